Context: an optimization exercise on an open-source flow, tuned for small area. The choices shown serve that exercise and are no tape-out recipe. In this exercise RTL edits were held to simulation tests only and were not proved equivalent to the original. Order is by start time. A run may have started before the one above it ended, and the first run may already hold edits. The series may have gaps, and a smaller design here may also do less where the tests do not look. No activity file was given, so power comes from the tool's default toggle rates.

==> design/flow/config.mk <==
export PLATFORM = sky130hd
export DESIGN_NAME = eriscv
export DESIGN_NICKNAME = eriscv
export VERILOG_FILES = /design/flow/design.v
export SDC_FILE = /design/flow/constraint.sdc
export NUM_CORES = 4
export LEC_CHECK = 0
export CAP_MARGIN = 20
export CORE_MARGIN = 2
export CORE_UTILIZATION = 40
export SLEW_MARGIN = 20
==> design/flow/constraint.sdc <==
create_clock -name core_clock -period 10.0 [get_ports {clk}]
set_input_delay 2.0000 -clock core_clock [delete_from_list [all_inputs] [get_ports {clk}]]
set_output_delay 2.0000 -clock core_clock [all_outputs]
set_load 0.01 [all_outputs]
==> design/flow/design.v <==
module pc_reg(
    input wire                  clk,
    input wire                  rst,
	input wire                  branch_flag_i,
	input wire[31:0]         branch_addr_i,
    output reg[31:0]    pc,   
	output reg                  ce
    );
	always @ (posedge clk) begin
		if (rst == 1'b1) begin
			ce <= 1'b0;    
		end else begin
			ce <= 1'b1;     
		end
	end
    always @ (posedge clk) begin
		if (ce == 1'b0) begin
			pc <= 32'h00000000;    
		end else begin
			if(branch_flag_i == 1'b1) begin
				pc <= branch_addr_i;
			end else begin 
				pc <= pc + 4'h4;       
			end
		end
	end
endmodule
module if_id(
	input wire clk,
	input wire rst,
	input wire[31:0]  if_pc,
	input wire[31:0]      if_inst,
	output reg[31:0]  id_pc,
	output reg[31:0]      id_inst  
);
	always @ (posedge clk) begin
		if (rst == 1'b1) begin
			id_pc <= 32'h00000000;
			id_inst <= 32'h00000000;
	  end else begin
			id_pc <= if_pc;
			id_inst <= if_inst;
		end
	end
endmodule
module id(
	input wire                  rst,
	input wire[31:0]	pc_i,    
	input wire[31:0]        inst_i,  
	input wire[31:0]         reg1_rdata_i,  
	input wire[31:0]         reg2_rdata_i,  
	input wire                  ex_reg_we_i,      
	input wire[31:0]         ex_reg_wdata_i,   
	input wire[4:0]     ex_reg_waddr_i,   
	input wire                  mem_reg_we_i,     
	input wire [31:0]        mem_reg_wdata_i,  
	input wire [4:0]    mem_reg_waddr_i,  
	output reg                  reg1_re_o,     
	output reg                  reg2_re_o,     
	output reg[4:0]     reg1_raddr_o,  
	output reg[4:0]     reg2_raddr_o,  
	output reg[7:0]       aluop_o,       
	output reg[2:0]      alusel_o,      
	output reg[31:0]         s_op1_o,       
	output reg[31:0]         s_op2_o,       
	output reg[4:0]     reg_waddr_o,   
	output reg                  reg_we_o,      
	output reg                  branch_flag_o,   
	output reg[31:0]         branch_addr_o,   
	output reg[31:0]         link_addr_o,     
	output reg[31:0]         mem_offset
);
	wire[6:0] opcode = inst_i[6:0];
	wire[2:0] funct3 = inst_i[14:12];
	wire[6:0] funct7 = inst_i[31:25];
	wire[4:0] rd     = inst_i[11:7];
	wire[4:0] rs1    = inst_i[19:15];
	wire[4:0] rs2    = inst_i[24:20];
	wire[4:0] shamt  = inst_i[24:20];
	wire[31:0] I_imm = {{21{inst_i[31]}},inst_i[31:20]};
	wire[31:0] U_imm = {inst_i[31],inst_i[30:12],12'b0};
	wire[31:0] S_imm = {{21{inst_i[31]}},inst_i[30:25], inst_i[11:7]};
	wire[31:0] B_imm = {{22{inst_i[31]}}, inst_i[7], inst_i[30:25], inst_i[11:8],1'b0};
	wire[31:0] J_imm = {{12{inst_i[31]}}, inst_i[19:12], inst_i[20], inst_i[30:21],1'b0};
	reg[31:0] imm;   
	reg inst_valid;      
	wire[31:0] pc_plus_4;
	wire[31:0] reg1_plus_I_imm;
    wire[31:0] pc_plus_J_imm;
    wire[31:0] pc_plus_B_imm;
	assign pc_plus_4 = pc_i + 4;
    assign reg1_plus_I_imm = s_op1_o + I_imm;
    assign pc_plus_J_imm = pc_i + J_imm;
   	assign pc_plus_B_imm = pc_i + B_imm;
	wire reg1_reg2_eq;
    wire reg1_reg2_ne;
    wire reg1_reg2_lt;
    wire reg1_reg2_ltu;
    wire reg1_reg2_ge;
    wire reg1_reg2_geu;
    assign reg1_reg2_eq  = (s_op1_o == s_op2_o);
    assign reg1_reg2_ne  = (s_op1_o != s_op2_o);
	assign reg1_reg2_lt  = ($signed(s_op1_o) < $signed(s_op2_o));
	assign reg1_reg2_ltu = (s_op1_o < s_op2_o);
	assign reg1_reg2_ge  = ($signed(s_op1_o) >= $signed(s_op2_o));
	assign reg1_reg2_geu = (s_op1_o >= s_op2_o);
	always @ (*) begin	
		if (rst == 1'b1) begin
			alusel_o <= 3'b000; 
			aluop_o <= 0; 
			inst_valid <= 1'b0; 
			reg1_re_o <= 0; 
			reg1_raddr_o <= 5'b00000; 
			reg2_re_o <= 0; 
			reg2_raddr_o <= 5'b00000; 
			reg_we_o <= 0; 
			reg_waddr_o <= 5'b00000; 
			imm <= 0; 
			mem_offset <= 0;
			branch_flag_o <= 0; 
			branch_addr_o <= 0; 
			link_addr_o <= 0;
		end 
		else begin
			alusel_o <= 3'b000; 
			aluop_o <= 0; 
			inst_valid <= 1'b0; 
			reg1_re_o <= 0; 
			reg1_raddr_o <= rs1; 
			reg2_re_o <= 0; 
			reg2_raddr_o <= rs2; 
			reg_we_o <= 0; 
			reg_waddr_o <= rd; 
			imm <= 0; 
			mem_offset <= 0;
			branch_flag_o <= 0; 
			branch_addr_o <= 0; 
			link_addr_o <= 0;
			case (opcode)
				7'b0110111 : begin
			alusel_o <= 3'b100; 
			aluop_o <= 7; 
			inst_valid <= 1'b0; 
			reg1_re_o <= 0; 
			reg1_raddr_o <= 5'b00000; 
			reg2_re_o <= 0; 
			reg2_raddr_o <= 5'b00000; 
			reg_we_o <= 1; 
			reg_waddr_o <= rd; 
			imm <= U_imm; 
			mem_offset <= 0;
				end
				7'b0010111 : begin
			alusel_o <= 3'b100; 
			aluop_o <= 7; 
			inst_valid <= 1'b0; 
			reg1_re_o <= 0; 
			reg1_raddr_o <= 5'b00000; 
			reg2_re_o <= 0; 
			reg2_raddr_o <= 5'b00000; 
			reg_we_o <= 1; 
			reg_waddr_o <= rd; 
			imm <= U_imm; 
			mem_offset <= 0;
				end
				7'b1101111 : begin
			alusel_o <= 3'b110; 
			aluop_o <= 11; 
			inst_valid <= 1'b0; 
			reg1_re_o <= 0; 
			reg1_raddr_o <= 5'b00000; 
			reg2_re_o <= 0; 
			reg2_raddr_o <= 5'b00000; 
			reg_we_o <= 1; 
			reg_waddr_o <= rd; 
			imm <= 0; 
			mem_offset <= 0;
			branch_flag_o <= 1; 
			branch_addr_o <= pc_plus_J_imm; 
			link_addr_o <= pc_plus_4;
				end
				7'b1100111 : begin
			alusel_o <= 3'b110; 
			aluop_o <= 12; 
			inst_valid <= 1'b0; 
			reg1_re_o <= 1; 
			reg1_raddr_o <= rs1; 
			reg2_re_o <= 0; 
			reg2_raddr_o <= 5'b00000; 
			reg_we_o <= 1; 
			reg_waddr_o <= rd; 
			imm <= 0; 
			mem_offset <= 0;
			branch_flag_o <= 1; 
			branch_addr_o <= (reg1_plus_I_imm & (~1)); 
			link_addr_o <= pc_plus_4;
				end
				7'b1100011 : begin
					case (funct3)
						3'b000 : begin
			alusel_o <= 3'b110; 
			aluop_o <= 13; 
			inst_valid <= 1'b0; 
			reg1_re_o <= 1; 
			reg1_raddr_o <= rs1; 
			reg2_re_o <= 1; 
			reg2_raddr_o <= rs2; 
			reg_we_o <= 0; 
			reg_waddr_o <= 5'b00000; 
			imm <= 0; 
			mem_offset <= 0;
							if (reg1_reg2_eq) 
			branch_flag_o <= 1; 
			branch_addr_o <= pc_plus_B_imm; 
			link_addr_o <= 0;
						end
						3'b001 : begin
			alusel_o <= 3'b110; 
			aluop_o <= 14; 
			inst_valid <= 1'b0; 
			reg1_re_o <= 1; 
			reg1_raddr_o <= rs1; 
			reg2_re_o <= 1; 
			reg2_raddr_o <= rs2; 
			reg_we_o <= 0; 
			reg_waddr_o <= 5'b00000; 
			imm <= 0; 
			mem_offset <= 0;
							if (reg1_reg2_ne) 
			branch_flag_o <= 1; 
			branch_addr_o <= pc_plus_B_imm; 
			link_addr_o <= 0;
						end
						3'b100 : begin
			alusel_o <= 3'b110; 
			aluop_o <= 15; 
			inst_valid <= 1'b0; 
			reg1_re_o <= 1; 
			reg1_raddr_o <= rs1; 
			reg2_re_o <= 1; 
			reg2_raddr_o <= rs2; 
			reg_we_o <= 0; 
			reg_waddr_o <= 5'b00000; 
			imm <= 0; 
			mem_offset <= 0;
							if (reg1_reg2_lt) 
			branch_flag_o <= 1; 
			branch_addr_o <= pc_plus_B_imm; 
			link_addr_o <= 0;
						end
						3'b101 : begin
			alusel_o <= 3'b110; 
			aluop_o <= 16; 
			inst_valid <= 1'b0; 
			reg1_re_o <= 1; 
			reg1_raddr_o <= rs1; 
			reg2_re_o <= 1; 
			reg2_raddr_o <= rs2; 
			reg_we_o <= 0; 
			reg_waddr_o <= 5'b00000; 
			imm <= 0; 
			mem_offset <= 0;
							if (reg1_reg2_ge) 
			branch_flag_o <= 1; 
			branch_addr_o <= pc_plus_B_imm; 
			link_addr_o <= 0;
						end
						3'b110 : begin
			alusel_o <= 3'b110; 
			aluop_o <= 17; 
			inst_valid <= 1'b0; 
			reg1_re_o <= 1; 
			reg1_raddr_o <= rs1; 
			reg2_re_o <= 1; 
			reg2_raddr_o <= rs2; 
			reg_we_o <= 0; 
			reg_waddr_o <= 5'b00000; 
			imm <= 0; 
			mem_offset <= 0;
							if (reg1_reg2_ltu) 
			branch_flag_o <= 1; 
			branch_addr_o <= pc_plus_B_imm; 
			link_addr_o <= 0;
						end
						3'b111 : begin
			alusel_o <= 3'b110; 
			aluop_o <= 18; 
			inst_valid <= 1'b0; 
			reg1_re_o <= 1; 
			reg1_raddr_o <= rs1; 
			reg2_re_o <= 1; 
			reg2_raddr_o <= rs2; 
			reg_we_o <= 0; 
			reg_waddr_o <= 5'b00000; 
			imm <= 0; 
			mem_offset <= 0;
							if (reg1_reg2_geu) 
			branch_flag_o <= 1; 
			branch_addr_o <= pc_plus_B_imm; 
			link_addr_o <= 0;
						end
						default : begin
						end
					endcase  
				end
				7'b0010011: begin                        
					case (funct3)
						3'b000 : begin
			alusel_o <= 3'b100; 
			aluop_o <= 7; 
			inst_valid <= 1'b0; 
			reg1_re_o <= 1; 
			reg1_raddr_o <= rs1; 
			reg2_re_o <= 0; 
			reg2_raddr_o <= 5'b00000; 
			reg_we_o <= 1; 
			reg_waddr_o <= rd; 
			imm <= I_imm; 
			mem_offset <= 0;
						end
						3'b010 : begin
			alusel_o <= 3'b100; 
			aluop_o <= 9; 
			inst_valid <= 1'b0; 
			reg1_re_o <= 1; 
			reg1_raddr_o <= rs1; 
			reg2_re_o <= 0; 
			reg2_raddr_o <= 5'b00000; 
			reg_we_o <= 1; 
			reg_waddr_o <= rd; 
			imm <= I_imm; 
			mem_offset <= 0;
						end
						3'b011 : begin
			alusel_o <= 3'b100; 
			aluop_o <= 10; 
			inst_valid <= 1'b0; 
			reg1_re_o <= 1; 
			reg1_raddr_o <= rs1; 
			reg2_re_o <= 0; 
			reg2_raddr_o <= 5'b00000; 
			reg_we_o <= 1; 
			reg_waddr_o <= rd; 
			imm <= I_imm; 
			mem_offset <= 0;
						end
						3'b100 : begin
			alusel_o <= 3'b001; 
			aluop_o <= 3; 
			inst_valid <= 1'b0; 
			reg1_re_o <= 1; 
			reg1_raddr_o <= rs1; 
			reg2_re_o <= 0; 
			reg2_raddr_o <= 5'b00000; 
			reg_we_o <= 1; 
			reg_waddr_o <= rd; 
			imm <= I_imm; 
			mem_offset <= 0;
						end
						3'b110: begin    
			alusel_o <= 3'b001; 
			aluop_o <= 2; 
			inst_valid <= 1'b0; 
			reg1_re_o <= 1; 
			reg1_raddr_o <= rs1; 
			reg2_re_o <= 0; 
			reg2_raddr_o <= 5'b00000; 
			reg_we_o <= 1; 
			reg_waddr_o <= rd; 
			imm <= I_imm; 
			mem_offset <= 0;
						end
						3'b111 : begin
			alusel_o <= 3'b001; 
			aluop_o <= 1; 
			inst_valid <= 1'b0; 
			reg1_re_o <= 1; 
			reg1_raddr_o <= rs1; 
			reg2_re_o <= 0; 
			reg2_raddr_o <= 5'b00000; 
			reg_we_o <= 1; 
			reg_waddr_o <= rd; 
			imm <= I_imm; 
			mem_offset <= 0;
						end
						3'b001 : begin
			alusel_o <= 3'b010; 
			aluop_o <= 4; 
			inst_valid <= 1'b0; 
			reg1_re_o <= 1; 
			reg1_raddr_o <= rs1; 
			reg2_re_o <= 0; 
			reg2_raddr_o <= 5'b00000; 
			reg_we_o <= 1; 
			reg_waddr_o <= rd; 
			imm <= shamt; 
			mem_offset <= 0;
						end
						3'b101 : begin
							case (funct7)
								7'b0000000 : begin
			alusel_o <= 3'b010; 
			aluop_o <= 5; 
			inst_valid <= 1'b0; 
			reg1_re_o <= 1; 
			reg1_raddr_o <= rs1; 
			reg2_re_o <= 0; 
			reg2_raddr_o <= 5'b00000; 
			reg_we_o <= 1; 
			reg_waddr_o <= rd; 
			imm <= shamt; 
			mem_offset <= 0;
								end
								7'b0100000 : begin
			alusel_o <= 3'b010; 
			aluop_o <= 6; 
			inst_valid <= 1'b0; 
			reg1_re_o <= 1; 
			reg1_raddr_o <= rs1; 
			reg2_re_o <= 0; 
			reg2_raddr_o <= 5'b00000; 
			reg_we_o <= 1; 
			reg_waddr_o <= rd; 
			imm <= shamt; 
			mem_offset <= 0;
								end
								default : begin
								end
							endcase   
						end
						default : begin
						end
					endcase  
				end
				7'b0110011: begin
					case (funct3)
						3'b000 : begin
							case (funct7)
								7'b0000000 : begin
			alusel_o <= 3'b100; 
			aluop_o <= 7; 
			inst_valid <= 1'b0; 
			reg1_re_o <= 1; 
			reg1_raddr_o <= rs1; 
			reg2_re_o <= 1; 
			reg2_raddr_o <= rs2; 
			reg_we_o <= 1; 
			reg_waddr_o <= rd; 
			imm <= 0; 
			mem_offset <= 0;
								end
								7'b0100000 : begin
			alusel_o <= 3'b100; 
			aluop_o <= 8; 
			inst_valid <= 1'b0; 
			reg1_re_o <= 1; 
			reg1_raddr_o <= rs1; 
			reg2_re_o <= 1; 
			reg2_raddr_o <= rs2; 
			reg_we_o <= 1; 
			reg_waddr_o <= rd; 
			imm <= 0; 
			mem_offset <= 0;
								end
								default : begin
								end
							endcase  
						end
						3'b001 : begin
			alusel_o <= 3'b010; 
			aluop_o <= 4; 
			inst_valid <= 1'b0; 
			reg1_re_o <= 1; 
			reg1_raddr_o <= rs1; 
			reg2_re_o <= 1; 
			reg2_raddr_o <= rs2; 
			reg_we_o <= 1; 
			reg_waddr_o <= rd; 
			imm <= 0; 
			mem_offset <= 0;
						end
						3'b010 : begin
			alusel_o <= 3'b100; 
			aluop_o <= 9; 
			inst_valid <= 1'b0; 
			reg1_re_o <= 1; 
			reg1_raddr_o <= rs1; 
			reg2_re_o <= 1; 
			reg2_raddr_o <= rs2; 
			reg_we_o <= 1; 
			reg_waddr_o <= rd; 
			imm <= 0; 
			mem_offset <= 0;
						end
						3'b011 : begin
			alusel_o <= 3'b100; 
			aluop_o <= 10; 
			inst_valid <= 1'b0; 
			reg1_re_o <= 1; 
			reg1_raddr_o <= rs1; 
			reg2_re_o <= 1; 
			reg2_raddr_o <= rs2; 
			reg_we_o <= 1; 
			reg_waddr_o <= rd; 
			imm <= 0; 
			mem_offset <= 0;
						end
						3'b100 : begin
			alusel_o <= 3'b001; 
			aluop_o <= 3; 
			inst_valid <= 1'b0; 
			reg1_re_o <= 1; 
			reg1_raddr_o <= rs1; 
			reg2_re_o <= 1; 
			reg2_raddr_o <= rs2; 
			reg_we_o <= 1; 
			reg_waddr_o <= rd; 
			imm <= 0; 
			mem_offset <= 0;
						end
						3'b101 : begin
							case (funct7)
								7'b0000000 : begin
			alusel_o <= 3'b010; 
			aluop_o <= 5; 
			inst_valid <= 1'b0; 
			reg1_re_o <= 1; 
			reg1_raddr_o <= rs1; 
			reg2_re_o <= 1; 
			reg2_raddr_o <= rs2; 
			reg_we_o <= 1; 
			reg_waddr_o <= rd; 
			imm <= 0; 
			mem_offset <= 0;
								end
								7'b0100000 : begin
			alusel_o <= 3'b010; 
			aluop_o <= 6; 
			inst_valid <= 1'b0; 
			reg1_re_o <= 1; 
			reg1_raddr_o <= rs1; 
			reg2_re_o <= 1; 
			reg2_raddr_o <= rs2; 
			reg_we_o <= 1; 
			reg_waddr_o <= rd; 
			imm <= 0; 
			mem_offset <= 0;
								end
								default : begin
								end
							endcase  
						end
						3'b110 : begin
			alusel_o <= 3'b001; 
			aluop_o <= 2; 
			inst_valid <= 1'b0; 
			reg1_re_o <= 1; 
			reg1_raddr_o <= rs1; 
			reg2_re_o <= 1; 
			reg2_raddr_o <= rs2; 
			reg_we_o <= 1; 
			reg_waddr_o <= rd; 
			imm <= 0; 
			mem_offset <= 0;
						end
						3'b111 : begin
			alusel_o <= 3'b001; 
			aluop_o <= 1; 
			inst_valid <= 1'b0; 
			reg1_re_o <= 1; 
			reg1_raddr_o <= rs1; 
			reg2_re_o <= 1; 
			reg2_raddr_o <= rs2; 
			reg_we_o <= 1; 
			reg_waddr_o <= rd; 
			imm <= 0; 
			mem_offset <= 0;
						end
						default : begin
						end
					endcase  
				end
				7'b0000011 : begin
					case (funct3)
						3'b000 : begin
			alusel_o <= 3'b111; 
			aluop_o <= 19; 
			inst_valid <= 1'b0; 
			reg1_re_o <= 1; 
			reg1_raddr_o <= rs1; 
			reg2_re_o <= 0; 
			reg2_raddr_o <= 0; 
			reg_we_o <= 1; 
			reg_waddr_o <= rd; 
			imm <= 0; 
			mem_offset <= I_imm;
						end
						3'b001 : begin
			alusel_o <= 3'b111; 
			aluop_o <= 20; 
			inst_valid <= 1'b0; 
			reg1_re_o <= 1; 
			reg1_raddr_o <= rs1; 
			reg2_re_o <= 0; 
			reg2_raddr_o <= 0; 
			reg_we_o <= 1; 
			reg_waddr_o <= rd; 
			imm <= 0; 
			mem_offset <= I_imm;
						end
						3'b010 : begin
			alusel_o <= 3'b111; 
			aluop_o <= 21; 
			inst_valid <= 1'b0; 
			reg1_re_o <= 1; 
			reg1_raddr_o <= rs1; 
			reg2_re_o <= 0; 
			reg2_raddr_o <= 0; 
			reg_we_o <= 1; 
			reg_waddr_o <= rd; 
			imm <= 0; 
			mem_offset <= I_imm;
						end
						3'b100 : begin
			alusel_o <= 3'b111; 
			aluop_o <= 22; 
			inst_valid <= 1'b0; 
			reg1_re_o <= 1; 
			reg1_raddr_o <= rs1; 
			reg2_re_o <= 0; 
			reg2_raddr_o <= 0; 
			reg_we_o <= 1; 
			reg_waddr_o <= rd; 
			imm <= 0; 
			mem_offset <= I_imm;
						end
						3'b101 : begin
			alusel_o <= 3'b111; 
			aluop_o <= 23; 
			inst_valid <= 1'b0; 
			reg1_re_o <= 1; 
			reg1_raddr_o <= rs1; 
			reg2_re_o <= 0; 
			reg2_raddr_o <= 0; 
			reg_we_o <= 1; 
			reg_waddr_o <= rd; 
			imm <= 0; 
			mem_offset <= I_imm;
						end
						default : begin
						end
					endcase  
				end
				7'b0100011 : begin
					case (funct3)
						3'b000 : begin
			alusel_o <= 3'b111; 
			aluop_o <= 24; 
			inst_valid <= 1'b0; 
			reg1_re_o <= 1; 
			reg1_raddr_o <= rs1; 
			reg2_re_o <= 1; 
			reg2_raddr_o <= rs2; 
			reg_we_o <= 0; 
			reg_waddr_o <= 0; 
			imm <= 0; 
			mem_offset <= S_imm;
						end
						3'b001 : begin
			alusel_o <= 3'b111; 
			aluop_o <= 25; 
			inst_valid <= 1'b0; 
			reg1_re_o <= 1; 
			reg1_raddr_o <= rs1; 
			reg2_re_o <= 1; 
			reg2_raddr_o <= rs2; 
			reg_we_o <= 0; 
			reg_waddr_o <= 0; 
			imm <= 0; 
			mem_offset <= S_imm;
						end
						3'b010 : begin
			alusel_o <= 3'b111; 
			aluop_o <= 26; 
			inst_valid <= 1'b0; 
			reg1_re_o <= 1; 
			reg1_raddr_o <= rs1; 
			reg2_re_o <= 1; 
			reg2_raddr_o <= rs2; 
			reg_we_o <= 0; 
			reg_waddr_o <= 0; 
			imm <= 0; 
			mem_offset <= S_imm;
						end
						default : begin
						end
					endcase  
				end
				default : begin
				end
			endcase   
		end   
	end   
	always @ (*) begin
		if(rst == 1'b1) begin 
			s_op1_o <= 32'h00000000; 
		end 
		else if((reg1_re_o == 1'b1) && (ex_reg_we_i == 1'b1) && (ex_reg_waddr_i == reg1_raddr_o) && (reg1_raddr_o != 5'b00000)) begin 
			s_op1_o <= ex_reg_wdata_i; 
		end 
		else if((reg1_re_o == 1'b1) && (mem_reg_we_i == 1'b1) && (mem_reg_waddr_i == reg1_raddr_o) && (reg1_raddr_o != 5'b00000)) begin 
			s_op1_o <= mem_reg_wdata_i; 
		end 
		else if(reg1_re_o == 1'b1) begin 
			s_op1_o <= reg1_rdata_i; 
		end 
		else if((reg1_re_o == 1'b0) && (opcode == 7'b0010111)) begin 
			s_op1_o <= pc_i; 
		end 
		else begin 
			s_op1_o <= 32'h00000000; 
		end
	end
	always @ (*) begin
		if(rst == 1'b1) begin 
			s_op2_o <= 32'h00000000; 
		end 
		else if((reg2_re_o == 1'b1) && (ex_reg_we_i == 1'b1) && (ex_reg_waddr_i == reg2_raddr_o) && (reg2_raddr_o != 5'b00000)) begin 
			s_op2_o <= ex_reg_wdata_i; 
		end 
		else if((reg2_re_o == 1'b1) && (mem_reg_we_i == 1'b1) && (mem_reg_waddr_i == reg2_raddr_o) && (reg2_raddr_o != 5'b00000)) begin 
			s_op2_o <= mem_reg_wdata_i; 
		end 
		else if(reg2_re_o == 1'b1) begin 
			s_op2_o <= reg2_rdata_i; 
		end 
		else if(reg2_re_o == 1'b0) begin 
			s_op2_o <= imm; 
		end 
		else begin 
			s_op2_o <= 32'h00000000; 
		end
	end
endmodule
module regs(
	input wire clk,
	input wire rst,
	input wire               we,      
	input wire[4:0]  waddr,   
	input wire[31:0]      wdata,   
	input wire               re1,     
	input wire[4:0]  raddr1,  
	output reg[31:0]      rdata1,  
	input wire               re2,     
	input wire[4:0]	 raddr2,  
	output reg[31:0]      rdata2   
);
reg[31:0]  regs[0:32-1];
always @ (posedge clk) begin
	if (rst == 1'b0) begin
		if((we == 1'b1) && (waddr != 5'h0)) begin
			regs[waddr] <= wdata;
		end
	end
end
always @ (*) begin
	if(rst == 1'b1) begin
		rdata1 <= 32'h00000000;
	end else if(raddr1 == 5'h0) begin  
	  	rdata1 <= 32'h00000000;    
	end else if((raddr1 == waddr) && (we == 1'b1) && (re1 == 1'b1)) begin
		rdata1 <= wdata;    
	end else if(re1 == 1'b1) begin
	    rdata1 <= regs[raddr1];
	end else begin
	    rdata1 <= 32'h00000000;
	end
end
always @ (*) begin
	if(rst == 1'b1) begin
		rdata2 <= 32'h00000000;
	end else if(raddr2 == 5'h0) begin
	  	rdata2 <= 32'h00000000;
	end else if((raddr2 == waddr) && (we == 1'b1) && (re2 == 1'b1)) begin
	  	rdata2 <= wdata;
	end else if(re2 == 1'b1) begin
	    rdata2 <= regs[raddr2];
	end else begin
	    rdata2 <= 32'h00000000;
	end
end
endmodule
module id_ex(
	input wire clk,
	input wire rst,
	input wire[7:0]         id_aluop,
	input wire[2:0]        id_alusel,
	input wire[31:0]           id_s_op1,
	input wire[31:0]           id_s_op2,
	input wire[4:0]       id_reg_waddr,
	input wire                    id_reg_we,	
	input wire[31:0]           id_link_addr,
	input wire[31:0]           id_mem_offset,
	output reg[7:0]         ex_aluop,
	output reg[2:0]        ex_alusel,
	output reg[31:0]           ex_s_op1,
	output reg[31:0]           ex_s_op2,
	output reg[4:0]       ex_reg_waddr,
	output reg                    ex_reg_we,
	output reg[31:0]           ex_link_addr,
	output reg[31:0]           ex_mem_offset
);
	always @ (posedge clk) begin
		if (rst == 1'b1) begin
			ex_aluop <= 0;
			ex_alusel <= 3'b000;
			ex_s_op1 <= 32'h00000000;
			ex_s_op2 <= 32'h00000000;
			ex_reg_waddr <= 5'b00000;
			ex_reg_we <= 1'b0;
			ex_link_addr <= 32'h00000000;
			ex_mem_offset <= 32'h00000000;
		end 
		else begin	
			ex_aluop <= id_aluop;
			ex_alusel <= id_alusel;
			ex_s_op1 <= id_s_op1;
			ex_s_op2 <= id_s_op2;
			ex_reg_waddr <= id_reg_waddr;
			ex_reg_we <= id_reg_we;	
			ex_link_addr <= id_link_addr;
			ex_mem_offset <= id_mem_offset;
		end
	end
endmodule
module ex(
	input wire rst,
	input wire[7:0]       aluop_i,
	input wire[2:0]      alusel_i,
	input wire[31:0]         s_op1_i,
	input wire[31:0]         s_op2_i,
	input wire[4:0]     reg_waddr_i,
	input wire                  reg_we_i,
	input wire[31:0]         link_addr_i,  
	input wire[31:0]         mem_offset,
	output reg[4:0]     reg_waddr_o,
	output reg                  reg_we_o,
	output reg[31:0]         reg_wdata_o,
	output wire[7:0]      aluop_o,
	output reg[31:0]         mem_addr_o,
	output wire[31:0]        rt_data_o
);
	reg[31:0] logic_out;
	reg[31:0] shift_out;
	reg[31:0] arith_out;
	reg[31:0] mem_out;
	assign aluop_o = aluop_i;
	assign rt_data_o = s_op2_i;
	always @ (*) begin
		if((rst == 1'b1) || (alusel_i != 3'b001)) begin
			logic_out <= 32'h00000000;
		end 
		else begin
			case (aluop_i)
				3: begin
					logic_out <= s_op1_i ^ s_op2_i;
				end
				2 : begin
					logic_out <= s_op1_i | s_op2_i;
				end
				1 : begin
					logic_out <= s_op1_i & s_op2_i;
				end
				default: begin
					logic_out <= 32'h00000000;
				end
			endcase 
		end     
	end  
	always @ (*) begin
		if((rst == 1'b1) || (alusel_i != 3'b010)) begin
			shift_out = 32'h00000000;
		end else begin
			case (aluop_i)
				4 : begin
					shift_out <= s_op1_i << s_op2_i[4:0];
				end
				5 : begin
					shift_out <= s_op1_i >> s_op2_i[4:0];
				end
				6 : begin   
					shift_out <= ({32{s_op1_i[31]}} << (6'd32 - {1'b0, s_op2_i[4:0]})) | (s_op1_i >> s_op2_i[4:0]);
					end
				default : begin
					shift_out <= 32'h00000000;
				end
			endcase  
		end  
	end  
	always @ (*) begin
		if((rst == 1'b1) || (alusel_i != 3'b100)) begin
			arith_out <= 32'h00000000;
		end else begin
			case (aluop_i)
				7 : begin
					arith_out <= s_op1_i + s_op2_i;
				end
				8 : begin
					arith_out <= s_op1_i - s_op2_i;
				end
				9 : begin
					arith_out <= $signed(s_op1_i) < $signed(s_op2_i);
				end
				10 : begin
					arith_out <= s_op1_i < s_op2_i;
				end
				default : begin
					arith_out <= 32'h00000000;
				end
			endcase  
		end  
	end  
	always @ (*) begin
		if((rst == 1'b1) || (alusel_i != 3'b111)) begin
			mem_out <= 32'h00000000;
		end else begin
			mem_out <= s_op1_i + mem_offset;
		end  
	end  
	always @ (*) begin
		reg_waddr_o <= reg_waddr_i;	 	 	
		reg_we_o <= reg_we_i;
		mem_addr_o <= 0;
		case (alusel_i) 
			3'b001:	begin
				reg_wdata_o <= logic_out;
			end
			3'b010 : begin
				reg_wdata_o <= shift_out;
			end
			3'b100 : begin
				reg_wdata_o <= arith_out;
			end
			3'b110 : begin
				reg_wdata_o <= link_addr_i;
			end
			3'b111 : begin
				reg_wdata_o <= 0;
				mem_addr_o <= mem_out;
			end
			default: begin
				reg_wdata_o <= 32'h00000000;
			end
		endcase
	end	
endmodule
module ex_mem(
	input wire clk,
	input wire rst,
	input wire[4:0]    ex_reg_waddr,
	input wire                 ex_reg_we,
	input wire[31:0]        ex_reg_wdata,
	input wire[7:0]      ex_aluop, 
	input wire[31:0]        ex_mem_addr,
	input wire[31:0]        ex_rt_data,
	output reg[4:0]    mem_reg_waddr,
	output reg                 mem_reg_we,
	output reg[31:0]        mem_reg_wdata,
	output reg[7:0]      mem_aluop, 
	output reg[31:0]        mem_mem_addr,
	output reg[31:0]        mem_rt_data
);
	always @ (posedge clk) begin
		if(rst == 1'b1) begin
			mem_reg_waddr <= 5'b00000;
			mem_reg_we    <= 1'b0;
			mem_reg_wdata <= 32'h00000000;	
			mem_aluop     <= 0;
			mem_mem_addr  <= 32'h00000000;
			mem_rt_data   <= 32'h00000000;
		end else begin
			mem_reg_waddr <= ex_reg_waddr;
			mem_reg_we    <= ex_reg_we;
			mem_reg_wdata <= ex_reg_wdata;	
			mem_aluop     <= ex_aluop;
			mem_mem_addr  <= ex_mem_addr;
			mem_rt_data   <= ex_rt_data;
		end
	end   
endmodule
module mem(
	input wire rst,
	input wire[4:0]   reg_waddr_i,
	input wire                reg_we_i,
	input wire[31:0]       reg_wdata_i,
	input wire[7:0]     aluop_i,
	input wire[31:0]       mem_addr_i,
	input wire[31:0]       rt_data_i,
	input wire[31:0]       mem_data_i ,
	output reg[4:0]   reg_waddr_o,
	output reg                reg_we_o,
	output reg[31:0]       reg_wdata_o,
	output reg[31:0]       mem_addr_o,
	output reg                mem_we_o,
	output reg[3:0]           mem_sel_o,
	output reg[31:0]       mem_data_o,
	output reg                mem_ce_o
);
always @ (*) begin
	if(rst == 1'b1) begin
		reg_waddr_o <= 5'b00000;
		reg_we_o <= 1'b0;
		reg_wdata_o <= 32'h00000000;
		mem_sel_o <= 4'b0000; 
		mem_we_o <= 1'b0; 
		mem_addr_o <= 32'h00000000; 
		mem_data_o <= 32'h00000000;
		mem_ce_o <= 1'b0;
	end else begin
		reg_waddr_o <= reg_waddr_i;
		reg_we_o <= reg_we_i;
		reg_wdata_o <= reg_wdata_i;   
		mem_sel_o <= 4'b1111;        
		mem_we_o <= 1'b0; 
		mem_addr_o <= 32'h00000000; 
		mem_data_o <= 32'h00000000;
		mem_ce_o <= 1'b0;
		case(aluop_i)
			19: begin
				mem_addr_o <= mem_addr_i;
				mem_we_o <= 1'b0;
				mem_ce_o <= 1'b1;
				case (mem_addr_i[1:0])
					2'b00   : reg_wdata_o <= {{24{mem_data_i[7]}}, mem_data_i[7:0]};
					2'b01   : reg_wdata_o <= {{24{mem_data_i[15]}}, mem_data_i[15:8]};
					2'b10   : reg_wdata_o <= {{24{mem_data_i[23]}}, mem_data_i[23:16]};
					2'b11   : reg_wdata_o <= {{24{mem_data_i[31]}}, mem_data_i[31:24]};
					default : reg_wdata_o <= 0;
				endcase 
			end
			20 : begin
				mem_addr_o <= mem_addr_i;
				mem_we_o <= 1'b0;
				mem_ce_o <= 1'b1;
				case (mem_addr_i[1:0])
					2'b00   : reg_wdata_o <= {{16{mem_data_i[15]}}, mem_data_i[15:0]};
					2'b10   : reg_wdata_o <= {{16{mem_data_i[31]}}, mem_data_i[31:16]};
					default : reg_wdata_o <= 0;
				endcase 
			end
			21 : begin
				mem_addr_o <= mem_addr_i;
				mem_we_o <= 1'b0;
				mem_ce_o <= 1'b1;
				case (mem_addr_i[1:0])
					2'b00   : reg_wdata_o <= mem_data_i;
					default : reg_wdata_o <= 0;
				endcase 
			end
			22 : begin
				mem_addr_o <= mem_addr_i;
				mem_we_o <= 1'b0;
				mem_ce_o <= 1'b1;
				case (mem_addr_i[1:0])
					2'b00   : reg_wdata_o <= {{24{1'b0}}, mem_data_i[7:0]};
					2'b01   : reg_wdata_o <= {{24{1'b0}}, mem_data_i[15:8]};
					2'b10   : reg_wdata_o <= {{24{1'b0}}, mem_data_i[23:16]};
					2'b11   : reg_wdata_o <= {{24{1'b0}}, mem_data_i[31:24]};
					default : reg_wdata_o <= 0;
				endcase 
			end
			23 : begin
				mem_addr_o <= mem_addr_i;
				mem_we_o <= 1'b0;
				mem_ce_o <= 1'b1;
				case (mem_addr_i[1:0])
					2'b00   : reg_wdata_o <= {{16{1'b0}}, mem_data_i[15:0]};
					2'b10   : reg_wdata_o <= {{16{1'b0}}, mem_data_i[31:16]};
					default : reg_wdata_o <= 0;
				endcase 
			end
			24 : begin
				mem_addr_o <= mem_addr_i;
				mem_we_o <= 1'b1;
				mem_ce_o <= 1'b1;
				mem_data_o <= {4{rt_data_i[7:0]}};
				case (mem_addr_i[1:0])
					2'b00   : mem_sel_o <= 4'b0001;
					2'b01   : mem_sel_o <= 4'b0010;
					2'b10   : mem_sel_o <= 4'b0100;
					2'b11   : mem_sel_o <= 4'b1000;
					default : mem_sel_o <= 4'b0000;
				endcase 
			end
			25 : begin
				mem_addr_o <= mem_addr_i;
				mem_we_o <= 1'b1;
				mem_ce_o <= 1'b1;
				mem_data_o <= {2{rt_data_i[15:0]}};
				case (mem_addr_i[1:0])
					2'b00   : mem_sel_o <= 4'b0011;
					2'b10   : mem_sel_o <= 4'b1100;
					default : mem_sel_o <= 4'b0000;
				endcase 
			end
			26 : begin
				mem_addr_o <= mem_addr_i;
				mem_we_o <= 1'b1;
				mem_ce_o <= 1'b1;
				mem_data_o <= rt_data_i;
				case (mem_addr_i[1:0])
					2'b00   : mem_sel_o <= 4'b1111;
					default : mem_sel_o <= 4'b0000;
				endcase 
			end
			default : begin
			end
		endcase		
	end  
end   
endmodule
module mem_wb(
	input wire clk,
	input wire rst,
	input wire[4:0]    mem_reg_waddr,
	input wire                 mem_reg_we,
	input wire[31:0]        mem_reg_wdata, 	
	output reg[4:0]    wb_reg_waddr,
	output reg                 wb_reg_we,
	output reg[31:0]        wb_reg_wdata
);
always @ (posedge clk) begin
	if(rst == 1'b1) begin
		wb_reg_waddr <= 5'b00000;
		wb_reg_we    <= 1'b0;
		wb_reg_wdata <= 32'h00000000;	
	end else begin
		wb_reg_waddr <= mem_reg_waddr;
		wb_reg_we    <= mem_reg_we;
		wb_reg_wdata <= mem_reg_wdata;			
	end
end   
endmodule
module eriscv(
	input wire clk,
	input wire rst,
	input wire[31:0]   rom_data_i,   
	output wire[31:0]  rom_addr_o,   
	output wire           rom_ce_o,     
	input wire[31:0]   ram_data_i,
	output wire[31:0]  ram_addr_o,
	output wire[31:0]  ram_data_o,
	output wire           ram_we_o,
	output wire[3:0]      ram_sel_o,
	output wire[3:0]      ram_ce_o
);
	wire[31:0]  pc;
	wire[31:0]  id_pc_i;
	wire[31:0]      id_inst_i;
	wire[7:0]     id_aluop_o;
	wire[2:0]    id_alusel_o;
	wire[31:0]       id_s_op1_o;
	wire[31:0]       id_s_op2_o;
	wire                id_reg_we_o;
	wire[4:0]   id_reg_waddr_o;
	wire                id_branch_flag_o;
	wire[31:0]       id_branch_addr_o;
	wire[31:0]       id_link_addr_o;
	wire[31:0]       id_mem_offset_o;
	wire[7:0]     ex_aluop_i;
	wire[2:0]    ex_alusel_i;
	wire[31:0]       ex_s_op1_i;
	wire[31:0]       ex_s_op2_i;
	wire                ex_reg_we_i;
	wire[4:0]   ex_reg_waddr_i;
	wire[31:0]       ex_link_addr_i;
	wire[31:0]       ex_mem_offset_i;
	wire                ex_reg_we_o;
	wire[4:0]   ex_reg_waddr_o;
	wire[31:0]       ex_reg_wdata_o;
	wire[7:0]     ex_aluop_o;
	wire[31:0]       ex_mem_addr_o;
	wire[31:0]       ex_rt_data_o;
	wire                mem_reg_we_i;
	wire[4:0]   mem_reg_waddr_i;
	wire[31:0]       mem_reg_wdata_i;
	wire[31:0]       mem_rt_data_i;
	wire[7:0]     mem_aluop_i;
	wire[31:0]       mem_mem_addr_i;
	wire                mem_reg_we_o;
	wire[4:0]   mem_reg_waddr_o;
	wire[31:0]       mem_reg_wdata_o;
	wire                wb_reg_we_i;
	wire[4:0]   wb_reg_waddr_i;
	wire[31:0]       wb_reg_wdata_i;
	wire                reg1_re;
	wire                reg2_re;
	wire[31:0]       reg1_rdata;
	wire[31:0]       reg2_rdata;
	wire[4:0]   reg1_raddr;
	wire[4:0]   reg2_raddr;
	pc_reg pc_reg0(
		.clk(clk),
		.rst(rst),
		.branch_flag_i(id_branch_flag_o),
		.branch_addr_i(id_branch_addr_o),
		.pc(pc),
		.ce(rom_ce_o)		
	);
	assign rom_addr_o = pc;
	assign ram_ce_o[3:1] = 3'b000;
	if_id if_id0(
		.clk(clk),
		.rst(rst),
		.if_pc(pc),
		.if_inst(rom_data_i),
		.id_pc(id_pc_i),
		.id_inst(id_inst_i)      	
	);
	id id0(
		.rst(rst),
		.pc_i(id_pc_i),
		.inst_i(id_inst_i),
		.reg1_rdata_i(reg1_rdata),
		.reg2_rdata_i(reg2_rdata),
		.ex_reg_we_i(ex_reg_we_o),
		.ex_reg_wdata_i(ex_reg_wdata_o),
		.ex_reg_waddr_i(ex_reg_waddr_o),
		.mem_reg_we_i(mem_reg_we_o),
		.mem_reg_wdata_i(mem_reg_wdata_o),
		.mem_reg_waddr_i(mem_reg_waddr_o),
		.reg1_re_o(reg1_re),
		.reg2_re_o(reg2_re),
		.reg1_raddr_o(reg1_raddr),
		.reg2_raddr_o(reg2_raddr), 
		.aluop_o(id_aluop_o),
		.alusel_o(id_alusel_o),
		.s_op1_o(id_s_op1_o),
		.s_op2_o(id_s_op2_o),
		.reg_waddr_o(id_reg_waddr_o),
		.reg_we_o(id_reg_we_o),
		.branch_flag_o(id_branch_flag_o),
		.branch_addr_o(id_branch_addr_o),
		.link_addr_o(id_link_addr_o),
		.mem_offset(id_mem_offset_o)
	);
	regs regs1(
		.clk(clk),
		.rst(rst),
		.we(wb_reg_we_i),
		.waddr(wb_reg_waddr_i),
		.wdata(wb_reg_wdata_i),
		.re1(reg1_re),
		.raddr1(reg1_raddr),
		.rdata1(reg1_rdata),
		.re2(reg2_re),
		.raddr2(reg2_raddr),
		.rdata2(reg2_rdata)
	);
	id_ex id_ex0(
		.clk(clk),
		.rst(rst),
		.id_aluop(id_aluop_o),
		.id_alusel(id_alusel_o),
		.id_s_op1(id_s_op1_o),
		.id_s_op2(id_s_op2_o),
		.id_reg_waddr(id_reg_waddr_o),
		.id_reg_we(id_reg_we_o),
		.id_link_addr(id_link_addr_o),
		.id_mem_offset(id_mem_offset_o),
		.ex_aluop(ex_aluop_i),
		.ex_alusel(ex_alusel_i),
		.ex_s_op1(ex_s_op1_i),
		.ex_s_op2(ex_s_op2_i),
		.ex_reg_waddr(ex_reg_waddr_i),
		.ex_reg_we(ex_reg_we_i),
		.ex_link_addr(ex_link_addr_i),
		.ex_mem_offset(ex_mem_offset_i)
	);		
	ex ex0(
		.rst(rst),
		.aluop_i(ex_aluop_i),
		.alusel_i(ex_alusel_i),
		.s_op1_i(ex_s_op1_i),
		.s_op2_i(ex_s_op2_i),
		.reg_waddr_i(ex_reg_waddr_i),
		.reg_we_i(ex_reg_we_i),
		.link_addr_i(ex_link_addr_i),
		.mem_offset(ex_mem_offset_i),
		.reg_waddr_o(ex_reg_waddr_o),
		.reg_we_o(ex_reg_we_o),
		.reg_wdata_o(ex_reg_wdata_o),
		.aluop_o(ex_aluop_o),
		.mem_addr_o(ex_mem_addr_o),
		.rt_data_o(ex_rt_data_o)
	);
	ex_mem ex_mem0(
		.clk(clk),
		.rst(rst),
		.ex_reg_waddr(ex_reg_waddr_o),
		.ex_reg_we(ex_reg_we_o),
		.ex_reg_wdata(ex_reg_wdata_o),
		.ex_aluop(ex_aluop_o),
		.ex_mem_addr(ex_mem_addr_o),
		.ex_rt_data(ex_rt_data_o),
		.mem_reg_waddr(mem_reg_waddr_i),
		.mem_reg_we(mem_reg_we_i),
		.mem_reg_wdata(mem_reg_wdata_i),
		.mem_aluop(mem_aluop_i),
		.mem_mem_addr(mem_mem_addr_i),
		.mem_rt_data(mem_rt_data_i)
	);
	mem mem0(
		.rst(rst),
		.reg_waddr_i(mem_reg_waddr_i),
		.reg_we_i(mem_reg_we_i),
		.reg_wdata_i(mem_reg_wdata_i),
		.aluop_i(mem_aluop_i),
		.mem_addr_i(mem_mem_addr_i),
		.rt_data_i(mem_rt_data_i),
		.mem_data_i(ram_data_i),
		.reg_waddr_o(mem_reg_waddr_o),
		.reg_we_o(mem_reg_we_o),
		.reg_wdata_o(mem_reg_wdata_o),
		.mem_addr_o(ram_addr_o),
		.mem_we_o(ram_we_o),
		.mem_sel_o(ram_sel_o),
		.mem_data_o(ram_data_o),
		.mem_ce_o(ram_ce_o[0])
	);
	mem_wb mem_wb0(
		.clk(clk),
		.rst(rst),
		.mem_reg_waddr(mem_reg_waddr_o),
		.mem_reg_we(mem_reg_we_o),
		.mem_reg_wdata(mem_reg_wdata_o),
		.wb_reg_waddr(wb_reg_waddr_i),
		.wb_reg_we(wb_reg_we_i),
		.wb_reg_wdata(wb_reg_wdata_i)
	);
endmodule
==> design/flow/run.sh <==
#!/bin/bash
# synth_recipe.tcl (not shown) runs the flow's synth.tcl, then flattens the netlist and writes it again
# the make line also repeats each setting of config.mk as NAME=value (left out here)
make -C /OpenROAD-flow-scripts/flow DESIGN_CONFIG=/design/flow/config.mk WORK_HOME=/design/flow/orfs CLKGATE_MAP_FILE= SYNTH_SCRIPT=/design/flow/synth_recipe.tcl finish
==> summary.md, run 1 <==
| Metric | Value |
|---|---|
| Nature of the critical path endpoint | `flip-flop` |
| Adder-Cell Fraction of Synth Area | `3.69%` |
| Post-DP HPWL | `283000 um` |
| Sequential element share of the synthesized area | `45.6%` |
| Clock-pin slew reported for the worst setup and hold paths after clock tree synthesis | `0.06 ns` |
| Top Ports | `172` |
| Fraction of layout instances using a drive strength above 1 | `10.1%` |
| Largest area contributor in the synthesized netlist | `sky130_fd_sc_hd__edfxtp_1` |
| P_int | `9960 uW` |
| Clock network fraction of design power | `45.8%` |
| Min cycle time layout | `9.18 ns` |
| Status | `complete, no violations` |
| Wire length of the first global-routing pass | `590000 um` |
| Number of routed nets with antenna violations | `0` |
| Worst-Skew Late Latency | `0.88 ns` |
| Summed negative setup slack over all endpoints | `0 ns` |
| TritonCTS sink count | `1388` |
| Input/output buffers | `168` |
| Post-synthesis register bit count | `1388` |
| DRC violations left | `0` |
| Setup slack on the worst flop-to-flop path | `0.82 ns` |
| # Max-Cap Violations | `0` |
| Path type of the worst min-delay path | `flip-flop to flip-flop` |
| Main area contributors after synthesis | `sky130_fd_sc_hd__edfxtp_1 37%, sky130_fd_sc_hd__dfxtp_1 8.7%, sky130_fd_sc_hd__nand2_1 5.2%` |
| Combined flip-flop and latch cell area | `0.0381 mm^2` |
| H-tree levels | `4` |
| Number of flops mapped to enable cells by yosys | `1024` |
| Flip-flop count of the largest register, all copies and words added | `1024` |
| Drt initial violations | `12.9k` |
| Initial Utilization | `40.2%` |
| Final worst-path setup slack | `0.821 ns` |
| Worst setup path startpoint | `if_id0.id_inst[3]` |
| CTS Buf Count | `161` |
| Drt total wl | `427000 um` |
| Simple-gate portion of the synthesized area | `18.7%` |
| Crit start category | `flip-flop` |
| DP Cell Count | `11.5k` |
| Die footprint | `0.212 mm^2` |
| Worst setup path endpoint | `pc_reg0.pc[27]` |
| Static Leakage | `0.0330 uW` |
| Pre-Repair DR Iteration Count | `12` |
| Global router's overall resource usage | `39.1%` |
| Count of fill cells added during filler insertion | `19.5k` |
| Largest voltage drop on the vdd net | `222 uV` |
| Fin. Hold Viols | `0` |
| Share of synthesized registers carrying an async set or reset | `0%` |
| Worst slew slack as a fraction of its limit | `12.1%` |
| Vias per std cell | `6.85` |
| Area growth from synthesis to final layout | `14.3%` |
| RSZ-0062 raised after global routing | `false` |
| Antenna violations before repair | `51` |
| Number of global-route vias before repair | `75.1k` |
| Capture instance of the worst register-to-register path | `pc_reg0.pc[27]` |
| Endpoint arrival time on the critical path | `9.94 ns` |
| Critical path type | `flip-flop to flip-flop` |
| Proportion of power drawn by flip-flops and latches | `45.7%` |
| Number of endpoints failing setup at the final stage | `0` |
| Post-CTS Setup Inserts | `0` |
| CP required | `10.76 ns` |
| Net count of the finished layout | `9192` |
| Final-layout worst hold slack | `0.492 ns` |
| CTS Hold Bufs | `0` |
| Finished Layout Cells | `11.8k` |
| Net Sw Power | `3460 uW` |
| CORE AREA | `0.207 mm^2` |
| Cell variety after synth | `100` |
| CTS tree | `done` |
| Fraction of the mapped netlist area in compound gates | `20.7%` |
| Startpoint of the worst-slack reg-to-reg timing path | `if_id0.id_inst[3]` |
| Maximum number of pins on one net before global-route repair | `148` |
| Library cell used as clock root buffer | `sky130_fd_sc_hd__clkbuf_16` |
| Cell Rows | `167` |
| Multiplexer share of the synthesized area | `5.41%` |
| Worst Clk Skew | `0.0502 ns` |
| Synthesized instance count | `8854` |
| Maximum number of buffers from clock root to sink | `3` |
| Pin slew with the least headroom to its limit | `1.32 ns` |
| Die Wd | `460 um` |
| Weighted congestion at the end of routability-driven global placement | `1.07` |
| Final worst-path cycle share | `91.8%` |
| Fraction of synthesized cell area in xor and xnor cells | `1.62%` |
| Number of cells traversed by the worst register-to-register path | `27` |
| Post-detailed-route wirelength per cell | `36.0 um` |
| Worst slack at placement | `0.826 ns` |
| Average cell area after synthesis | `9.41 um^2` |
| Total standard cell area after synthesis | `0.0833 mm^2` |
| Global route total overflow | `0` |
| Fraction of power spent switching nets | `25.8%` |
| Predominant post-synthesis flop cell | `sky130_fd_sc_hd__edfxtp_1` |
| Multi-input logic area | `0.0425 mm^2` |
| Post-cts repair resize count | `0` |
| Total count of max-transition violations in the final report | `0` |
| Comb pwr share | `8.5%` |
| Largest family of logic cells by synthesized area | `compound AO/OA/AOI/OAI gates` |
| Maximum achievable frequency | `109 MHz` |
| Power Density | `141 mW/mm^2` |
| Critical-path maximum fanout | `49` |
| Height of the die | `460 um` |
| Register name with the most flops | `regs1.regs` |
| Synth warn | `9` |
| Top cell type's share of synthesized area | `36.9%` |
| Vias after detailed routing | `81.0k` |
-- synthesized netlist by cell type (34+ instances only) --
cell,count
sky130_fd_sc_hd__nand4_1,133
sky130_fd_sc_hd__inv_1,166
sky130_fd_sc_hd__and2_1,98
sky130_fd_sc_hd__o22ai_1,105
sky130_fd_sc_hd__mux4_2,93
sky130_fd_sc_hd__xor2_1,65
sky130_fd_sc_hd__nand2_1,1152
sky130_fd_sc_hd__buf_2,76
sky130_fd_sc_hd__nor3_1,184
sky130_fd_sc_hd__o211ai_1,75
sky130_fd_sc_hd__mux2i_1,184
sky130_fd_sc_hd__a21o_1,82
sky130_fd_sc_hd__a22oi_1,73
sky130_fd_sc_hd__o31ai_1,91
sky130_fd_sc_hd__edfxtp_1,1024
sky130_fd_sc_hd__mux2_2,51
sky130_fd_sc_hd__a211o_1,34
sky130_fd_sc_hd__nor4_1,36
sky130_fd_sc_hd__a31oi_1,97
sky130_fd_sc_hd__o221ai_1,38
sky130_fd_sc_hd__and3_1,258
sky130_fd_sc_hd__buf_1,116
sky130_fd_sc_hd__or3_1,70
sky130_fd_sc_hd__nor2_1,611
sky130_fd_sc_hd__dfxtp_1,364
sky130_fd_sc_hd__o311ai_0,38
sky130_fd_sc_hd__clkbuf_1,514
sky130_fd_sc_hd__o21bai_1,46
sky130_fd_sc_hd__nand3_1,398
sky130_fd_sc_hd__a221oi_1,132
sky130_fd_sc_hd__a21oi_1,661
sky130_fd_sc_hd__nand2b_1,50
sky130_fd_sc_hd__ha_1,236
sky130_fd_sc_hd__a311oi_1,59
sky130_fd_sc_hd__o21a_1,49
sky130_fd_sc_hd__o21ai_0,399
sky130_fd_sc_hd__xnor2_1,89
sky130_fd_sc_hd__nor2b_1,171
sky130_fd_sc_hd__a211oi_1,325
-- logic make-up (layout without fill, tap and decap cells) --
family	count (synthesis)	count (layout)
buf+inv	887	1016
flops	1388	1388
other cells	1	68
xor+xnor	154	154
fa+ha+maj	242	242
compound gates	2576	2576
simple gates	3278	3278
mux	328	328
-- power groups by stage --
stage	Combinational [uW]	Clock (uW)	Sequential [uW]
2_1_floorplan	619	0	6250
3_3_place_gp	1080	0	6260
3_5_place_dp	1080	0	6260
4_1_cts	1090	6170	6140
5_1_grt	1170	6380	6140
6_report	1140	6150	6140
-- through the flow --
stage / cell area (um^2) / utilization (%) / total power [uW]
final: 95200 / 46.0 / 13400
after global routing: 95200 / 46.0 / 13700
after CTS: 95100 / 45.9 / 13400
after detailed placement: 89700 / 43.3 / 7340
after global placement: 89600 / 43.3 / 7340
after floorplan: 83500 / - / 6870
-- layout make-up --
cell class	count	share of cell area [%]
Tap cell	2788	3.66
Timing Repair Buffer	548	5.29
Clock buffer	197	4.56
Clock inverter	99	1.12
Inverter	172	0.686
Sequential cell	1388	40.0
Multi-Input combinational cell	6613	44.6
Antenna cell	33	0.0867
-- critical path, stage by stage, from the launching register on --
cell	delay (ns)
sky130_fd_sc_hd__dfxtp_1	0.81
sky130_fd_sc_hd__nand3b_1	0.27
sky130_fd_sc_hd__nor3_4	0.07
sky130_fd_sc_hd__buf_12	0.21
sky130_fd_sc_hd__nor2_1	0.96
sky130_fd_sc_hd__nand3_1	0.67
sky130_fd_sc_hd__o32ai_1	0.41
sky130_fd_sc_hd__nand4_1	0.22
sky130_fd_sc_hd__buf_4	0.31
sky130_fd_sc_hd__inv_2	0.38
sky130_fd_sc_hd__nor2_1	0.07
sky130_fd_sc_hd__buf_4	0.26
sky130_fd_sc_hd__nand2_1	0.24
sky130_fd_sc_hd__nor2_1	0.16
sky130_fd_sc_hd__o311ai_0	1.01
sky130_fd_sc_hd__ha_1	0.39
sky130_fd_sc_hd__nand4_1	0.15
sky130_fd_sc_hd__or2_2	0.15
sky130_fd_sc_hd__o21ai_0	0.10
sky130_fd_sc_hd__a211o_1	0.24
sky130_fd_sc_hd__a31oi_1	0.25
sky130_fd_sc_hd__mux2_2	0.38
sky130_fd_sc_hd__nor4_1	0.38
sky130_fd_sc_hd__o21ai_4	0.19
sky130_fd_sc_hd__buf_4	0.23
sky130_fd_sc_hd__o21a_1	0.23
sky130_fd_sc_hd__or4b_1	0.18
sky130_fd_sc_hd__nand3_1	0.08
-- worst min path at each step --
| stage | start | cells past startpoint | to |
|---|---|---|---|
| after floorplan | ex_mem0.mem_reg_we | 2 | mem_wb0.wb_reg_we |
| after global placement | ex_mem0.mem_reg_we | 2 | mem_wb0.wb_reg_we |
| after detailed placement | ex_mem0.mem_reg_we | 2 | mem_wb0.wb_reg_we |
| after CTS | ex_mem0.mem_reg_we | 2 | mem_wb0.wb_reg_we |
| after global routing | ex_mem0.mem_reg_we | 2 | mem_wb0.wb_reg_we |
| final | ex_mem0.mem_reg_we | 2 | mem_wb0.wb_reg_we |
-- cell usage in the layout, fill, tap and decap left out, drive strengths merged, types with 258 or more instances in the layout --
cell type and n:
nand2 1153, edfxtp 1024, a21oi 662, nor2 611, o21ai 406, nand3 398
buf 381, dfxtp 364, a211oi 325, and3 258
-- per-layer routing --
layer / share of wire, % / global-route usage, %
met1: 35 / 46.5
met2: 43 / 58.8
met3: 12 / 11.4
met4: 9.5 / 31.3
met5: 0.054 / 0
==> run 2, diff against run 1 <==
==> design/flow/design.v (replaced) <==
module eriscv(
	input  wire        clk,
	input  wire        rst,
	input  wire [31:0] rom_data_i,
	output wire [31:0] rom_addr_o,
	output wire        rom_ce_o,
	input  wire [31:0] ram_data_i,
	output wire [31:0] ram_addr_o,
	output wire [31:0] ram_data_o,
	output wire        ram_we_o,
	output wire [3:0]  ram_sel_o,
	output wire [3:0]  ram_ce_o
);
	genvar gi, gb, gg;
	reg         ce;
	reg  [31:1] pc;           
	wire        taken;
	wire [31:0] target;
	always @(posedge clk) ce <= ~rst;
	wire [31:2] pc_inc;
	inc30 u_inc(.a(pc[31:2]), .y(pc_inc));
	wire        tk = ce & taken;
	wire        nt = ce & ~taken;
	wire [31:1] pc_seq = {pc_inc, pc[1]};
	wire [31:1] pc_nx;
	generate
		for (gb = 1; gb < 32; gb = gb + 1) begin : g_pc
			ao22 u(.a1(tk), .a2(target[gb]), .b1(nt), .b2(pc_seq[gb]), .x(pc_nx[gb]));
		end
	endgenerate
	always @(posedge clk) pc <= pc_nx;
	assign rom_ce_o   = ce;
	assign rom_addr_o = {pc, 1'b0};
	reg  [31:1] d_pc;
	reg  [31:2] d_ins;
	reg         d_v;         
	always @(posedge clk) begin
		d_pc  <= pc;
		d_ins <= rom_data_i[31:2];
		d_v   <= ~rst & rom_data_i[1] & rom_data_i[0];
	end
	wire [31:0] ins = {d_ins, 2'b11};
	wire [4:0]  opc = ins[6:2];
	wire [2:0]  f3  = ins[14:12];
	wire [6:0]  f7  = ins[31:25];
	wire [4:0]  rd  = ins[11:7];
	wire [4:0]  rs1 = ins[19:15];
	wire [4:0]  rs2 = ins[24:20];
	wire [31:0] pcd = {d_pc, 1'b0};
	wire f7ok = (f7 == 7'b0000000) | (f7 == 7'b0100000);
	wire is_lui   = d_v & (opc == 5'b01101);
	wire is_auipc = d_v & (opc == 5'b00101);
	wire is_jal   = d_v & (opc == 5'b11011);
	wire is_jalr  = d_v & (opc == 5'b11001);
	wire is_br    = d_v & (opc == 5'b11000) & (f3[2:1] != 2'b01);
	wire is_opimm = d_v & (opc == 5'b00100) & ((f3 != 3'b101) | f7ok);
	wire is_op    = d_v & (opc == 5'b01100) & (((f3 != 3'b000) & (f3 != 3'b101)) | f7ok);
	wire is_load  = d_v & (opc == 5'b00000) & ((f3 == 3'b000) | (f3 == 3'b001) | (f3 == 3'b010) |
	                                           (f3 == 3'b100) | (f3 == 3'b101));
	wire is_store = d_v & (opc == 5'b01000) & ((f3 == 3'b000) | (f3 == 3'b001) | (f3 == 3'b010));
	wire is_alu   = is_op | is_opimm;
	wire d_we = (is_lui | is_auipc | is_jal | is_jalr | is_alu | is_load) & (rd != 5'd0);
	reg  [31:0] e_a, e_b;
	reg  [2:0]  e_f3;
	reg         e_alt;
	reg  [4:0]  e_rd;
	reg         e_we, e_mem, e_st;
	reg  [31:0] m_res, m_sd;
	reg  [2:0]  m_f3;
	reg  [4:0]  m_rd;
	reg         m_we, m_mem, m_st;
	wire [31:0] e_res;
	wire [31:0] m_val;
	wire e_ld   = e_mem & ~e_st;
	wire ex_m1  = e_we & (e_rd == rs1);
	wire me_m1  = m_we & (m_rd == rs1);
	wire ex_m2  = e_we & (e_rd == rs2);
	wire me_m2  = m_we & (m_rd == rs2);
	wire rf_1   = ~ex_m1 & ~me_m1;
	wire rf_2   = ~ex_m2 & ~me_m2;
	wire [32:0] s1, s2;
	assign s1[0]  = ex_m1 & ~e_ld;
	assign s2[0]  = ex_m2 & ~e_ld;
	assign s1[32] = ~ex_m1 & me_m1;
	assign s2[32] = ~ex_m2 & me_m2;
	reg  [991:0] rfq;            
	wire         wen = m_we & ~rst;
	generate
		for (gi = 1; gi < 32; gi = gi + 1) begin : g_rf
			assign s1[gi] = rf_1 & (rs1 == gi);
			assign s2[gi] = rf_2 & (rs2 == gi);
			wire we_r  = wen & (m_rd == gi);
			wire we_rn = ~we_r;
			wire [31:0] nx;
			for (gb = 0; gb < 32; gb = gb + 1) begin : g_b
				ao22 u_h(.a1(rfq[32*(gi-1)+gb]), .a2(we_rn), .b1(we_r), .b2(m_val[gb]), .x(nx[gb]));
			end
			always @(posedge clk) rfq[32*(gi-1) +: 32] <= nx;
		end
	endgenerate
	wire [31:0] r1, r2;
	generate
		for (gb = 0; gb < 32; gb = gb + 1) begin : g_rd
			wire [32:0] d;
			assign d[0]  = e_res[gb];
			assign d[32] = m_val[gb];
			for (gi = 1; gi < 32; gi = gi + 1) begin : g_d
				assign d[gi] = rfq[32*(gi-1)+gb];
			end
			wire [10:0] y1, y2;
			for (gg = 0; gg < 11; gg = gg + 1) begin : g_g
				aoi222 u1(.a0(s1[3*gg]), .b0(d[3*gg]), .a1(s1[3*gg+1]), .b1(d[3*gg+1]),
				          .a2(s1[3*gg+2]), .b2(d[3*gg+2]), .y(y1[gg]));
				aoi222 u2(.a0(s2[3*gg]), .b0(d[3*gg]), .a1(s2[3*gg+1]), .b1(d[3*gg+1]),
				          .a2(s2[3*gg+2]), .b2(d[3*gg+2]), .y(y2[gg]));
			end
			nand11 n1(.a(y1), .y(r1[gb]));
			nand11 n2(.a(y2), .y(r2[gb]));
		end
	endgenerate
	wire eq, ltu, lt;
	cmp32 u_cmp(.a(r1), .b(r2), .eq(eq), .ltu(ltu), .lt(lt));
	wire cond = (f3[2] ? (f3[1] ? ltu : lt) : eq) ^ f3[0];
	assign taken = is_jal | is_jalr | (is_br & cond);
	wire        b_pc = is_jal | is_br;
	wire        b_r1 = ~b_pc;
	wire [31:0] base;
	generate
		for (gb = 0; gb < 32; gb = gb + 1) begin : g_base
			ao22 u(.a1(b_pc), .a2(pcd[gb]), .b1(b_r1), .b2(r1[gb]), .x(base[gb]));
		end
	endgenerate
	wire o_j = is_jal;
	wire o_b = is_br;
	wire o_s = is_store;
	wire o_i = ~(is_jal | is_br | is_store);
	wire [31:0] offs;
	assign offs[0]     = (o_s & ins[7]) | (o_i & ins[20]);
	assign offs[4:1]   = ({4{o_j | o_i}} & ins[24:21]) | ({4{o_b | o_s}} & ins[11:8]);
	assign offs[10:5]  = ins[30:25];
	assign offs[11]    = (o_j & ins[20]) | (o_b & ins[7]) | ((o_s | o_i) & ins[31]);
	assign offs[19:12] = ({8{o_j}} & ins[19:12]) | ({8{~o_j}} & {8{ins[31]}});
	assign offs[31:20] = {12{ins[31]}};
	wire [31:0] t_p, t_g;
	wire        t_co;
	bk32 u_tadd(.a(base), .b(offs), .cin(1'b0), .s(target), .cout(t_co), .p(t_p), .g(t_g));
	wire        d_shl = is_alu & (f3 == 3'b001);
	wire        a_t   = is_load | is_store;
	wire        a_pc  = is_auipc | is_jal | is_jalr;
	wire        a_r1  = is_alu & ~d_shl;
	wire [31:0] d_a;
	generate
		for (gb = 0; gb < 32; gb = gb + 1) begin : g_da
			ao2222 u(.a0(a_t), .b0(target[gb]), .a1(a_pc), .b1(pcd[gb]),
			         .a2(a_r1), .b2(r1[gb]), .a3(d_shl), .b3(r1[31-gb]), .x(d_a[gb]));
		end
	endgenerate
	wire st_b = is_store & (f3[1:0] == 2'b00);
	wire st_h = is_store & (f3[1:0] == 2'b01);
	wire b_r2 = is_op | is_br | (is_store & f3[1]);    
	wire b_r2h = b_r2 | st_h;                           
	wire b_u  = is_lui | is_auipc;
	wire b_i  = ~(is_op | is_br | is_store | is_lui | is_auipc | is_jal | is_jalr);
	wire b_4  = is_jal | is_jalr;
	wire [31:0] d_b;
	generate
		for (gb = 0; gb < 8; gb = gb + 1) begin : g_db0
			if (gb == 2) begin : g4
				ao222 u(.a0(is_op | is_br | is_store), .b0(r2[gb]), .a1(b_i), .b1(ins[20+gb]),
				        .a2(b_4), .b2(1'b1), .x(d_b[gb]));
			end else begin : gn
				ao22 u(.a1(is_op | is_br | is_store), .a2(r2[gb]), .b1(b_i), .b2(ins[20+gb]), .x(d_b[gb]));
			end
		end
		for (gb = 8; gb < 11; gb = gb + 1) begin : g_db1
			ao222 u(.a0(b_r2h), .b0(r2[gb]), .a1(st_b), .b1(r2[gb-8]), .a2(b_i), .b2(ins[20+gb]), .x(d_b[gb]));
		end
		begin : g_db11
			ao222 u(.a0(b_r2h), .b0(r2[11]), .a1(st_b), .b1(r2[3]), .a2(b_i), .b2(ins[31]), .x(d_b[11]));
		end
		for (gb = 12; gb < 16; gb = gb + 1) begin : g_db2
			ao2222 u(.a0(b_r2h), .b0(r2[gb]), .a1(st_b), .b1(r2[gb-8]), .a2(b_u), .b2(ins[gb]),
			         .a3(b_i), .b3(ins[31]), .x(d_b[gb]));
		end
		for (gb = 16; gb < 24; gb = gb + 1) begin : g_db3
			ao2222 u(.a0(b_r2), .b0(r2[gb]), .a1(st_b | st_h), .b1(r2[gb-16]), .a2(b_u), .b2(ins[gb]),
			         .a3(b_i), .b3(ins[31]), .x(d_b[gb]));
		end
		for (gb = 24; gb < 32; gb = gb + 1) begin : g_db4
			ao22222 u(.a0(b_r2), .b0(r2[gb]), .a1(st_b), .b1(r2[gb-24]), .a2(st_h), .b2(r2[gb-16]),
			          .a3(b_u), .b3(ins[gb]), .a4(b_i), .b4(ins[31]), .x(d_b[gb]));
		end
	endgenerate
	wire [2:0]  d_f3  = (is_alu | is_load | is_store) ? f3 : 3'b000;
	wire        d_alt = ins[30] & ((is_op & (f3 == 3'b000)) | (is_alu & (f3 == 3'b101)));
	always @(posedge clk) begin
		e_a   <= d_a;
		e_b   <= d_b;
		e_f3  <= d_f3;
		e_alt <= d_alt;
		e_rd  <= rd;
		if (rst) begin
			e_we  <= 1'b0;
			e_mem <= 1'b0;
			e_st  <= 1'b0;
		end else begin
			e_we  <= d_we;
			e_mem <= is_load | is_store;
			e_st  <= is_store;
		end
	end
	ex_alu u_alu(.a(e_a), .b(e_b), .f3(e_f3), .alt(e_alt), .pass(e_mem), .y(e_res));
	always @(posedge clk) begin
		m_res <= e_res;
		m_sd  <= e_b;
		m_f3  <= e_f3;
		m_rd  <= e_rd;
		if (rst) begin
			m_we  <= 1'b0;
			m_mem <= 1'b0;
			m_st  <= 1'b0;
		end else begin
			m_we  <= e_we;
			m_mem <= e_mem;
			m_st  <= e_st;
		end
	end
	wire [1:0] ma = m_res[1:0];
	assign ram_ce_o   = {3'b000, m_mem & ~rst};
	assign ram_we_o   = m_st;
	assign ram_addr_o = m_res;
	assign ram_data_o = m_sd;
	reg [3:0] sel;
	always @(*) begin
		case (m_f3[1:0])
			2'b00:   sel = 4'b0001 << ma;
			2'b01:   sel = ma[0] ? 4'b0000 : (ma[1] ? 4'b1100 : 4'b0011);
			2'b10:   sel = (ma == 2'b00) ? 4'b1111 : 4'b0000;
			default: sel = 4'b0000;
		endcase
	end
	assign ram_sel_o = sel;
	wire ml   = m_mem & ~m_st;
	wire lb   = ml & (m_f3[1:0] == 2'b00);
	wire lh   = ml & (m_f3[1:0] == 2'b01);
	wire lw   = ml & (m_f3[1:0] == 2'b10);
	wire nl   = ~ml;
	wire a00  = (ma == 2'b00);
	wire a01  = (ma == 2'b01);
	wire a10  = (ma == 2'b10);
	wire a11  = (ma == 2'b11);
	wire sb0  = (lb | lh | lw) & a00;
	wire sb1  = lb & a01;
	wire sb2  = (lb | lh) & a10;
	wire sb3  = lb & a11;
	wire sh0  = (lh | lw) & a00;
	wire sh1  = lh & a10;
	wire sw   = lw & a00;
	wire sgn  = ~m_f3[2] & (lb ? (ma[1] ? (ma[0] ? ram_data_i[31] : ram_data_i[23])
	                                    : (ma[0] ? ram_data_i[15] : ram_data_i[7]))
	                           : (ma[1] ? ram_data_i[31] : ram_data_i[15]));
	wire sx1  = lb;                        
	wire sx2  = lb | (lh & ~ma[0]);         
	generate
		for (gb = 0; gb < 8; gb = gb + 1) begin : g_ld0
			ao22222 u(.a0(sb0), .b0(ram_data_i[gb]), .a1(sb1), .b1(ram_data_i[gb+8]),
			          .a2(sb2), .b2(ram_data_i[gb+16]), .a3(sb3), .b3(ram_data_i[gb+24]),
			          .a4(nl), .b4(m_res[gb]), .x(m_val[gb]));
		end
		for (gb = 8; gb < 16; gb = gb + 1) begin : g_ld1
			ao2222 u(.a0(sh0), .b0(ram_data_i[gb]), .a1(sh1), .b1(ram_data_i[gb+16]),
			         .a2(sx1), .b2(sgn), .a3(nl), .b3(m_res[gb]), .x(m_val[gb]));
		end
		for (gb = 16; gb < 32; gb = gb + 1) begin : g_ld2
			ao222 u(.a0(sw), .b0(ram_data_i[gb]), .a1(sx2), .b1(sgn), .a2(nl), .b2(m_res[gb]), .x(m_val[gb]));
		end
	endgenerate
endmodule
module ex_alu(input [31:0] a, input [31:0] b, input [2:0] f3, input alt, input pass,
              output [31:0] y);
	wire sub  = (f3 == 3'b000) ? alt : (f3[2:1] == 2'b01);
	wire np   = ~pass;
	wire ssum = np & (f3 == 3'b000);
	wire sx   = np & (f3 == 3'b100 | f3 == 3'b110);
	wire sg   = np & (f3 == 3'b111 | f3 == 3'b110);
	wire ssr  = np & (f3 == 3'b101);
	wire ssl  = np & (f3 == 3'b001);
	wire sslt = np & (f3 == 3'b010);
	wire sltu = np & (f3 == 3'b011);
	wire [31:0] bx = b ^ {32{sub}};
	wire [31:0] s, p, g;
	wire        co;
	bk32 u_add(.a(a), .b(bx), .cin(sub), .s(s), .cout(co), .p(p), .g(g));
	wire        ltu = ~co;
	wire        lt  = (a[31] ^ b[31]) ? a[31] : s[31];
	wire [31:0] shr;
	sh32 u_sh(.x(a), .n(b[4:0]), .fill(alt & a[31]), .y(shr));
	wire c0 = (sslt & lt) | (sltu & ltu);
	genvar i;
	generate
		for (i = 0; i < 32; i = i + 1) begin : g_y
			wire t;
			ao222222 u(.a0(ssum), .b0(s[i]), .a1(sx), .b1(p[i]), .a2(sg), .b2(g[i]),
			           .a3(ssr), .b3(shr[i]), .a4(ssl), .b4(shr[31-i]), .a5(pass), .b5(a[i]), .x(t));
			if (i == 0) begin : g0
				assign y[i] = t | c0;
			end else begin : gn
				assign y[i] = t;
			end
		end
	endgenerate
endmodule
module sh32(input [31:0] x, input [4:0] n, input fill, output [31:0] y);
	wire [3:0] s1 = 4'b0001 << n[1:0];
	wire [3:0] s2 = 4'b0001 << n[3:2];
	wire       n4n = ~n[4];
	wire [34:0] xe = {{3{fill}}, x};
	wire [31:0] y1, y2;
	wire [43:0] y1e = {{12{fill}}, y1};
	wire [47:0] y2e = {{16{fill}}, y2};
	genvar i;
	generate
		for (i = 0; i < 32; i = i + 1) begin : g
			ao2222 u1(.a0(s1[0]), .b0(xe[i]), .a1(s1[1]), .b1(xe[i+1]),
			          .a2(s1[2]), .b2(xe[i+2]), .a3(s1[3]), .b3(xe[i+3]), .x(y1[i]));
			ao2222 u2(.a0(s2[0]), .b0(y1e[i]), .a1(s2[1]), .b1(y1e[i+4]),
			          .a2(s2[2]), .b2(y1e[i+8]), .a3(s2[3]), .b3(y1e[i+12]), .x(y2[i]));
			ao22 u3(.a1(n4n), .a2(y2e[i]), .b1(n[4]), .b2(y2e[i+16]), .x(y[i]));
		end
	endgenerate
endmodule
module inc30(input [29:0] a, output [29:0] y);
	wire [30:0] c;
	assign c[0] = 1'b1;
	genvar i;
	generate
		for (i = 0; i < 30; i = i + 1) begin : g
			assign y[i]   = a[i] ^ c[i];
			assign c[i+1] = a[i] & c[i];
		end
	endgenerate
endmodule
module bk32(input [31:0] a, input [31:0] b, input cin, output [31:0] s, output cout,
            output [31:0] p, output [31:0] g);
	wire w1, w2, w4, w5, w7, w8, w10, w11, w13, w14, w16, w17, w19, w20, w22, w23, w25, w26, w28, w29, w31, w32, w34, w35, w37, w38, w40, w41, w43, w44, w46, w47, w49, w50, w52, w53, w55, w56, w58, w59, w61, w62, w64, w65, w67, w68, w70, w71, w73, w74, w76, w77, w79, w80, w82, w83, w85, w86, w88, w89, w91, w92, w94, w95, w97, w99, w101, w103, w105, w107, w109, w111, w113, w115, w117, w119, w121, w123, w125, w127, w129, w131, w133, w135, w137, w139, w141, w143, w145, w147, w149, w151, w153, w155, w157, w159, w161, w163, w165, w167, w169, w171, w173, w175, w177, w179, w181, w183, w185, w187, w189, w191, w193, w195, w197, w199, w201, w203, w205, w207, w209, w211, w213, w215, w217, w219, w221, w223, w225, w227, w229, w231, w233, w235, w237, w239, w241, w243, w245, w247, w249, w251, w253, w255, w257, w259, w261, w263, w265, w267, w269, w271, w273, w275, w277, w279, w281, w283;
	ha u3(.a(a[0]), .b(b[0]), .s(w2), .c(w1));
	ha u6(.a(a[1]), .b(b[1]), .s(w5), .c(w4));
	ha u9(.a(a[2]), .b(b[2]), .s(w8), .c(w7));
	ha u12(.a(a[3]), .b(b[3]), .s(w11), .c(w10));
	ha u15(.a(a[4]), .b(b[4]), .s(w14), .c(w13));
	ha u18(.a(a[5]), .b(b[5]), .s(w17), .c(w16));
	ha u21(.a(a[6]), .b(b[6]), .s(w20), .c(w19));
	ha u24(.a(a[7]), .b(b[7]), .s(w23), .c(w22));
	ha u27(.a(a[8]), .b(b[8]), .s(w26), .c(w25));
	ha u30(.a(a[9]), .b(b[9]), .s(w29), .c(w28));
	ha u33(.a(a[10]), .b(b[10]), .s(w32), .c(w31));
	ha u36(.a(a[11]), .b(b[11]), .s(w35), .c(w34));
	ha u39(.a(a[12]), .b(b[12]), .s(w38), .c(w37));
	ha u42(.a(a[13]), .b(b[13]), .s(w41), .c(w40));
	ha u45(.a(a[14]), .b(b[14]), .s(w44), .c(w43));
	ha u48(.a(a[15]), .b(b[15]), .s(w47), .c(w46));
	ha u51(.a(a[16]), .b(b[16]), .s(w50), .c(w49));
	ha u54(.a(a[17]), .b(b[17]), .s(w53), .c(w52));
	ha u57(.a(a[18]), .b(b[18]), .s(w56), .c(w55));
	ha u60(.a(a[19]), .b(b[19]), .s(w59), .c(w58));
	ha u63(.a(a[20]), .b(b[20]), .s(w62), .c(w61));
	ha u66(.a(a[21]), .b(b[21]), .s(w65), .c(w64));
	ha u69(.a(a[22]), .b(b[22]), .s(w68), .c(w67));
	ha u72(.a(a[23]), .b(b[23]), .s(w71), .c(w70));
	ha u75(.a(a[24]), .b(b[24]), .s(w74), .c(w73));
	ha u78(.a(a[25]), .b(b[25]), .s(w77), .c(w76));
	ha u81(.a(a[26]), .b(b[26]), .s(w80), .c(w79));
	ha u84(.a(a[27]), .b(b[27]), .s(w83), .c(w82));
	ha u87(.a(a[28]), .b(b[28]), .s(w86), .c(w85));
	ha u90(.a(a[29]), .b(b[29]), .s(w89), .c(w88));
	ha u93(.a(a[30]), .b(b[30]), .s(w92), .c(w91));
	ha u96(.a(a[31]), .b(b[31]), .s(w95), .c(w94));
	a21o u98(.a1(w2), .a2(cin), .b1(w1), .x(w97));
	a21oi u100(.a1(w5), .a2(w97), .b1(w4), .y(w99));
	a21oi u102(.a1(w11), .a2(w7), .b1(w10), .y(w101));
	nand2 u104(.a(w11), .b(w8), .y(w103));
	a21oi u106(.a1(w17), .a2(w13), .b1(w16), .y(w105));
	nand2 u108(.a(w17), .b(w14), .y(w107));
	a21oi u110(.a1(w23), .a2(w19), .b1(w22), .y(w109));
	nand2 u112(.a(w23), .b(w20), .y(w111));
	a21oi u114(.a1(w29), .a2(w25), .b1(w28), .y(w113));
	nand2 u116(.a(w29), .b(w26), .y(w115));
	a21oi u118(.a1(w35), .a2(w31), .b1(w34), .y(w117));
	nand2 u120(.a(w35), .b(w32), .y(w119));
	a21oi u122(.a1(w41), .a2(w37), .b1(w40), .y(w121));
	nand2 u124(.a(w41), .b(w38), .y(w123));
	a21oi u126(.a1(w47), .a2(w43), .b1(w46), .y(w125));
	nand2 u128(.a(w47), .b(w44), .y(w127));
	a21oi u130(.a1(w53), .a2(w49), .b1(w52), .y(w129));
	nand2 u132(.a(w53), .b(w50), .y(w131));
	a21oi u134(.a1(w59), .a2(w55), .b1(w58), .y(w133));
	nand2 u136(.a(w59), .b(w56), .y(w135));
	a21oi u138(.a1(w65), .a2(w61), .b1(w64), .y(w137));
	nand2 u140(.a(w65), .b(w62), .y(w139));
	a21oi u142(.a1(w71), .a2(w67), .b1(w70), .y(w141));
	nand2 u144(.a(w71), .b(w68), .y(w143));
	a21oi u146(.a1(w77), .a2(w73), .b1(w76), .y(w145));
	nand2 u148(.a(w77), .b(w74), .y(w147));
	a21oi u150(.a1(w83), .a2(w79), .b1(w82), .y(w149));
	nand2 u152(.a(w83), .b(w80), .y(w151));
	a21oi u154(.a1(w89), .a2(w85), .b1(w88), .y(w153));
	nand2 u156(.a(w89), .b(w86), .y(w155));
	a21oi u158(.a1(w95), .a2(w91), .b1(w94), .y(w157));
	nand2 u160(.a(w95), .b(w92), .y(w159));
	o21ai u162(.a1(w103), .a2(w99), .b1(w101), .y(w161));
	o21ai u164(.a1(w111), .a2(w105), .b1(w109), .y(w163));
	nor2 u166(.a(w111), .b(w107), .y(w165));
	o21ai u168(.a1(w119), .a2(w113), .b1(w117), .y(w167));
	nor2 u170(.a(w119), .b(w115), .y(w169));
	o21ai u172(.a1(w127), .a2(w121), .b1(w125), .y(w171));
	nor2 u174(.a(w127), .b(w123), .y(w173));
	o21ai u176(.a1(w135), .a2(w129), .b1(w133), .y(w175));
	nor2 u178(.a(w135), .b(w131), .y(w177));
	o21ai u180(.a1(w143), .a2(w137), .b1(w141), .y(w179));
	nor2 u182(.a(w143), .b(w139), .y(w181));
	o21ai u184(.a1(w151), .a2(w145), .b1(w149), .y(w183));
	nor2 u186(.a(w151), .b(w147), .y(w185));
	o21ai u188(.a1(w159), .a2(w153), .b1(w157), .y(w187));
	nor2 u190(.a(w159), .b(w155), .y(w189));
	a21oi u192(.a1(w165), .a2(w161), .b1(w163), .y(w191));
	a21oi u194(.a1(w173), .a2(w167), .b1(w171), .y(w193));
	nand2 u196(.a(w173), .b(w169), .y(w195));
	a21oi u198(.a1(w181), .a2(w175), .b1(w179), .y(w197));
	nand2 u200(.a(w181), .b(w177), .y(w199));
	a21oi u202(.a1(w189), .a2(w183), .b1(w187), .y(w201));
	nand2 u204(.a(w189), .b(w185), .y(w203));
	o21ai u206(.a1(w195), .a2(w191), .b1(w193), .y(w205));
	o21ai u208(.a1(w203), .a2(w197), .b1(w201), .y(w207));
	nor2 u210(.a(w203), .b(w199), .y(w209));
	a21oi u212(.a1(w209), .a2(w205), .b1(w207), .y(w211));
	inv u214(.a(w205), .y(w213));
	o21ai u216(.a1(w199), .a2(w213), .b1(w197), .y(w215));
	inv u218(.a(w191), .y(w217));
	a21oi u220(.a1(w169), .a2(w217), .b1(w167), .y(w219));
	a21oi u222(.a1(w177), .a2(w205), .b1(w175), .y(w221));
	a21oi u224(.a1(w185), .a2(w215), .b1(w183), .y(w223));
	inv u226(.a(w161), .y(w225));
	o21ai u228(.a1(w107), .a2(w225), .b1(w105), .y(w227));
	o21ai u230(.a1(w115), .a2(w191), .b1(w113), .y(w229));
	o21ai u232(.a1(w123), .a2(w219), .b1(w121), .y(w231));
	inv u234(.a(w205), .y(w233));
	o21ai u236(.a1(w131), .a2(w233), .b1(w129), .y(w235));
	o21ai u238(.a1(w139), .a2(w221), .b1(w137), .y(w237));
	inv u240(.a(w215), .y(w239));
	o21ai u242(.a1(w147), .a2(w239), .b1(w145), .y(w241));
	o21ai u244(.a1(w155), .a2(w223), .b1(w153), .y(w243));
	inv u246(.a(w99), .y(w245));
	a21oi u248(.a1(w8), .a2(w245), .b1(w7), .y(w247));
	a21oi u250(.a1(w14), .a2(w161), .b1(w13), .y(w249));
	a21oi u252(.a1(w20), .a2(w227), .b1(w19), .y(w251));
	inv u254(.a(w191), .y(w253));
	a21oi u256(.a1(w26), .a2(w253), .b1(w25), .y(w255));
	a21oi u258(.a1(w32), .a2(w229), .b1(w31), .y(w257));
	inv u260(.a(w219), .y(w259));
	a21oi u262(.a1(w38), .a2(w259), .b1(w37), .y(w261));
	a21oi u264(.a1(w44), .a2(w231), .b1(w43), .y(w263));
	a21oi u266(.a1(w50), .a2(w205), .b1(w49), .y(w265));
	a21oi u268(.a1(w56), .a2(w235), .b1(w55), .y(w267));
	inv u270(.a(w221), .y(w269));
	a21oi u272(.a1(w62), .a2(w269), .b1(w61), .y(w271));
	a21oi u274(.a1(w68), .a2(w237), .b1(w67), .y(w273));
	a21oi u276(.a1(w74), .a2(w215), .b1(w73), .y(w275));
	a21oi u278(.a1(w80), .a2(w241), .b1(w79), .y(w277));
	inv u280(.a(w223), .y(w279));
	a21oi u282(.a1(w86), .a2(w279), .b1(w85), .y(w281));
	a21oi u284(.a1(w92), .a2(w243), .b1(w91), .y(w283));
	xor2 u285(.a(w2), .b(cin), .x(s[0]));
	xor2 u286(.a(w5), .b(w97), .x(s[1]));
	xnor2 u287(.a(w8), .b(w99), .x(s[2]));
	xnor2 u288(.a(w11), .b(w247), .x(s[3]));
	xor2 u289(.a(w14), .b(w161), .x(s[4]));
	xnor2 u290(.a(w17), .b(w249), .x(s[5]));
	xor2 u291(.a(w20), .b(w227), .x(s[6]));
	xnor2 u292(.a(w23), .b(w251), .x(s[7]));
	xnor2 u293(.a(w26), .b(w191), .x(s[8]));
	xnor2 u294(.a(w29), .b(w255), .x(s[9]));
	xor2 u295(.a(w32), .b(w229), .x(s[10]));
	xnor2 u296(.a(w35), .b(w257), .x(s[11]));
	xnor2 u297(.a(w38), .b(w219), .x(s[12]));
	xnor2 u298(.a(w41), .b(w261), .x(s[13]));
	xor2 u299(.a(w44), .b(w231), .x(s[14]));
	xnor2 u300(.a(w47), .b(w263), .x(s[15]));
	xor2 u301(.a(w50), .b(w205), .x(s[16]));
	xnor2 u302(.a(w53), .b(w265), .x(s[17]));
	xor2 u303(.a(w56), .b(w235), .x(s[18]));
	xnor2 u304(.a(w59), .b(w267), .x(s[19]));
	xnor2 u305(.a(w62), .b(w221), .x(s[20]));
	xnor2 u306(.a(w65), .b(w271), .x(s[21]));
	xor2 u307(.a(w68), .b(w237), .x(s[22]));
	xnor2 u308(.a(w71), .b(w273), .x(s[23]));
	xor2 u309(.a(w74), .b(w215), .x(s[24]));
	xnor2 u310(.a(w77), .b(w275), .x(s[25]));
	xor2 u311(.a(w80), .b(w241), .x(s[26]));
	xnor2 u312(.a(w83), .b(w277), .x(s[27]));
	xnor2 u313(.a(w86), .b(w223), .x(s[28]));
	xnor2 u314(.a(w89), .b(w281), .x(s[29]));
	xor2 u315(.a(w92), .b(w243), .x(s[30]));
	xnor2 u316(.a(w95), .b(w283), .x(s[31]));
	assign cout = ~w211;
	assign p = {w95, w92, w89, w86, w83, w80, w77, w74, w71, w68, w65, w62, w59, w56, w53, w50, w47, w44, w41, w38, w35, w32, w29, w26, w23, w20, w17, w14, w11, w8, w5, w2};
	assign g = {w94, w91, w88, w85, w82, w79, w76, w73, w70, w67, w64, w61, w58, w55, w52, w49, w46, w43, w40, w37, w34, w31, w28, w25, w22, w19, w16, w13, w10, w7, w4, w1};
endmodule
module cmp32(input [31:0] a, input [31:0] b, output eq, output ltu, output lt);
	function [1:0] tree(input [31:0] l0, input [31:0] e0);
		reg [31:0] L, E;
		integer i, l;
		begin
			L = l0; E = e0;
			for (l = 1; l < 32; l = l * 2)
				for (i = 2*l-1; i < 32; i = i + 2*l) begin
					L[i] = L[i] | (E[i] & L[i-l]);
					E[i] = E[i] & E[i-l];
				end
			tree = {L[31], E[31]};
		end
	endfunction
	wire [31:0] e0 = ~(a ^ b);
	wire [31:0] lu = ~a & b;
	wire [31:0] ls = {a[31] & ~b[31], lu[30:0]};
	wire [1:0]  tu = tree(lu, e0);
	wire [1:0]  ts = tree(ls, e0);
	assign eq  = tu[0];
	assign ltu = tu[1];
	assign lt  = ts[1];
endmodule
module ao22(input a1, input a2, input b1, input b2, output x);
	assign x = (a1 & a2) | (b1 & b2);
endmodule
module ao222(input a0, input b0, input a1, input b1, input a2, input b2, output x);
	assign x = (a0 & b0) | (a1 & b1) | (a2 & b2);
endmodule
module ao2222(input a0, input b0, input a1, input b1, input a2, input b2,
              input a3, input b3, output x);
	assign x = (a0 & b0) | (a1 & b1) | (a2 & b2) | (a3 & b3);
endmodule
module ao22222(input a0, input b0, input a1, input b1, input a2, input b2,
               input a3, input b3, input a4, input b4, output x);
	assign x = (a0 & b0) | (a1 & b1) | (a2 & b2) | (a3 & b3) | (a4 & b4);
endmodule
module ao222222(input a0, input b0, input a1, input b1, input a2, input b2,
                input a3, input b3, input a4, input b4, input a5, input b5, output x);
	wire y0, y1;
	aoi222 u0(.a0(a0), .b0(b0), .a1(a1), .b1(b1), .a2(a2), .b2(b2), .y(y0));
	aoi222 u1(.a0(a3), .b0(b3), .a1(a4), .b1(b4), .a2(a5), .b2(b5), .y(y1));
	nand2 u2(.a(y0), .b(y1), .y(x));
endmodule
module nand2(input a, input b, output y);
	assign y = ~(a & b);
endmodule
module aoi222(input a0, input b0, input a1, input b1, input a2, input b2, output y);
	assign y = ~((a0 & b0) | (a1 & b1) | (a2 & b2));
endmodule
module nand11(input [10:0] a, output y);
	assign y = ~&a;
endmodule
module ha(input a, input b, output s, output c);
	assign s = a ^ b;
	assign c = a & b;
endmodule
module a21o(input a1, input a2, input b1, output x);
	assign x = (a1 & a2) | b1;
endmodule
module a21oi(input a1, input a2, input b1, output y);
	assign y = ~((a1 & a2) | b1);
endmodule
module o21ai(input a1, input a2, input b1, output y);
	assign y = ~((a1 | a2) & b1);
endmodule
module nor2(input a, input b, output y);
	assign y = ~(a | b);
endmodule
module inv(input a, output y);
	assign y = ~a;
endmodule
module xor2(input a, input b, output x);
	assign x = a ^ b;
endmodule
module xnor2(input a, input b, output x);
	assign x = ~(a ^ b);
endmodule
--- a/design/flow/config.mk
+++ b/design/flow/config.mk
@@ -6,6 +6,10 @@
 export NUM_CORES = 4
 export LEC_CHECK = 0
-export CAP_MARGIN = 20
+export CAP_MARGIN = 10
 export CORE_MARGIN = 2
-export CORE_UTILIZATION = 40
-export SLEW_MARGIN = 20
+export CORE_UTILIZATION = 55
+export CTS_CLUSTER_DIAMETER = 100
+export CTS_CLUSTER_SIZE = 25
+export SLEW_MARGIN = 10
+export SYNTH_HIERARCHICAL = 1
+export SYNTH_MINIMUM_KEEP_SIZE = 0
==> run 2 against run 1 <==
  * The layout now fails its checks (max-capacitance violations)
  * Clock power down 55%
  * Hold slack worse by 0.12 ns
  * Combinational power down 47%
  * Die area down 53%
  * Global-route usage up 9.7 points
  * Highest routed layer unchanged
==> summary.md, run 2 <==
| Metric | Value |
|---|---|
| Sum of buffers and inverters on the critical path | `2` |
| Largest voltage drop on the vdd net | `162 uV` |
| Post-place instance area | `0.0580 mm^2` |
| Worst-Skew Late Latency | `0.75 ns` |
| Total standard cell area after synthesis | `0.0538 mm^2` |
| Die footprint | `0.100 mm^2` |
| Checks that blocked a clean result | `max-capacitance violations` |
| Capture instance of the worst register-to-register path | `e_a[31]` |
| TritonCTS sink count | `1237` |
| Maximum number of pins on one net before global-route repair | `47` |
| RSZ-0062 raised after global routing | `false` |
| Power Density | `141 mW/mm^2` |
| Global route total overflow | `0` |
| Weighted congestion at the end of routability-driven global placement | `0.998` |
| CORE AREA | `0.0967 mm^2` |
| Master of the slowest instance on the critical path | `sky130_fd_sc_hd__o21ai_1` |
| Antenna violations before repair | `13` |
| Input/output buffers | `167` |
| Top Ports | `172` |
| Pre-Repair DR Iteration Count | `15` |
| Nature of the critical path endpoint | `flip-flop` |
| Average cell area after synthesis | `11.1 um^2` |
| Endpoint arrival time on the critical path | `9.47 ns` |
| Post-cts repair resize count | `0` |
| Critical-path maximum fanout | `12` |
| Synth warn | `8` |
| Register name with the most flops | `rfq` |
| Maximum achievable frequency | `113 MHz` |
| Maximum number of buffers from clock root to sink | `3` |
| CTS Hold Bufs | `0` |
| Post-route cell area | `0.0596 mm^2` |
| Hold Startpoint | `pc[9]` |
| CTS tree | `done` |
| Library cell used as clock root buffer | `sky130_fd_sc_hd__clkbuf_16` |
| Summed negative setup slack over all endpoints | `0 ns` |
| CP required | `10.63 ns` |
| Crit start category | `flip-flop` |
| Post-CTS Setup Inserts | `0` |
| Global router's overall resource usage | `48.8%` |
| Drt initial violations | `12.5k` |
| Wire length of the first global-routing pass | `358000 um` |
| Min cycle time layout | `8.84 ns` |
| Total count of max-transition violations in the final report | `2` |
| Number of routed nets with antenna violations | `0` |
| Post-DP HPWL | `154000 um` |
| Initial Utilization | `55.6%` |
| Final worst-path cycle share | `88.4%` |
| Largest stage delay, worst path | `0.57 ns` |
| Leading cell type in the layout, fill and taps excluded | `sky130_fd_sc_hd__dfxtp_1` |
| Cell Rows | `114` |
| Net count of the finished layout | `5302` |
| Fraction of layout instances using a drive strength above 1 | `9.05%` |
| H-tree levels | `2` |
| Worst Clk Skew | `0.0444 ns` |
| Worst slack at placement | `1.43 ns` |
| Synthesized instance count | `4844` |
| Worst hold path endpoint | `d_pc[9]` |
| Status | `finished with violations` |
| Number of cells on the worst hold path | `0` |
| Area growth from synthesis to final layout | `10.8%` |
| Number of global-route vias before repair | `49.9k` |
| Startpoint of the worst-slack reg-to-reg timing path | `e_f3[0]` |
| Final-layout worst hold slack | `0.374 ns` |
| # Max-Cap Violations | `1` |
| Setup slack on the worst flop-to-flop path | `1.16 ns` |
| Die Wd | `317 um` |
| Worst slew slack as a fraction of its limit | `-1.59%` |
| Height of the die | `317 um` |
| Most frequent cells in the layout | `1237 x sky130_fd_sc_hd__dfxtp_1, 1095 x sky130_fd_sc_hd__a22o_1, 805 x sky130_fd_sc_hd__a222oi_1, 251 x sky130_fd_sc_hd__nand2_1, 248 x sky130_fd_sc_hd__a22oi_1` |
| Clock-pin slew reported for the worst setup and hold paths after clock tree synthesis | `0.11 ns` |
| Post-detailed-route wirelength per cell | `40.0 um` |
| Final worst-path setup slack | `1.16 ns` |
| Vias after detailed routing | `53.9k` |
| Cell family with the largest share of critical-path delay | `compound AO/OA/AOI/OAI gates` |
| Number of endpoints failing setup at the final stage | `0` |
| Number of cells traversed by the worst register-to-register path | `35` |
| Pin slew with the least headroom to its limit | `1.51 ns` |
| Fin. Hold Viols | `0` |
| DRC violations left | `0` |
| Static Leakage | `0.0225 uW` |
| Total power draw | `8390 uW` |
| CTS Buf Count | `57` |
| Path type of the worst min-delay path | `flip-flop to flip-flop` |
| Flip-flop count of the largest register, all copies and words added | `992` |
| Drt total wl | `256000 um` |
| Vias per std cell | `8.42` |
| Critical path type | `flip-flop to flip-flop` |
## run 2: changes by cell type in the layout (fill, tap and decap cells not counted), moves of 255 or more
cell                       delta
sky130_fd_sc_hd__o21ai_0    -386
sky130_fd_sc_hd__nand3_1    -319
sky130_fd_sc_hd__dfxtp_1    +884
sky130_fd_sc_hd__nand2_1    -896
sky130_fd_sc_hd__edfxtp_1  -1024
sky130_fd_sc_hd__a211oi_1   -322
sky130_fd_sc_hd__a22o_1    +1082
sky130_fd_sc_hd__a21oi_1    -641
sky130_fd_sc_hd__nor2_1     -534
sky130_fd_sc_hd__and3_1     -255
sky130_fd_sc_hd__a222oi_1   +795
## run 2: power breakdown
| part | switching, uW | internal, uW | leakage [uW] | total [uW] |
|---|---|---|---|---|
| logic | 423 | 176 | 0.0117 | 599 |
| registers | 73.9 | 4980 | 0.0100 | 5050 |
| clock network | 1660 | 1070 | 0.000770 | 2740 |
| total | 2160 | 6230 | 0.0225 | 8390 |
## run 2: worst max path at each step
| stage | from | end | slack [ns] | cells past startpoint |
|---|---|---|---|---|
| CTS | e_f3[0] | e_a[31] | 1.45 | 35 |
| detailed placement | e_f3[0] | e_a[31] | 1.43 | 35 |
| floorplan | e_f3[0] | pc[10] | 2.47 | 34 |
| global route | e_f3[0] | e_a[31] | 0.71 | 35 |
| finish | e_f3[0] | e_a[31] | 1.16 | 35 |
| global placement | e_f3[0] | e_a[31] | 1.71 | 35 |
## run 2: metrics by stage
stage                     utilization, %  std cells
final                               61.6       6407
after global routing                61.6       6398
after global placement              60.0       6328
after detailed placement            60.0       6328
after CTS                           61.6       6394
after floorplan                        -       4851
## run 2: cell type report
class                           instances  area (um^2)
Inverter                              108          405
Multi-Input combinational cell       3350        28100
Antenna cell                           13         32.5
Clock inverter                          8          136
Sequential cell                      1237        24800
Clock buffer                           58         1430
Fill cell                            8103        37100
Timing Repair Buffer                  357         3100
Tap cell                             1276         1600
## run 2: per-layer routing
metal	vias to the layer above	GRT usage (%)	part of all wire [%]	routed length, um
met5	-	1.42	0.092	236
met1	25919	58.7	34	87200
met3	1217	21.5	17	42400
met4	10	37.9	9.3	23900
met2	4948	67.8	40	103000
li1	21825	-	-	-
==> run 3, diff against run 2 <==
==> design/flow/flow/run.sh (new file) <==
#!/bin/bash
# The standard layout, with the port buffers made from the smallest buffer cell
# (sky130_fd_sc_hd__buf_1) instead of the one buffer_ports picks by default.
set -euo pipefail
bash standard.sh "BUFFER_PORTS_ARGS=-buffer_cell sky130_fd_sc_hd__buf_1" finish > orfs_make.log 2>&1
==> design/flow/standard.sh (new file) <==
#!/bin/bash
# synth_recipe.tcl (not shown) runs the flow's synth.tcl, then flattens the netlist and writes it again
# the make line also repeats each setting of config.mk as NAME=value (left out here)
make -C /OpenROAD-flow-scripts/flow DESIGN_CONFIG=/design/flow/config.mk WORK_HOME=/design/flow/orfs CLKGATE_MAP_FILE= SYNTH_SCRIPT=/design/flow/synth_recipe.tcl "${@:-finish}"
removed: design/flow/run.sh
==> run 3 against run 2 <==
  * The run now finishes clean
  * Hold slack got worse by 0.0036 ns
  * Sequential share of layout area is 0.76 points higher
  * Clock-buffer cell count increased by 1
  * Power is 0.48% lower
  * Synthesized cell count did not move
  * Clock skew rose by 0.0020 ns
  * Sequential cell count unchanged
  * Core utilization shrank 1.1 points
  * Via count shrank 0.67%
  * Worst setup slack lost 0.29 ns
  * First-iteration DRC count shrank 3.2%
  * Critical endpoint unchanged
  * Largest power group unchanged
==> summary.md, run 3 <==
| Metric | Value |
|---|---|
| Drt total wl | `254000 um` |
| Power Density | `143 mW/mm^2` |
| Drt initial violations | `12.1k` |
| Min cycle time layout | `9.13 ns` |
| Weighted congestion at the end of routability-driven global placement | `1.01` |
| Top Ports | `172` |
| Pin slew with the least headroom to its limit | `1.24 ns` |
| Leading cell type in the layout, fill and taps excluded | `sky130_fd_sc_hd__dfxtp_1` |
| Fin. Hold Viols | `0` |
| Crit start category | `flip-flop` |
| Worst Clk Skew | `0.0465 ns` |
| Die Wd | `317 um` |
| RSZ-0062 raised after global routing | `false` |
| Worst slack at placement | `1.19 ns` |
| Total standard cell area after synthesis | `0.0538 mm^2` |
| Vias after detailed routing | `53.6k` |
| Final worst-path cycle share | `91.3%` |
| Static Leakage | `0.0220 uW` |
| Maximum achievable frequency | `109 MHz` |
| Worst slew slack as a fraction of its limit | `17.1%` |
| CP required | `10.61 ns` |
| Global route total overflow | `0` |
| Endpoint arrival time on the critical path | `9.74 ns` |
| Total count of max-transition violations in the final report | `0` |
| H-tree levels | `2` |
| Fraction of layout instances using a drive strength above 1 | `9.03%` |
| Final worst-path setup slack | `0.866 ns` |
| Number of routed nets with antenna violations | `0` |
| Most frequent cells in the layout | `1237 x sky130_fd_sc_hd__dfxtp_1, 1095 x sky130_fd_sc_hd__a22o_1, 805 x sky130_fd_sc_hd__a222oi_1, 251 x sky130_fd_sc_hd__nand2_1, 248 x sky130_fd_sc_hd__a22oi_1` |
| Critical path type | `flip-flop to flip-flop` |
| Antenna violations before repair | `11` |
| Number of global-route vias before repair | `48.7k` |
| Largest voltage drop on the vdd net | `130 uV` |
| Path type of the worst min-delay path | `flip-flop to flip-flop` |
| Status | `complete, no violations` |
| Master of the slowest instance on the critical path | `sky130_fd_sc_hd__o21bai_4` |
| # Max-Cap Violations | `0` |
| Post-cts repair resize count | `0` |
| Cell family with the largest share of critical-path delay | `compound AO/OA/AOI/OAI gates` |
| Initial Utilization | `55.6%` |
| Flip-flop count of the largest register, all copies and words added | `992` |
| Input/output buffers | `167` |
| CORE AREA | `0.0967 mm^2` |
| Average cell area after synthesis | `11.1 um^2` |
| DRC violations left | `0` |
| Area growth from synthesis to final layout | `8.85%` |
| Die footprint | `0.100 mm^2` |
| Net count of the finished layout | `5298` |
| Vias per std cell | `8.37` |
| Library cell used as clock root buffer | `sky130_fd_sc_hd__clkbuf_16` |
| Cell Rows | `114` |
| Clock-pin slew reported for the worst setup and hold paths after clock tree synthesis | `0.10 ns` |
| TritonCTS sink count | `1237` |
| Wire length of the first global-routing pass | `353000 um` |
| Synthesized instance count | `4844` |
| Maximum number of buffers from clock root to sink | `3` |
| Worst-Skew Late Latency | `0.74 ns` |
| Post-detailed-route wirelength per cell | `39.6 um` |
| Register name with the most flops | `rfq` |
| Maximum number of pins on one net before global-route repair | `47` |
| CTS tree | `done` |
| Post-DP HPWL | `154000 um` |
| Critical-path maximum fanout | `20` |
| Synth warn | `8` |
| Nature of the critical path endpoint | `flip-flop` |
| Pre-Repair DR Iteration Count | `14` |
| Number of endpoints failing setup at the final stage | `0` |
| Sum of buffers and inverters on the critical path | `2` |
| Post-CTS Setup Inserts | `0` |
| CTS Buf Count | `57` |
| CTS Hold Bufs | `0` |
| Summed negative setup slack over all endpoints | `0 ns` |
| Global router's overall resource usage | `48.2%` |
| Largest stage delay, worst path | `0.62 ns` |
| Height of the die | `317 um` |
run 3: per-stage QoR:
| stage | instances | power (uW) | utilization, % | cell area (um^2) | hold slack, ns |
|---|---|---|---|---|---|
| 6_report | 6400 | 8350 | 60.5 | 58500 | 0.370 |
| 5_1_grt | 6393 | 8500 | 60.5 | 58500 | 0.375 |
| 4_1_cts | 6390 | 8300 | 60.5 | 58500 | 0.369 |
| 3_5_place_dp | 6324 | 5680 | 58.9 | 56900 | 0.356 |
| 3_3_place_gp | 6324 | 5680 | 58.9 | 56900 | 0.357 |
| 2_1_floorplan | 4851 | 5440 | - | 53800 | 0.347 |
run 3: layout make-up:
type	instances	area (um^2)
Antenna cell	10	25.0
Clock buffer	59	1460
Clock inverter	7	116
Fill cell	8300	38200
Inverter	108	405
Multi-Input combinational cell	3350	28100
Sequential cell	1237	24800
Tap cell	1276	1600
Timing Repair Buffer	353	2020
run 3: path summary, 6_finish.rpt:
| check | from | end | slack (ns) | cells past startpoint |
|---|---|---|---|---|
| setup / recovery | e_f3[0] | e_a[31] | 0.87 | 35 |
| hold / removal | e_b[14] | m_sd[14] | 0.37 | 0 |
| setup reg to reg | e_f3[0] | e_a[31] | 0.87 | 35 |
| hold reg to reg | e_b[14] | m_sd[14] | 0.37 | 0 |
run 3: report_power, final:
group          leakage [uW]  internal [uW]  total [uW]  switching [uW]
registers            0.0100           4980        5050            71.4
logic                0.0112            133         556             422
clock network      0.000767           1060        2740            1680
total                0.0220           6170        8350            2170
run 3: worst reg2reg max path: cells and delay by family (launching register included):
kind            cells  cell delay [ns]
fa+ha+maj           3             0.91
compound gates     23             5.95
xor+xnor            3             0.43
buf+inv             2             0.22
simple gates        4             1.05
flops               1             0.46
run 3: metal layers:
| layer | part of all wire [%] | global-route usage [%] | wire length, um |
|---|---|---|---|
| met1 | 34 | 57.7 | 86400 |
| met4 | 9.4 | 36.4 | 24000 |
| met5 | 0.032 | 0.331 | 80 |
| met2 | 41 | 69.1 | 103000 |
| met3 | 16 | 19.5 | 39800 |
==> run 4, diff against run 3 <==
--- a/design/flow/design.v
+++ b/design/flow/design.v
@@ -86,10 +86,19 @@
 	reg  [991:0] rfq;            
 	wire         wen = m_we & ~rst;
+	wire [3:0] l1 = 4'b0001 << rs1[1:0];
+	wire [3:0] l2 = 4'b0001 << rs2[1:0];
+	wire [3:0] wl = 4'b0001 << m_rd[1:0];
+	wire [7:0] h1 = {8{rf_1}} & (8'b00000001 << rs1[4:2]);
+	wire [7:0] h2 = {8{rf_2}} & (8'b00000001 << rs2[4:2]);
+	wire [7:0] hw = {8{wen}}  & (8'b00000001 << m_rd[4:2]);
+	wire [3:0] l1n = ~l1, l2n = ~l2, wln = ~wl;
+	wire [7:0] h1n = ~h1, h2n = ~h2, hwn = ~hw;
 	generate
 		for (gi = 1; gi < 32; gi = gi + 1) begin : g_rf
-			assign s1[gi] = rf_1 & (rs1 == gi);
-			assign s2[gi] = rf_2 & (rs2 == gi);
-			wire we_r  = wen & (m_rd == gi);
-			wire we_rn = ~we_r;
+			wire we_r, we_rn;
+			nor2  u_s1(.a(l1n[gi % 4]), .b(h1n[gi / 4]), .y(s1[gi]));
+			nor2  u_s2(.a(l2n[gi % 4]), .b(h2n[gi / 4]), .y(s2[gi]));
+			nor2  u_w(.a(wln[gi % 4]), .b(hwn[gi / 4]), .y(we_r));
+			nand2 u_wn(.a(wl[gi % 4]), .b(hw[gi / 4]), .y(we_rn));
 			wire [31:0] nx;
 			for (gb = 0; gb < 32; gb = gb + 1) begin : g_b
==> run 4 against run 3 <==
  * Critical path depth stayed put
  * Sequential cell count stayed put
  * Clock skew is 0.010 ns higher
  * Sequential share of layout area is 0.13 points higher
  * Core utilization is 0.095 points lower
  * Via count is 1.4% lower
  * Non-clock buffer count is 8 lower
  * Critical endpoint unchanged
  * Largest power group unchanged
==> summary.md, run 4 <==
| Metric | Value |
|---|---|
| Net count of the finished layout | `5290` |
| Area growth from synthesis to final layout | `9.13%` |
| Maximum number of pins on one net before global-route repair | `47` |
| TritonCTS sink count | `1237` |
| Sum of buffers and inverters on the critical path | `2` |
| Worst slew slack as a fraction of its limit | `8.21%` |
| Total count of max-transition violations in the final report | `0` |
| Post-detailed-route wirelength per cell | `39.3 um` |
| CTS Buf Count | `57` |
| Height of the die | `316 um` |
| Maximum achievable frequency | `111 MHz` |
| Number of routed nets with antenna violations | `0` |
| Worst setup path startpoint | `e_f3[0]` |
| Leading cell type in the layout, fill and taps excluded | `sky130_fd_sc_hd__dfxtp_1` |
| # Max-Cap Violations | `0` |
| Register name with the most flops | `rfq` |
| Crit start category | `flip-flop` |
| Vias per std cell | `8.27` |
| CTS Hold Bufs | `0` |
| Input/output buffers | `167` |
| Vias after detailed routing | `52.8k` |
| Flip-flop count of the largest register, all copies and words added | `992` |
| Largest stage delay, worst path | `0.58 ns` |
| Fin. Hold Viols | `0` |
| DRC violations left | `0` |
| Number of global-route vias before repair | `48.6k` |
| Synth warn | `8` |
| CTS tree | `done` |
| Critical path type | `flip-flop to flip-flop` |
| Setup slack on the worst flop-to-flop path | `0.95 ns` |
| Startpoint of the worst-slack reg-to-reg timing path | `e_f3[0]` |
| Largest voltage drop on the vdd net | `141 uV` |
| Post-cts repair resize count | `0` |
| Total standard cell area after synthesis | `0.0535 mm^2` |
| Synthesized instance count | `4815` |
| Total power draw | `8340 uW` |
| Nature of the critical path endpoint | `flip-flop` |
| Wire length of the first global-routing pass | `349000 um` |
| Capture instance of the worst register-to-register path | `e_a[31]` |
| CORE AREA | `0.0966 mm^2` |
| Power Density | `143 mW/mm^2` |
| Global router's overall resource usage | `47.8%` |
| Die Wd | `316 um` |
| Worst setup path endpoint | `e_a[31]` |
| Critical-path maximum fanout | `18` |
| Die footprint | `0.0997 mm^2` |
| Status | `complete, no violations` |
| Number of endpoints failing setup at the final stage | `0` |
| Worst Clk Skew | `0.0566 ns` |
| Post-CTS Setup Inserts | `0` |
| Critical path depth in cells | `35` |
| Master of the slowest instance on the critical path | `sky130_fd_sc_hd__o21ai_1` |
| Worst-Skew Late Latency | `0.77 ns` |
| Fraction of layout instances using a drive strength above 1 | `9.07%` |
| Post-DP HPWL | `152000 um` |
| Drt initial violations | `11.7k` |
| Min cycle time layout | `9.05 ns` |
| Drt total wl | `251000 um` |
| Antenna violations before repair | `9` |
| Path type of the worst min-delay path | `flip-flop to flip-flop` |
| Maximum number of buffers from clock root to sink | `3` |
| Summed negative setup slack over all endpoints | `0 ns` |
| H-tree levels | `2` |
| CP required | `10.61 ns` |
| Top Ports | `172` |
| Clock-pin slew reported for the worst setup and hold paths after clock tree synthesis | `0.11 ns` |
| Most frequent cells in the layout | `1237 x sky130_fd_sc_hd__dfxtp_1, 1095 x sky130_fd_sc_hd__a22o_1, 805 x sky130_fd_sc_hd__a222oi_1, 252 x sky130_fd_sc_hd__nand2_1, 248 x sky130_fd_sc_hd__a22oi_1` |
| RSZ-0062 raised after global routing | `false` |
| Library cell used as clock root buffer | `sky130_fd_sc_hd__clkbuf_16` |
| Weighted congestion at the end of routability-driven global placement | `0.999` |
| Average cell area after synthesis | `11.1 um^2` |
| Static Leakage | `0.0219 uW` |
| Pre-Repair DR Iteration Count | `15` |
| Cell Rows | `114` |
| Global route total overflow | `0` |
| Number of cells traversed by the worst register-to-register path | `35` |
| Pin slew with the least headroom to its limit | `1.37 ns` |
| Final worst-path cycle share | `90.5%` |
| Initial Utilization | `55.4%` |
| Endpoint arrival time on the critical path | `9.66 ns` |
| Cell family with the largest share of critical-path delay | `compound AO/OA/AOI/OAI gates` |
==> run 4: worst register-to-register path: cells and delay by family, from the launching register on <==
kind	cells	cell delay (ns)
compound gates	23	5.98
fa+ha+maj	3	0.93
simple gates	4	0.91
flops	1	0.48
xor+xnor	3	0.39
buf+inv	2	0.22
==> run 4: through the flow <==
stage,util (%),instances,cell area [um^2],setup WS [ns],hold WS (ns)
finish,60.4,6387,58300,0.955,0.366
global route,60.4,6381,58300,0.657,0.377
floorplan,-,4822,53500,2.48,0.338
detailed placement,58.8,6315,56700,1.26,0.360
global placement,58.8,6315,56700,1.49,0.361
CTS,60.4,6380,58300,1.19,0.369
==> run 4: power breakdown <==
part	switching, uW	internal, uW	leakage [uW]
Combinational	426	134	0.0111
Sequential	74.2	4980	0.0100
Clock	1680	1050	0.000766
Total	2180	6160	0.0219
==> run 4: how the worst min path moves through the flow <==
stage	from	end	slack, ns	cells after the start
2_1_floorplan	d_ins[11]	e_rd[4]	0.34	0
3_3_place_gp	pc[7]	d_pc[7]	0.36	0
3_5_place_dp	e_b[19]	m_sd[19]	0.36	0
4_1_cts	pc[6]	d_pc[6]	0.37	0
5_1_grt	pc[6]	d_pc[6]	0.38	0
6_report	pc[6]	d_pc[6]	0.37	0
==> run 4: cell type report <==
| class | instances | area [um^2] |
|---|---|---|
| timing repair buffer | 345 | 1980 |
| sequential | 1237 | 24800 |
| multi-input combinational | 3359 | 28000 |
| tap | 1276 | 1600 |
| inverter | 99 | 372 |
| clock inverter | 8 | 136 |
| antenna | 6 | 15.0 |
| clock buffer | 57 | 1430 |
| fill | 8232 | 38200 |
==> run 4: layer usage <==
| layer | up-vias | global-route usage [%] | wire length (um) |
|---|---|---|---|
| met5 | - | 1.56 | 230 |
| met4 | 12 | 35.5 | 22200 |
| met3 | 1125 | 17.4 | 38800 |
| met2 | 4576 | 69.4 | 103000 |
| met1 | 25434 | 57.8 | 86100 |
| li1 | 21655 | - | - |
==> run 5, diff against run 4 <==
--- a/design/flow/config.mk
+++ b/design/flow/config.mk
@@ -8,5 +8,5 @@
 export CAP_MARGIN = 10
 export CORE_MARGIN = 2
-export CORE_UTILIZATION = 55
+export CORE_UTILIZATION = 65
 export CTS_CLUSTER_DIAMETER = 100
 export CTS_CLUSTER_SIZE = 25
==> run 5 against run 4 <==
  * Still clean
  * Clock skew fell by 0.0029 ns
  * Die area fell by 15%
  * Wire length fell by 1.5%
  * First-iteration DRC count rose by 28%
  * Critical path type unchanged
  * Via count rose by 3.8%
  * Combinational power rose by 2%
==> summary.md, run 5 <==
| Metric | Value |
|---|---|
| Pin slew with the least headroom to its limit | `1.31 ns` |
| Fin. Hold Viols | `0` |
| Vias per std cell | `8.87` |
| Post-CTS Setup Inserts | `0` |
| Height of the die | `291 um` |
| Startpoint of the worst-slack reg-to-reg timing path | `e_f3[0]` |
| Average cell area after synthesis | `11.1 um^2` |
| Flip-flop count of the largest register, all copies and words added | `992` |
| CP required | `10.59 ns` |
| Crit start category | `flip-flop` |
| Power Density | `144 mW/mm^2` |
| Die footprint | `0.0845 mm^2` |
| Antenna violations before repair | `27` |
| Largest stage delay, worst path | `0.81 ns` |
| Summed negative setup slack over all endpoints | `0 ns` |
| Top Ports | `172` |
| Worst setup path startpoint | `e_f3[0]` |
| Post-route cell area | `0.0578 mm^2` |
| Synth warn | `8` |
| Total power draw | `8310 uW` |
| CTS Buf Count | `57` |
| Fraction of layout instances using a drive strength above 1 | `9.09%` |
| Worst-Skew Late Latency | `0.74 ns` |
| Critical-path maximum fanout | `31` |
| Area growth from synthesis to final layout | `8.22%` |
| Clock-pin slew reported for the worst setup and hold paths after clock tree synthesis | `0.09 ns` |
| Net count of the finished layout | `5276` |
| Min cycle time layout | `8.84 ns` |
| Post-place instance area | `0.0563 mm^2` |
| Maximum number of buffers from clock root to sink | `3` |
| Master of the slowest instance on the critical path | `sky130_fd_sc_hd__or3_1` |
| Endpoint arrival time on the critical path | `9.43 ns` |
| RSZ-0062 raised after global routing | `false` |
| Number of cells on the worst hold path | `0` |
| DRC violations left | `0` |
| Leading cell type in the layout, fill and taps excluded | `sky130_fd_sc_hd__dfxtp_1` |
| Drt total wl | `247000 um` |
| Library cell used as clock root buffer | `sky130_fd_sc_hd__clkbuf_16` |
| Number of endpoints failing setup at the final stage | `0` |
| Total standard cell area after synthesis | `0.0535 mm^2` |
| Global router's overall resource usage | `55.6%` |
| Pre-Repair DR Iteration Count | `17` |
| Register name with the most flops | `rfq` |
| Final-layout worst hold slack | `0.376 ns` |
| CTS Hold Bufs | `0` |
| Number of global-route vias before repair | `49.7k` |
| Weighted congestion at the end of routability-driven global placement | `1.05` |
| Final worst-path cycle share | `88.4%` |
| Post-cts repair resize count | `0` |
| Hold Startpoint | `pc[13]` |
| TritonCTS sink count | `1237` |
| Maximum achievable frequency | `113 MHz` |
| Largest voltage drop on the vdd net | `182 uV` |
| Synthesized instance count | `4815` |
| Status | `complete, no violations` |
| Global route total overflow | `0` |
| Static Leakage | `0.0218 uW` |
| Number of routed nets with antenna violations | `0` |
| CORE AREA | `0.0817 mm^2` |
| Most frequent cells in the layout | `1237 x sky130_fd_sc_hd__dfxtp_1, 1095 x sky130_fd_sc_hd__a22o_1, 805 x sky130_fd_sc_hd__a222oi_1, 248 x sky130_fd_sc_hd__a22oi_1, 237 x sky130_fd_sc_hd__nand2_1` |
| CTS tree | `done` |
| DP Cell Count | `6096` |
| Count of fill cells added during filler insertion | `6269` |
| Post-detailed-route wirelength per cell | `40.0 um` |
| Drt initial violations | `15.0k` |
| Finished Layout Cells | `6179` |
| Worst slew slack as a fraction of its limit | `12.3%` |
| Vias after detailed routing | `54.8k` |
| Number of cells traversed by the worst register-to-register path | `30` |
| CP dominant cell by count | `sky130_fd_sc_hd__a21oi_2` |
| Critical path type | `flip-flop to flip-flop` |
| # Max-Cap Violations | `0` |
| Nature of the critical path endpoint | `flip-flop` |
| Wire length of the first global-routing pass | `350000 um` |
| Die Wd | `291 um` |
| H-tree levels | `2` |
| Maximum number of pins on one net before global-route repair | `47` |
| Initial Utilization | `65.4%` |
| Path type of the worst min-delay path | `flip-flop to flip-flop` |
| Worst Clk Skew | `0.0537 ns` |
| Input/output buffers | `167` |
| Post-DP HPWL | `151000 um` |
| Total count of max-transition violations in the final report | `0` |
| Cell Rows | `105` |
-- run 5: worst max-delay path: cells and delay by family, from the launching register on --
family	cells	cell delay [ns]
flops	1	0.47
buf+inv	3	0.68
fa+ha+maj	2	0.65
xor+xnor	3	0.43
compound gates	14	4.03
simple gates	8	2.47
-- run 5: per-layer routing --
layer	up-vias	wire length, um	global-route usage, %
li1	21687	-	-
met1	25815	79400	65.7
met2	5668	95900	76.8
met3	1596	45600	27.8
met4	32	25600	41.1
met5	-	506	2.89
-- run 5: cell type report --
type | count | area, um^2 | share of cell area, %
Multi-Input combinational cell | 3359 | 27900 | 48.3
Timing Repair Buffer | 331 | 1860 | 3.21
Tap cell | 1070 | 1340 | 2.31
Clock buffer | 58 | 1440 | 2.49
Antenna cell | 18 | 45.0 | 0.0779
Inverter | 99 | 372 | 0.642
Clock inverter | 7 | 97.6 | 0.169
Sequential cell | 1237 | 24800 | 42.8
-- run 5: path summary, 6_finish.rpt --
| path | endpoint | slack, ns |
|---|---|---|
| max | e_a[31] | 1.16 |
| min | d_pc[13] | 0.38 |
| max reg2reg | e_a[31] | 1.16 |
| min reg2reg | d_pc[13] | 0.38 |
-- run 5: report_power, final --
group	switching [uW]	total, uW	internal (uW)
logic	435	568	133
clock network	1640	2690	1050
registers	77.0	5050	4980
total	2150	8310	6160
-- run 5: through the flow --
| step | utilization, % | setup slack (ns) |
|---|---|---|
| 2_1_floorplan | - | 2.48 |
| 4_1_cts | 70.7 | 1.43 |
| 5_1_grt | 70.7 | 0.792 |
| 3_5_place_dp | 68.9 | 1.41 |
| 3_3_place_gp | 68.9 | 1.64 |
| 6_report | 70.8 | 1.16 |

## separate check: timing with driven ports
No port has a modelled driver above. Below, the same layouts with a new extraction and two added sets of constraints.
Step 1, drivers: a clkbuf_16 drives clk and a buf_2 each remaining input, both assumed.
Step 2 also shifts input and output timing later by t, the mid clock arrival at the registers, as if the neighbouring blocks saw the same clock.
Three values: ideal ports, drivers, drivers and shift; two values: the first two.
| run | shift t [ns] | setup WS [ns] | worst register clock-pin slew, ns | worst slew at a driven data input, ns | cell pins on the clock port's net |
|---|---|---|---|---|---|
| run 1 | 0.940 | 0.821 / 0.821 / 0.624 | 0.07 / 0.07 | 0.05 | 1 |
| run 2 | 0.802 | 1.156 / 1.156 / 1.156 | 0.11 / 0.11 | 0.05 | 1 |
| run 3 | 0.798 | 0.866 / 0.866 / 0.866 | 0.11 / 0.11 | 0.04 | 1 |
| run 4 | 0.815 | 0.955 / 0.955 / 0.955 | 0.11 / 0.11 | 0.03 | 1 |
| run 5 | 0.794 | 1.159 / 1.159 / 1.159 | 0.12 / 0.12 | 0.05 | 1 |
The setup slack of run 1, which loses most, moves by 0.000 ns with the drivers and by -0.197 ns with both steps.
